This is an optimization exercise on Yosys and OpenROAD, whose aim is small area, not a production implementation.
RTL that was checked went through simulation tests only; none was proved equivalent to the original.
The runs stand in the order in which they began. Some may have run side by side, so a run need not build on the results above it, and the first need not be the original design.
The series may have gaps, and a smaller design here may also do less where the tests do not look.
Only the layout flow was run in runs 3 to 5; the RTL was not checked for function there.
The clock cells of runs 9 to 14 come from the design's own scripts or RTL, not from TritonCTS.
The clock port is modelled as an ideal driver, which makes a skipped or thinned clock tree look cheaper than it is; a real chip needs a root buffer or a tree.

<file path="flow/run.sh">
#!/bin/bash
# synth_recipe.tcl (not shown) runs the flow's synth.tcl, then flattens the netlist and writes it again
# the make line also repeats each setting of config.mk as NAME=value (left out here)
make -C /OpenROAD-flow-scripts/flow DESIGN_CONFIG=/design/flow/config.mk WORK_HOME=/design/flow/orfs CLKGATE_MAP_FILE= SYNTH_SCRIPT=/design/flow/synth_recipe.tcl finish
</file>
<file path="flow/config.mk">
export PLATFORM = sky130hd
export DESIGN_NAME = uart
export DESIGN_NICKNAME = uart
export VERILOG_FILES = /design/flow/design.v
export SDC_FILE = /design/flow/constraint.sdc
export NUM_CORES = 4
export LEC_CHECK = 0
export CAP_MARGIN = 20
export CORE_MARGIN = 2
export CORE_UTILIZATION = 40
export SLEW_MARGIN = 20
</file>
<file path="flow/constraint.sdc">
create_clock -name core_clock -period 5.0 [get_ports {clk}]
set_input_delay 1.0000 -clock core_clock [delete_from_list [all_inputs] [get_ports {clk}]]
set_output_delay 1.0000 -clock core_clock [all_outputs]
set_load 0.01 [all_outputs]
</file>
<file path="flow/design.v">
module baud_counter(
    input                   rst_n,
    input                   clk,
    input                   rd_n,
    input                   wr_n,                   
    input                   TEN,
    input                   REN,
    input       [1:0]       SM, 
    input       [7:0]       din,
    input       [7:0]       AB, 
    output      [7:0]       dout,               
    output                  TC                     
    );
    reg [7:0]               th, thB;
    reg [7:0]               tl, tlB;
    wire                    thselect, tlselect;     
    wire                    ENtimec;
    always @(posedge clk or negedge rst_n)
        if(!rst_n) begin
            thB <= 8'b0;
            tlB <= 8'b0;
        end else begin
            if(!wr_n && thselect) thB <= din;        
            if(!wr_n && tlselect) tlB <= din;
        end
    always @(posedge clk)                            
        if(!ENtimec || TC)                           
            if(SM == 2'b00) begin
                th <= 8'b1111_1111;
                tl <= 8'b1111_1010;                  
            end else begin
                th <= thB;
                tl <= tlB;
            end
        else
            {th, tl} <= {th, tl} + 1'b1;            
    assign  thselect = (AB == 8'h97);
    assign  tlselect = (AB == 8'h96);
    assign  dout = (!rd_n && thselect) ? thB : 
                   (!rd_n && tlselect) ? tlB : 8'b0;
    assign  ENtimec = TEN || REN;                    
    assign  TC = &{th, tl};                          
endmodule
module control(
    input wire              rst_n,
    input wire              clk,
    input wire  [7:0]       din,
    input wire  [7:0]       AB,
    input wire              set_rb8,
    input wire              rb8,
    input wire              rd_n,
    input wire              wr_n,
    input wire              TI,
    input wire              RI,
    output wire             tb8,
    output wire             REN,
    output wire [7:0]       dout,
    output wire [1:0]       SM,
    output wire             SM2,                   
    output wire             SCON_RI,
    output wire             Intuart
    );
    reg [7:0]               SCON;
    wire                    SCON_select;
    always @(posedge clk or negedge rst_n)
        if(!rst_n)
            SCON <= 8'b0;
        else if(!wr_n && SCON_select)
            SCON <= din;
        else begin
            if(TI) SCON[1] <= 1'b1;       
            if(RI) SCON[0] <= 1'b1;
            if(set_rb8) SCON[2] <= rb8;
        end
    assign  SCON_select = (AB == 8'h99);
    assign  dout = (!rd_n && SCON_select) ? SCON : 8'b0;
    assign  SM = SCON[7:6];
    assign  SM2 = SCON[5];
    assign  REN = SCON[4];
    assign  tb8 = SCON[3];
    assign  Intuart = SCON[1] || SCON[0];
    assign  SCON_RI = SCON[0];
endmodule
module fsm(
    input wire          rst_n,
    input wire          clk,
    input wire  [7:0]   din,
    input wire  [7:0]   AB,
    input wire          wr_n,
    input wire  [1:0]   SM,
    input wire          tb8,
    input wire          TC,
    output reg          TI,
    output reg          TxD,
    output reg          TEN,
    input               REN,
    input               SCON_RI,
    output wire         RxDo,
    output wire         ENRxD,
    output              T7
    );
    reg [3:0]           Tbaud_counter;
    wire                Tbaud;
    wire                T0;
    wire                T8;
    reg                 TxDclk;
    reg [2:0]           Tstate,
                        Next_Tstate;
    reg [2:0]           data_counter;
    wire                data_counter_end;
    reg [7:0]           TBUF;
    wire                TBUF_select;
    assign  ENRxD = !REN && TEN && (SM==2'b00);          
    assign  RxDo = TBUF[0];                              
    assign  TBUF_select = (AB == 8'h98);
    always @(posedge clk or negedge rst_n)
        if(!rst_n)
            TBUF <= 8'b0;
        else if((Tstate==3'b010)) begin
            if(((SM!=2'b00) && Tbaud) || ((SM==2'b00) && T8))
                TBUF <= TBUF >> 1;
        end
        else if(!wr_n && TBUF_select)
            TBUF <= din;
    always @(posedge clk or negedge rst_n)
        if(!rst_n)
            TEN <= 1'b0;
        else if((!wr_n && TBUF_select)|| (SM==2'b0 && REN))    
            TEN <= 1'b1;
        else if((Next_Tstate==3'b000) && Tbaud)
            TEN <= 1'b0;
    always @(posedge clk or negedge rst_n)
        if(!rst_n)
            Tstate <= 3'b000;
        else if(Tbaud)
            Tstate <= Next_Tstate;
    always @(*)
        case(Tstate)
            3'b000,
            3'b100:      TxD = 1'b1;
            3'b001:     TxD = 1'b0;
            3'b010:    
                begin
                    if(SM == 2'b00)
                        TxD = TxDclk;                            
                    else                        
                        TxD = TBUF[0];                           
                end
            3'b011:       TxD = tb8;
            default:    TxD = 1'bx;
        endcase      
    always @(*) begin
        Next_Tstate = 3'b000;
        case(Tstate)
            3'b000:begin
                if(!TEN)
                    Next_Tstate = 3'b000;
                else if(SM == 2'b00)             
                    case (REN)
                        1'b1:   if(!SCON_RI)    Next_Tstate = 3'b010;
                                else            Next_Tstate = 3'b000;   
                        1'b0:                   Next_Tstate = 3'b010;
                        default :  ;
                    endcase
                else
                    Next_Tstate = 3'b001;       
            end
            3'b001:                      
                Next_Tstate = 3'b010;
            3'b010:begin
                if(data_counter_end)
                    case(SM)
                        2'b00:Next_Tstate = 3'b000;           
                        2'b01:Next_Tstate = 3'b100;           
                        2'b10,
                        2'b11:Next_Tstate = 3'b011;            
                        default:;
                    endcase
                else
                    Next_Tstate = 3'b010;
            end
            3'b011:
                Next_Tstate = 3'b100;
            3'b100:
                Next_Tstate = 3'b000;
            default:
                Next_Tstate = 3'bx;
        endcase
    end
    always @(posedge clk)
        if(!TEN)
            Tbaud_counter <= 4'b0000;
        else if(TC)
            Tbaud_counter <= Tbaud_counter+1'b1;
    assign  Tbaud = (Tbaud_counter == 4'b1111) && TC;
    assign  T7 = (Tbaud_counter == 4'b0111) && TC;         
    assign  T8 = (Tbaud_counter == 4'b1000) && TC;
    assign  data_counter_end = (data_counter==3'b111);
    always @(posedge clk)
        if(Tstate!=3'b010)
            data_counter <= 0;
        else if(Tbaud)
            data_counter <= data_counter+1'b1;
    always @(posedge clk)
        if(SM==2'b10)
            TI <= (Tstate==3'b011) && Tbaud;
        else if((SM==2'b00) && REN)                          
            TI <= 1'b0;
        else
            TI <= data_counter_end && Tbaud;                  
    always @(posedge clk)
        if(Tstate!=3'b010)
            TxDclk <= 1'b0;
        else if(T7 || Tbaud)
            TxDclk <= !TxDclk;
endmodule
module receive(
    input wire           rst_n,
    input wire           clk,
    input wire  [7: 0]   AB,
    output wire [7: 0]   dout,
    input wire           rd_n,
    input wire  [1: 0]   SM,
    input wire           SM2,
    output reg           set_rb8,
                         rb8,
    input wire           TC,
    output reg           RI,
    input wire           SCON_RI,
    input wire           RxD,
    input wire           REN,
    input wire           T7
    );
    reg         [3: 0]   Rbaud_counter;
    wire                 Rbaud;
    wire                 R7,R8,R9;
    reg         [2: 0]   Rstate,
                         Next_Rstate;
    reg                 Rxdin;                  
    reg         [2: 0]  data_capture;
    reg                 Rvalid;  
    reg         [2: 0]  data_counter;
    wire                data_counter_end;
    reg         [7: 0]  Rshift,
                        RBUF;
    wire                RBUF_select;
    wire                recvJudge;    
    always @(posedge clk or negedge rst_n)
        if(!rst_n)
            Rvalid <= 1'b0;
        else if(SM == 2'b00)
            Rvalid <= REN;
        else case (Rstate)
            3'b000:  if(REN)
                        Rvalid <= !RxD;
            3'b001: if(Rbaud)
                        Rvalid <= !Rxdin;
            3'b011:   if(Rbaud)
                        Rvalid <= recvJudge;
            3'b100:  if((SM == 2'b01) && Rbaud)
                        Rvalid <= recvJudge;
            default :;
        endcase
    always @(posedge clk)
        if(!REN)
            data_capture <= 3'b111;
        else if(R7 || R8 || R9) begin                 
            data_capture[0] <= RxD;
            data_capture[2:1] <= data_capture[1:0];
        end
    always @(data_capture)
        case(data_capture)
            3'b111, 3'b011, 3'b110, 3'b101 : Rxdin = 1'b1;
            default:Rxdin = 1'b0;
        endcase
    always @(posedge clk or negedge rst_n)
        if(!rst_n)
            Rstate <= 3'b000;
        else if(Rbaud)
            Rstate <= Next_Rstate;
    always @(*) begin
        Next_Rstate = 3'b000;
        case(Rstate)
            3'b000:begin
                if(!REN)
                    Next_Rstate = 3'b000;
                else if(SM == 2'b00)
                    if(!SCON_RI)
                        Next_Rstate = 3'b010;
                    else
                        Next_Rstate = 3'b000;
                else if(Rvalid)
                    Next_Rstate = 3'b001;
                else
                    Next_Rstate = 3'b000;
            end
            3'b001:begin
                if(!Rxdin)
                    Next_Rstate = 3'b010;
                else
                    Next_Rstate = 3'b000;
            end
            3'b010:begin
                if(data_counter_end)
                    case(SM)
                        2'b00,
                        2'b01 : Next_Rstate = 3'b100;
                        2'b10,
                        2'b11 : Next_Rstate = 3'b011;
                        default: ;
                    endcase
                else
                    Next_Rstate = Rstate;
            end
            3'b011:   if(recvJudge)
                        Next_Rstate = 3'b100;
                    else
                        Next_Rstate = 3'b000;
            3'b100:  Next_Rstate = 3'b000;
            default: ;
        endcase
    end
    always @(posedge clk)
        if(Rstate != 3'b010)
            data_counter <= 3'b000;
        else if((Rstate == 3'b010) && Rbaud)
            data_counter <= data_counter + 1'b1;
    always @(posedge clk) begin
        if((Rstate == 3'b010) && Rbaud)
            Rshift <= {Rxdin, Rshift[7: 1]};
    end
    always @(posedge clk or negedge rst_n)
        if(!rst_n)
            RBUF <= 8'b0;
        else if((Rstate == 3'b100) && Rbaud)
            case (SM)
                2'b01:  if(recvJudge)
                            RBUF <= Rshift;
                default:    RBUF <= Rshift;
            endcase
    always @(*)
        if(Rstate == 3'b011 && recvJudge) begin
            set_rb8 = Rbaud;
            rb8     = Rxdin;
        end else begin
            set_rb8 = 0;
            rb8     = 0;
        end
    always @(posedge clk)
        if(!REN)                               
            Rbaud_counter <= 4'b1111;
        else if(Rvalid && TC)
            Rbaud_counter <= Rbaud_counter + 1'b1;
        else if(!Rvalid)
            Rbaud_counter <= 4'b1111;
    assign  Rbaud = (SM == 2'b00)? (T7) : ((Rbaud_counter == 4'b1111) && TC);
    assign  R7 = (Rbaud_counter == 4'b0111) && TC;
    assign  R8 = (Rbaud_counter == 4'b1000) && TC;
    assign  R9 = (Rbaud_counter == 4'b1001) && TC;
    always @(posedge clk)
        RI <= (Rstate == 3'b100) && Rbaud;
    assign  data_counter_end = (data_counter == 3'b111);
    assign  RBUF_select = (AB == 8'h98);
    assign  dout = (!rd_n && RBUF_select) ? RBUF : 8'b0;
    assign recvJudge    = (Rxdin || !SM2) && !SCON_RI; 
endmodule
module uart(
    input           rst_n,
    input           clk,
    input   [7:0]   AB,
    input   [7:0]   DB_i,
    output  [7:0]   DB_o,
    output          DB_oe,
    input           RxD_i,
    output          RxD_o,
    output          RxD_oe,
    input           rd,
    input           wr,
    output  wire    TxD,
    output  wire    Intuart     
    );
    wire            RxD;
    wire    [7:0]   din;
    wire    [7:0]   douttimer;
    wire    [7:0]   doutbuf;
    wire    [7:0]   doutcon;
    wire    [7:0]   dout;
    wire            TC;         
    wire            rb8;        
    wire    [1:0]   SM;        
    wire            SM2;
    wire            uart_select;
    wire            REN;
    wire            TEN;
    wire            tb8;
    wire            TI;
    wire            RxDo;       
    wire            set_rb8;
    wire            RI;
    wire            T7;
    wire            SCON_RI;
    wire            ENRxD;      
    assign  RxD_o = RxDo;
    assign  RxD_oe = ENRxD;
    assign  RxD = ENRxD ? RxDo : RxD_i;
    assign  din = DB_i;
    assign  dout = douttimer | doutbuf | doutcon;
    assign  DB_o = dout;
    assign  DB_oe = !rd && uart_select;
    assign  uart_select = (AB[7:4] == 4'b1001) & (   
                          (AB[3:0] == 4'b0110) |     
                          (AB[3:0] == 4'b0111) |              
                          (AB[3:0] == 4'b1000) |     
                          (AB[3:0] == 4'b1001)        
                        );
    baud_counter counter(
        .rst_n      (rst_n       ),
        .clk        (clk        ),
        .din        (din        ),
        .dout       (douttimer  ),
        .AB         (AB         ),
        .rd_n       (rd         ),
        .wr_n       (wr         ),
        .TEN        (TEN        ),
        .REN        (REN        ),
        .SM         (SM         ),
        .TC         (TC         )
    );
    fsm fsm1(
        .rst_n      (rst_n       ),
        .clk        (clk        ),
        .AB         (AB         ),
        .din        (din        ),
        .wr_n       (wr         ),
        .SM         (SM         ),
        .tb8        (tb8        ),
        .TC         (TC         ),
        .TI         (TI         ),
        .TxD        (TxD        ),
        .TEN        (TEN        ),
        .REN        (REN        ),
        .RxDo       (RxDo       ),
        .ENRxD      (ENRxD      ),
        .SCON_RI    (SCON_RI    ),
        .T7         (T7         )
    );
    receive receive1(
        .rst_n      (rst_n       ),
        .clk        (clk        ),
        .AB         (AB         ),
        .dout       (doutbuf    ),
        .rd_n       (rd         ),
        .SM         (SM         ),
        .SM2        (SM2        ),
        .set_rb8    (set_rb8    ),
        .rb8        (rb8        ),
        .TC         (TC         ),
        .RI         (RI         ),
        .RxD        (RxD        ),
        .REN        (REN        ),
        .SCON_RI    (SCON_RI    ),
        .T7         (T7         )
    );
    control control1(
        .rst_n      (rst_n       ),
        .clk        (clk        ),
        .din        (din        ),
        .dout       (doutcon    ),
        .AB         (AB         ),
        .rd_n       (rd         ),
        .wr_n       (wr         ),
        .SM         (SM         ),
        .SM2        (SM2        ),
        .REN        (REN        ),
        .tb8        (tb8        ),
        .set_rb8    (set_rb8    ),
        .rb8        (rb8        ),
        .TI         (TI         ),
        .RI         (RI         ),
        .SCON_RI    (SCON_RI    ),
        .Intuart    (Intuart    )
    );
endmodule
</file>
==> results of run 1 <==
[worst paths after layout]
check                                   startpoint  depth (start not counted)  slack (ns)                  to
worst max register to register    control1.SCON[7]                          4        2.17  receive1.Rshift[0]
worst max-delay path                         AB[6]                          7        0.63             DB_o[1]
worst min register to register  receive1.Rshift[4]                          0        0.46  receive1.Rshift[3]
worst min-delay path            receive1.Rshift[4]                          0        0.46  receive1.Rshift[3]
max in group asynchronous                    rst_n                          2        3.87      counter.tlB[6]
min in group asynchronous                    rst_n                          2        0.71    receive1.RBUF[4]
[cells in the final DEF (no fill, tap or decap), types with 8 or more instances in the layout]
cell	count
a21oi_1	25
clkbuf_8	9
clkdlybuf4s50_1	32
dfrtp_1	48
dfxtp_1	36
edfxtp_1	8
ha_1	10
inv_1	13
mux2_1	9
mux2_2	24
mux2i_1	17
nand2_1	27
nand3_1	12
nand4_1	8
nor2_1	28
nor3_1	14
o21ai_0	17
xnor2_1	8
xor2_1	13
[metrics by stage]
stage | cell area (um^2) | std cells | hold slack [ns] | util [%]
after floorplan | 4500 | 431 | 0.419 | -
after global placement | 4960 | 592 | 0.441 | 45.6
after detailed placement | 4960 | 592 | 0.439 | 45.6
after CTS | 5150 | 608 | 0.468 | 47.3
after global routing | 5160 | 608 | 0.479 | 47.4
final | 5160 | 608 | 0.462 | 47.4
[registers in the layout (all words and copies together) (netlist names), 4 cells and up]
register                cells
fsm1.TBUF                   8
counter.tl                  8
fsm1.Tbaud_counter          4
counter.thB                 8
control1.SCON               8
counter.th                  8
receive1.Rbaud_counter      4
counter.tlB                 8
receive1.RBUF               8
receive1.Rshift             8
[layer usage]
metal | routed length (um) | share of wire (%) | GRT usage, % | vias to the layer above
li1 | - | - | - | 1646
met1 | 5170 | 50 | 26.1 | 1645
met2 | 4540 | 44 | 28.0 | 58
met3 | 411 | 4.0 | 2.35 | 10
met4 | 149 | 1.5 | 6.78 | 0
met5 | 0 | 0 | 0 | -
[critical path: stages]
cell	delay, ns
clkdlybuf4s50_1	0.39
nand4bb_1	0.34
or2_2	0.39
nor2_1	0.41
a22oi_1	0.15
o21ai_0	0.12
clkdlybuf4s50_1	0.57
[cell families (layout without fill, tap and decap cells)]
family / Yosys count / count (layout) / share of synthesized area [%]
compound gates: 91 / 91 / 13.2
xor+xnor: 21 / 21 / 4.09
fa+ha+maj: 11 / 11 / 3.01
buf+inv: 30 / 67 / 2.73
flops: 92 / 92 / 48.1
mux: 50 / 50 / 12.0
simple gates: 136 / 136 / 16.8
[area by class of cell]
class	count	area [um^2]	area share (%)
Multi-Input combinational cell	309	2220	43.0
Sequential cell	92	2160	41.9
Timing Repair Buffer	38	363	7.04
Tap cell	140	175	3.40
Clock buffer	9	124	2.40
Clock inverter	7	65.1	1.26
Inverter	13	48.8	0.946
==> reports/results.ini, run 1 <==
[status]
outcome=finished clean

[die]
initial_core_util_pct=41.3
die_x_um=110
num_rows=38
die_h_um=110
io_pins=34
coreArea_um2=10900
die-area_um2=12100

[timing]
fin_ws_ns=0.628
fmax_mhz=229
setup_tns_ns=0
hold_viol_final=0
tightest_slew_ns=0.987
grt_setup_unrepaired=false
finalCritPeriodShare_pct=87.4
clock_skew_ns=0.0137
period_minus_slack_ns=4.37
drv_slew=0
setup_viol=0
relSlewSlack_pct=33.6

[drt]
drt-total-wl_um=10300
firstDrtPassIters=5
drtIter0Drc=143
drc=0
vias_per_cell=5.52
wl_per_cell_um=16.9
via_count=3359
postRouteAntennaNets=0

[placed_design]
gp_congestion=0.837
dpl.hpwl_um=7520
post-place-ws_ns=0.650
port_buffers=33

[logic_synthesis]
synthesis.nets=462
synthesis.instances=431
synthArstFlopShare_pct=52.2
yosysTopAreaCellShare_pct=26.7
yosys-top-cells-area=dfrtp_1, dfxtp_1, mux2_2
synth_area_per_cell_um2=10.4
synth_area_um2=4500
ys_dominant_reg_cell=dfrtp_1
synth_common_cells=dfrtp_1, dfxtp_1, nor2_1
seq_area_frac_synth_pct=48.1
yosysMostFrequentCell=dfrtp_1
synth_top_cell_by_area=dfrtp_1
ys_types=68
ys_warn_count=4
synth_edf_count=8
ys_ff_latch=92

[layout]
diodes=0
nets=494
fill_cells=1037
drive_gt1_share_pct=14.1
syn2layout_area_growth_pct=14.7

[critical_path]
arrival_ns=3.37
crit_fanout=8
startpoint_type=input port
cp-end-kind=output pin
critPathKind=input port to output pin
cp.required_ns=4.00

[clock_network]
clock_path_buffers=2
cts_sinks=92
htree_levels=3
post_cts_resized=0
cts_buffers=9
cts_hold_buffers=0
cts_tree=built
clkSlewWorstSetupHoldPaths_ns=0.10
post-cts-setup-buffers=0
insertion_delay_ns=0.38
clockRootBuffer=clkbuf_8

[global_routing]
overflow=0
grt_usage_pct=18.2
antenna_found_initial=0
grt_max_degree=49
grt_pass1_wl_um=16700
grt_pass1_vias=3294

[min_path]
hp-class=flop to flop

[run]
cap_violations=0

Power of run 1 is not shown: the default activity estimate is doubtful for this run.
==> run 2, diff against run 1 <==
--- a/flow/config.mk
+++ b/flow/config.mk
@@ -7,5 +7,6 @@
 export LEC_CHECK = 0
+export ABC_AREA = 1
 export CAP_MARGIN = 20
 export CORE_MARGIN = 2
-export CORE_UTILIZATION = 40
+export CORE_UTILIZATION = 70
 export SLEW_MARGIN = 20
==> reports/results.ini, run 2 <==
[timing]
setup_tns_ns=0  ; unchanged
tightest_slew_ns=0.844  ; was 0.987 ns
clock_skew_ns=0.0108  ; was 0.0137 ns
setup_viol=0  ; unchanged
drv_slew=0  ; unchanged
period_minus_slack_ns=4.30  ; was 4.37 ns
grt_setup_unrepaired=false  ; unchanged
hold_viol_final=0  ; unchanged
finalCritPeriodShare_pct=86.0  ; was 87.4%
fmax_mhz=233  ; was 229 MHz
relSlewSlack_pct=43.5  ; was 33.6%

[logic_synthesis]
synth_mux_area_share_pct=0  ; was 12.0%
synthArstFlopShare_pct=52.2  ; unchanged
synth_xor_area_share_pct=2.47  ; was 4.09%
synth-simple-area-share_pct=28.8  ; was 16.8%
yosysTopAreaCellShare_pct=26.1  ; was 26.7%
ys_types=40  ; was 68
yosys-top-cells-area=dfrtp_1, dfxtp_1, nand2_1  ; was dfrtp_1, dfxtp_1, mux2_2
ys_warn_count=4  ; unchanged
synth_area_um2=4610  ; was 4500 um^2
synth_edf_count=8  ; unchanged
synth_top_family_by_area=simple AND/OR/NAND/NOR gates  ; unchanged
synthesis.nets=622  ; was 462
synthAdderAreaFrac_pct=2.72  ; was 3.01%
synth_area_per_cell_um2=7.80  ; was 10.4 um^2
synth_top_cell_by_area=dfrtp_1  ; unchanged
synth_common_cells=nand2_1, o21ai_0, inv_1  ; was dfrtp_1, dfxtp_1, nor2_1
synth_compound_area_share_pct=13.2  ; about the same
seq_area_frac_synth_pct=46.9  ; was 48.1%
ys_ff_latch=92  ; unchanged
yosysMostFrequentCell=nand2_1  ; was dfrtp_1
synthesis.instances=591  ; was 431
ys_dominant_reg_cell=dfrtp_1  ; unchanged

[die]
coreArea_um2=6350  ; was 10,900 um^2
die_x_um=85.1  ; was 110 um
die-area_um2=7250  ; was 12,100 um^2
io_pins=34  ; unchanged
num_rows=29  ; was 38
die_h_um=85.1  ; was 110 um
initial_core_util_pct=72.6  ; was 41.3%

[global_routing]
overflow=0  ; unchanged
grt_pass1_vias=3894  ; was 3,294
grt_usage_pct=32.6  ; was 18.2%
antenna_found_initial=0  ; unchanged
grt_max_degree=49  ; unchanged
grt_pass1_wl_um=18400  ; was 16,700 um

[critical_path]
r2r_start=control1.SCON[7]  ; unchanged
startpoint_type=input port  ; unchanged
worstSetupStartpoint=AB[5]  ; was AB[6]
ff2ff_path_depth=5  ; was 4
r2r_slack_ns=2.69  ; was 2.17 ns
rr_endpoint=receive1.Rshift[4]  ; was receive1.Rshift[0]
critPathCapture=DB_o[3]  ; was DB_o[1]
cp.required_ns=4.00  ; about the same
crit_fanout=8  ; unchanged
critPathKind=input port to output pin  ; unchanged
cp-end-kind=output pin  ; unchanged
arrival_ns=3.30  ; was 3.37 ns

[layout]
syn2layout_area_growth_pct=12.8  ; was 14.7%
layout_common_cells=nand2_1, o21ai_0, inv_1  ; was dfrtp_1, dfxtp_1, clkdlybuf4s50_1
final_common_cell=nand2_1  ; was dfrtp_1
nets=657  ; was 494
drive_gt1_share_pct=6.81  ; was 14.1%
diodes=0  ; unchanged
fill_cells=443  ; was 1,037

[clock_network]
post_cts_resized=0  ; unchanged
cts_buffers=9  ; unchanged
post-cts-setup-buffers=0  ; unchanged
clockRootBuffer=clkbuf_8  ; unchanged
clkSlewWorstSetupHoldPaths_ns=0.09  ; was 0.10 ns
clock_path_buffers=2  ; unchanged
cts_tree=built  ; unchanged
cts_hold_buffers=0  ; unchanged
cts_sinks=92  ; unchanged
htree_levels=3  ; unchanged
insertion_delay_ns=0.37  ; was 0.38 ns

[drt]
vias_per_cell=5.85  ; was 5.52
postRouteAntennaNets=0  ; unchanged
drc=0  ; unchanged
firstDrtPassIters=5  ; unchanged
via_count=4140  ; was 3,359
drtIter0Drc=368  ; was 143
wl_per_cell_um=15.6  ; was 16.9 um
drt-total-wl_um=11000  ; was 10,300 um

[min_path]
hp-class=flop to flop  ; unchanged

[placed_design]
gp_congestion=0.927  ; was 0.837
port_buffers=33  ; unchanged
dpl.hpwl_um=8100  ; was 7520 um

[status]
outcome=finished clean  ; unchanged

[run]
cap_violations=0  ; unchanged

==> run 2: cell families after synthesis <==
group	count (synthesis)
compound gates	108
fa+ha+maj	10
flops	92
simple gates	300
xor+xnor	13
buf+inv	68
==> run 2: final cells by class <==
class	instances	area (um^2)	area share (%)
sequential	92	2160	41.6
inverter	59	221	4.26
clock buffer	10	128	2.46
tap	77	96.3	1.85
timing repair buffer	33	328	6.31
multi-input combinational	431	2170	41.8
clock inverter	6	87.6	1.69
==> run 2: routing by layer <==
| metal | vias to the layer above | share of wire, % | GRT usage (%) |
|---|---|---|---|
| met1 | 1920 | 41 | 41.7 |
| met4 | 0 | 4.1 | 16.0 |
| li1 | 2004 | - | - |
| met3 | 43 | 6.2 | 5.06 |
| met5 | - | 0 | 0 |
| met2 | 173 | 48 | 54.1 |
==> run 2: worst max-delay path: stages <==
cell and delay (ns):
clkdlybuf4s50_1 0.41, nor2_1 0.10, nand3_1 0.17, or2_2 0.37
nor2_1 0.40, nand2_1 0.12, nand4_1 0.16, clkdlybuf4s50_1 0.56
==> run 2: through the flow <==
| step | area (um^2) | cells | hold WS, ns | util (%) | worst slack (ns) |
|---|---|---|---|---|---|
| 2_1_floorplan | 4610 | 591 | 0.427 | - | 1.92 |
| 3_3_place_gp | 4980 | 692 | 0.436 | 78.4 | 0.819 |
| 3_5_place_dp | 4980 | 692 | 0.437 | 78.4 | 0.753 |
| 5_1_grt | 5190 | 708 | 0.471 | 81.8 | 0.527 |
| 4_1_cts | 5190 | 708 | 0.462 | 81.8 | 0.730 |
| 6_report | 5190 | 708 | 0.462 | 81.8 | 0.701 |
==> run 2: worst min path at each step <==
stage / startpoint / slack [ns] / endpoint / depth (start not counted)
finish: receive1.Rshift[5] / 0.46 / receive1.Rshift[4] / 0
global route: receive1.Rshift[5] / 0.47 / receive1.Rshift[4] / 0
CTS: receive1.Rshift[5] / 0.46 / receive1.Rshift[4] / 0
detailed placement: receive1.Rshift[2] / 0.44 / receive1.Rshift[1] / 0
global placement: receive1.Rshift[5] / 0.44 / receive1.Rshift[4] / 0
floorplan: fsm1.TxDclk / 0.43 / fsm1.TxDclk / 1
Power of run 2 is not shown: the default activity estimate is doubtful for this run.
==> run 3, diff against run 2 <==
==> flow/design.v (replaced) <==
module uart(
    input           rst_n,
    input           clk,
    input   [7:0]   AB,
    input   [7:0]   DB_i,
    output  [7:0]   DB_o,
    output          DB_oe,
    input           RxD_i,
    output          RxD_o,
    output          RxD_oe,
    input           rd,
    input           wr,
    output          TxD,
    output          Intuart
    );
    localparam [3:0] S_IDLE  = 4'b0000,
                     S_START = 4'b0001,
                     S_CRC   = 4'b0011,
                     S_STOP  = 4'b0100,
                     S_D0    = 4'b1000;
    reg  [7:0]  thB, tlB;        
    reg  [15:0] cnt;             
    reg  [7:0]  SCON;
    reg  [7:0]  TBUF;
    reg  [7:0]  RBUF;
    reg  [7:0]  Rshift;
    reg         TEN;
    reg  [3:0]  ts;              
    reg  [3:0]  tb;              
    reg         TI;
    reg         Rvalid;
    reg  [3:0]  rs;              
    reg  [3:0]  rb;              
    reg  [2:0]  dc;              
    reg         RI;
    wire        sel   = AB[7:4] == 4'b1001;
    wire        we    = !wr && sel;
    wire        we_tl = we && AB[3:0] == 4'b0110;
    wire        we_th = we && AB[3:0] == 4'b0111;
    wire        we_sb = we && AB[3:0] == 4'b1000;
    wire        we_sc = we && AB[3:0] == 4'b1001;
    wire [1:0]  SM   = SCON[7:6];
    wire        SM0  = SM == 2'b00;
    wire        SM2  = SCON[5];
    wire        REN  = SCON[4];
    wire        TB8  = SCON[3];
    wire        SRI  = SCON[0];
    wire        TC     = &cnt;
    wire        EN     = TEN || REN;
    wire [15:0] reload = SM0 ? 16'hFFFA : {thB, tlB};
    always @(posedge clk)
        if (!rst_n) begin
            thB <= 8'b0;
            tlB <= 8'b0;
        end else begin
            if (we_th) thB <= DB_i;
            if (we_tl) tlB <= DB_i;
        end
    always @(posedge clk)
        if (!EN || TC) cnt <= reload;
        else           cnt <= cnt + 1'b1;
    wire        t_idle  = ts == S_IDLE;
    wire        t_data  = ts[3];
    wire        t_crc   = ts == S_CRC;
    wire        t_stop  = ts == S_STOP;
    wire        t_dend  = ts == 4'b1111;
    wire        Tbaud   = tb == 4'd15 && TC;
    wire        T7      = tb == 4'd7  && TC;
    wire        T8      = tb == 4'd8  && TC;
    reg  [3:0]  ts_next;
    always @(*) begin
        ts_next = S_IDLE;
        if (t_data) begin
            if (!t_dend)       ts_next = ts + 1'b1;
            else if (SM0)      ts_next = S_IDLE;
            else if (!SM[1])   ts_next = S_STOP;
            else               ts_next = S_CRC;
        end else if (t_idle) begin
            if (!TEN)          ts_next = S_IDLE;
            else if (!SM0)     ts_next = S_START;
            else if (REN && SRI) ts_next = S_IDLE;
            else               ts_next = S_D0;
        end else if (ts == S_START)
            ts_next = S_D0;
        else if (t_crc)
            ts_next = S_STOP;
    end
    always @(posedge clk)
        if (!rst_n)
            ts <= S_IDLE;
        else if (Tbaud)
            ts <= ts_next;
    always @(posedge clk)
        if (!rst_n)
            TEN <= 1'b0;
        else if (we_sb || (SM0 && REN))
            TEN <= 1'b1;
        else if (ts_next == S_IDLE && Tbaud)
            TEN <= 1'b0;
    always @(posedge clk)
        if (!rst_n)
            TBUF <= 8'b0;
        else if (t_data) begin
            if (SM0 ? T8 : Tbaud)
                TBUF <= TBUF >> 1;
        end else if (we_sb)
            TBUF <= DB_i;
    always @(posedge clk)
        if (!TEN)    tb <= 4'd0;
        else if (TC) tb <= tb + 1'b1;
    always @(posedge clk)
        if (SM == 2'b10)      TI <= t_crc && Tbaud;
        else if (SM0 && REN)  TI <= 1'b0;
        else                  TI <= t_dend && Tbaud;
    assign TxD = t_data ? (SM0 ? tb[3] : TBUF[0]) :
                 t_crc  ? TB8 :
                 (ts != S_START);
    wire        r_idle  = rs == S_IDLE;
    wire        r_data  = rs[3];
    wire        r_start = rs == S_START;
    wire        r_crc   = rs == S_CRC;
    wire        r_stop  = rs == S_STOP;
    wire        r_dend  = rs == 4'b1111;
    wire        Rbaud   = SM0 ? T7 : (rb == 4'd15 && TC);
    wire        R789    = (rb == 4'd7 || rb == 4'd8 || rb == 4'd9) && TC;
    wire        Rxdin   = (dc[0] & dc[1]) | (dc[0] & dc[2]) | (dc[1] & dc[2]);
    wire        judge   = (Rxdin || !SM2) && !SRI;
    reg  [3:0]  rs_next;
    always @(*) begin
        rs_next = S_IDLE;
        if (r_data) begin
            if (!r_dend)       rs_next = rs + 1'b1;
            else if (!SM[1])   rs_next = S_STOP;
            else               rs_next = S_CRC;
        end else if (r_idle) begin
            if (!REN)          rs_next = S_IDLE;
            else if (SM0)      rs_next = SRI ? S_IDLE : S_D0;
            else               rs_next = Rvalid ? S_START : S_IDLE;
        end else if (r_start)
            rs_next = Rxdin ? S_IDLE : S_D0;
        else if (r_crc)
            rs_next = judge ? S_STOP : S_IDLE;
    end
    always @(posedge clk)
        if (!rst_n)
            rs <= S_IDLE;
        else if (Rbaud)
            rs <= rs_next;
    always @(posedge clk)
        if (!rst_n)
            Rvalid <= 1'b0;
        else if (SM0)
            Rvalid <= REN;
        else if (r_idle) begin
            if (REN) Rvalid <= !RxD_i;
        end else if (r_start) begin
            if (Rbaud) Rvalid <= !Rxdin;
        end else if (r_crc || (r_stop && SM == 2'b01)) begin
            if (Rbaud) Rvalid <= judge;
        end
    always @(posedge clk)
        if (!REN || !Rvalid) rb <= 4'b1111;
        else if (TC)         rb <= rb + 1'b1;
    always @(posedge clk)
        if (!REN)      dc <= 3'b111;
        else if (R789) dc <= {dc[1:0], RxD_i};
    always @(posedge clk)
        if (r_data && Rbaud)
            Rshift <= {Rxdin, Rshift[7:1]};
    always @(posedge clk)
        if (!rst_n)
            RBUF <= 8'b0;
        else if (r_stop && Rbaud && (SM != 2'b01 || judge))
            RBUF <= Rshift;
    always @(posedge clk)
        RI <= r_stop && Rbaud;
    always @(posedge clk)
        if (!rst_n)
            SCON <= 8'b0;
        else if (we_sc)
            SCON <= DB_i;
        else begin
            if (TI) SCON[1] <= 1'b1;
            if (RI) SCON[0] <= 1'b1;
            if (r_crc && judge && Rbaud) SCON[2] <= Rxdin;
        end
    assign DB_oe   = !rd && sel && (AB[3:1] == 3'b011 || AB[3:1] == 3'b100);
    assign DB_o    = AB[3] ? (AB[0] ? SCON : RBUF) : (AB[0] ? thB : tlB);
    assign Intuart = SCON[1] || SCON[0];
    assign RxD_oe  = !REN && TEN && SM0;
    assign RxD_o   = TBUF[0];
endmodule
--- a/flow/config.mk
+++ b/flow/config.mk
@@ -7,6 +7,5 @@
 export LEC_CHECK = 0
-export ABC_AREA = 1
 export CAP_MARGIN = 20
 export CORE_MARGIN = 2
-export CORE_UTILIZATION = 70
+export CORE_UTILIZATION = 40
 export SLEW_MARGIN = 20
==> reports/results.ini, run 3 <==
[clock_network]
post_cts_resized=0  ; unchanged
cts_buffers=9  ; unchanged
clkSlewWorstSetupHoldPaths_ns=0.09  ; about the same
post-cts-setup-buffers=0  ; unchanged
clockRootBuffer=clkbuf_8  ; unchanged
insertion_delay_ns=0.38  ; was 0.37 ns
cts_tree=built  ; unchanged
cts_hold_buffers=0  ; unchanged
clock_path_buffers=2  ; unchanged
cts_sinks=87  ; was 92
htree_levels=3  ; unchanged

[timing]
hold_viol_final=0  ; unchanged
setup_tns_ns=0  ; unchanged
clock_skew_ns=0.0106  ; was 0.0108 ns
drv_slew=0  ; unchanged
grt_setup_unrepaired=false  ; unchanged
tightest_slew_ns=0.838  ; was 0.844 ns
period_minus_slack_ns=3.96  ; was 4.30 ns
fmax_mhz=253  ; was 233 MHz
setup_viol=0  ; unchanged
finalCritPeriodShare_pct=79.2  ; was 86.0%
relSlewSlack_pct=44.0  ; was 43.5%

[global_routing]
antenna_found_initial=0  ; unchanged
grt_max_degree=47  ; was 49
grt_usage_pct=19.5  ; was 32.6%
grt_pass1_wl_um=17500  ; was 18,400 um
grt_pass1_vias=3398  ; was 3,894
overflow=0  ; unchanged

[layout]
diodes=0  ; unchanged
largest_reg_flops=16
drive_gt1_share_pct=8.10  ; was 6.81%
syn2layout_area_growth_pct=14.3  ; was 12.8%
nets=534  ; was 657
layout_common_cells=dfxtp_1, nor2_1, nand2_1, mux2i_1, clkdlybuf4s50_1  ; was nand2_1, o21ai_0, inv_1
regMostFlops=cnt
final_common_cell=dfxtp_1  ; was nand2_1
final_util_pct=46.3  ; was 81.8%

[drt]
vias_per_cell=5.46  ; was 5.85
via_count=3527  ; was 4,140
drt-total-wl_um=10800  ; was 11,000 um
drtIter0Drc=201  ; was 368
drc=0  ; unchanged
firstDrtPassIters=4  ; was 5
postRouteAntennaNets=0  ; unchanged
wl_per_cell_um=16.7  ; was 15.6 um

[die]
io_pins=34  ; unchanged
die-area_um2=11700  ; was 7250 um^2
initial_core_util_pct=40.5  ; was 72.6%
die_h_um=108  ; was 85.1 um
die_x_um=108  ; was 85.1 um
coreArea_um2=10700  ; was 6350 um^2
num_rows=38  ; was 29

[status]
outcome=finished clean  ; unchanged

[logic_synthesis]
synth_area_um2=4350  ; was 4610 um^2
synth_edf_count=8  ; unchanged
seq_area_frac_synth_pct=41.9  ; was 46.9%
yosys-top-cells-area=dfxtp_1, mux2i_1, nor2_1  ; was dfrtp_1, dfxtp_1, nand2_1
synthesis.nets=509  ; was 622
ys_warn_count=1  ; was 4
synth_common_cells=dfxtp_1, nor2_1, mux2i_1, nand2_1  ; was nand2_1, o21ai_0, inv_1
ys_types=61  ; was 40
yosysMostFrequentCell=dfxtp_1  ; was nand2_1
ys_ff_latch=87  ; was 92
synthArstFlopShare_pct=0  ; was 52.2%
yosysTopAreaCellShare_pct=36.4  ; was 26.1%
ys_dominant_reg_cell=dfxtp_1  ; was dfrtp_1
synth_top_cell_by_area=dfxtp_1  ; was dfrtp_1
synthesis.instances=476  ; was 591
synth_area_per_cell_um2=9.14  ; was 7.80 um^2

[critical_path]
crit_fanout=5  ; was 8
cp.required_ns=4.00  ; about the same
path_depth=5  ; was 8
crit_slowest_cell=clkdlybuf4s50_1  ; unchanged
critPathKind=input port to output pin  ; unchanged
cp_cell_sequence=clkdlybuf4s50_1 > nor3b_1 > nor2_1 > nor3_1 > clkdlybuf4s50_1  ; was clkdlybuf4s50_1 > nor2_1 > nand3_1 > or2_2 > nor2_1 > nand2_1 > nand4_1 > clkdlybuf4s50_1
cp-end-kind=output pin  ; unchanged
ff2ff_path_depth=4  ; was 5
cp_num_buf_inv=2  ; unchanged
cpLargestDelayFamily=buffers and inverters  ; was simple AND/OR/NAND/NOR gates
startpoint_type=input port  ; unchanged
arrival_ns=2.96  ; was 3.30 ns
cpPeakStageDelay_ns=0.67  ; was 0.56 ns
critical_path.most_common_cell=clkdlybuf4s50_1

[placed_design]
port_buffers=33  ; unchanged
gp_congestion=0.872  ; was 0.927
dpl.hpwl_um=7880  ; was 8100 um

[min_path]
hp-class=flop to flop  ; unchanged
hold_depth=0  ; unchanged

[run]
cap_violations=0  ; unchanged

## run 3: cell type report
type	instances	area, um^2
clock buffer	9	124
clock inverter	7	76.3
sequential	87	1820
multi-input combinational	347	2340
tap	140	175
fill	1087	5780
timing repair buffer	38	368
inverter	18	67.6
## run 3: kinds of logic after synthesis
| family | Yosys count | share of synthesized area, % |
|---|---|---|
| AOI/OAI and AO/OA | 84 | 12.7 |
| xor gates and xnor gates | 19 | 3.83 |
| adders and majority gates | 13 | 3.68 |
| buffers and inverters | 42 | 4.37 |
| DFF | 87 | 41.9 |
| muxes | 47 | 13.1 |
| and+or+nand+nor | 184 | 20.4 |
## run 3: metrics by stage
step / worst slack, ns / std cells / hold slack, ns / area, um^2
finish: 1.04 / 646 / 0.461 / 4970
global route: 0.991 / 646 / 0.470 / 4970
CTS: 1.04 / 646 / 0.465 / 4970
detailed placement: 1.04 / 630 / 0.442 / 4770
global placement: 1.08 / 629 / 0.430 / 4760
floorplan: 2.04 / 476 / 0.406 / 4350
## run 3: worst register-to-register path: cells and delay by family (launching register included)
kind / cells / cell delay, ns
AND/OR/NAND/NOR: 4 / 1.79
flip-flops: 1 / 0.42
## run 3: final timing paths
path	from	to	slack (ns)
setup / recovery	AB[3]	DB_oe	1.04
hold / removal	Rshift[2]	Rshift[1]	0.46
setup reg to reg	cnt[10]	Rshift[7]	2.42
hold reg to reg	Rshift[2]	Rshift[1]	0.46
## run 3: metal layers
layer | GRT usage [%] | vias to the layer above | share of wire (%) | routed length, um
met5 | 0 | - | 0 | 0
met4 | 9.89 | 0 | 3.1 | 332
met3 | 3.13 | 25 | 4.1 | 439
met2 | 30.0 | 82 | 46 | 4930
met1 | 26.6 | 1663 | 47 | 5060
li1 | - | 1757 | - | -
Power of run 3 is not shown: the default activity estimate is doubtful for this run.
==> run 4, diff against run 3 <==
==> flow/flow/run.sh (new file) <==
#!/bin/bash
# Layout flow: the standard flow, with an area-oriented abc mapping in synthesis
# and minimum-size port buffers. Each tool's output is logged under orfs/logs; make's
# own output goes to flow_make.log.
set -euo pipefail
W=$(pwd)
export MY_ABC_SCRIPT=$W/flow/area.abc
bash standard.sh SYNTH_SCRIPT=$W/flow/synth.tcl \
  "BUFFER_PORTS_ARGS=-buffer_cell sky130_fd_sc_hd__buf_1" finish > $W/flow_make.log 2>&1
==> flow/flow/area.abc (new file) <==
strash
dch
amap
topo
==> flow/flow/synth.tcl (new file) <==
# The standard synthesis script, with abc given the area-oriented script in MY_ABC_SCRIPT
proc synth {args} { yosys synth -nofsm -noshare {*}$args }
proc abc {args} {
  set i [lsearch -exact $args -script]
  if { $i >= 0 && [info exists ::env(MY_ABC_SCRIPT)] } {
    lset args [expr { $i + 1 }] $::env(MY_ABC_SCRIPT)
  }
  yosys abc {*}$args
}
source $::env(SCRIPTS_DIR)/synth.tcl
# left out here: clear keep_hierarchy, flatten, clean up, hide names made inside functions, write 1_2_yosys.v
==> flow/standard.sh (new file) <==
#!/bin/bash
# synth_recipe.tcl (not shown) runs the flow's synth.tcl, then flattens the netlist and writes it again
# the make line also repeats each setting of config.mk as NAME=value (left out here)
make -C /OpenROAD-flow-scripts/flow DESIGN_CONFIG=/design/flow/config.mk WORK_HOME=/design/flow/orfs CLKGATE_MAP_FILE= SYNTH_SCRIPT=/design/flow/synth_recipe.tcl "${@:-finish}"
removed: flow/run.sh
==> reports/results.ini, run 4 <==
[placed_design]
dpl.hpwl_um=7610  ; was 7880 um
place_area_um2=4280  ; was 4770 um^2
gp_congestion=0.927  ; was 0.872
port_buffers=33  ; unchanged

[critical_path]
r2r_slack_ns=1.00  ; was 2.42 ns
crit_fanout=11  ; was 5
critPathKind=flop to flop  ; was input port to output pin
startpoint_type=flop  ; was input port
arrival_ns=4.29  ; was 2.96 ns
cp.required_ns=5.29  ; was 4.00 ns
cp-end-kind=flop  ; was output pin

[drt]
vias_per_cell=5.65  ; was 5.46
via_count=3602  ; was 3,527
drtIter0Drc=289  ; was 201
postRouteAntennaNets=0  ; unchanged
wl_per_cell_um=16.2  ; was 16.7 um
drc=0  ; unchanged
firstDrtPassIters=5  ; was 4
drt-total-wl_um=10400  ; was 10,800 um

[clock_network]
clock_path_buffers=2  ; unchanged
clockRootBuffer=clkbuf_8  ; unchanged
insertion_delay_ns=0.37  ; was 0.38 ns
htree_levels=3  ; unchanged
post_cts_resized=0  ; unchanged
cts_tree=built  ; unchanged
clkSlewWorstSetupHoldPaths_ns=0.08  ; was 0.09 ns
cts_hold_buffers=0  ; unchanged
cts_buffers=9  ; unchanged
post-cts-setup-buffers=0  ; unchanged
cts_sinks=87  ; unchanged

[layout]
largest_reg_flops=16  ; unchanged
final_area_um2=4490  ; was 4970 um^2
fill_cells=973  ; was 1,087
nets=533  ; was 534
drive_gt1_share_pct=4.75  ; was 8.10%
final_util_pct=46.6  ; was 46.3%
final_common_cell=dfxtp_1  ; unchanged
syn2layout_area_growth_pct=14.4  ; was 14.3%
regMostFlops=cnt  ; unchanged
layout_common_cells=dfxtp_1, clkinv_1, nor2_1  ; was dfxtp_1, nor2_1, nand2_1, mux2i_1, clkdlybuf4s50_1
diodes=0  ; unchanged

[global_routing]
antenna_found_initial=0  ; unchanged
grt_pass1_vias=3300  ; was 3,398
overflow=0  ; unchanged
grt_max_degree=35  ; was 47
grt_pass1_wl_um=16800  ; was 17,500 um
grt_usage_pct=20.7  ; was 19.5%

[die]
coreArea_um2=9640  ; was 10,700 um^2
die-area_um2=10600  ; was 11,700 um^2
num_rows=36  ; was 38
die_h_um=103  ; was 108 um
die_x_um=103  ; was 108 um
io_pins=34  ; unchanged
initial_core_util_pct=40.8  ; was 40.5%

[timing]
setup_tns_ns=0  ; unchanged
period_minus_slack_ns=4.00  ; was 3.96 ns
relSlewSlack_pct=33.2  ; was 44.0%
finalCritPeriodShare_pct=80.0  ; was 79.2%
setup_viol=0  ; unchanged
grt_setup_unrepaired=false  ; unchanged
hold_viol_final=0  ; unchanged
tightest_slew_ns=0.995  ; was 0.838 ns
drv_slew=0  ; unchanged
clock_skew_ns=0.0109  ; was 0.0106 ns
fmax_mhz=250  ; was 253 MHz

[run]
cap_violations=0  ; unchanged

[logic_synthesis]
synth_edf_count=8  ; unchanged
ys_types=33  ; was 61
synthArstFlopShare_pct=0  ; unchanged
ys_warn_count=1  ; unchanged
yosysTopAreaCellShare_pct=40.3  ; was 36.4%
yosysMostFrequentCell=dfxtp_1  ; unchanged
synthesis.instances=448  ; was 476
ys_ff_latch=87  ; unchanged
synthesis.nets=481  ; was 509
synth_common_cells=dfxtp_1, clkinv_1, nor2_1  ; was dfxtp_1, nor2_1, mux2i_1, nand2_1
yosys-top-cells-area=dfxtp_1, clkinv_1, edfxtp_1  ; was dfxtp_1, mux2i_1, nor2_1
synth_top_cell_by_area=dfxtp_1  ; unchanged
seq_area_frac_synth_pct=46.4  ; was 41.9%
synth_area_um2=3930  ; was 4350 um^2
ys_dominant_reg_cell=dfxtp_1  ; unchanged
synth_area_per_cell_um2=8.77  ; was 9.14 um^2

[status]
outcome=finished clean  ; unchanged

[min_path]
hp-class=flop to flop  ; unchanged

run 4: worst max-delay path: stages (launching register included):
cell      delay, ns
dfxtp_1        0.37
ha_1           0.19
nand3_1        0.13
nor2_1         0.16
clkinv_1       0.12
nor3_1         0.36
and3_1         0.25
nand3_1        0.08
buf_4          0.19
a221oi_1       0.54
clkinv_1       0.41
nor2_1         0.70
o221ai_1       0.26
a21oi_1        0.16
run 4: area by class of cell:
type | count | area (um^2) | share of cell area, %
repair buffers | 41 | 184 | 4.09
flip-flops and latches | 87 | 1820 | 40.5
multi-input cells | 293 | 1860 | 41.4
clock buffers | 11 | 153 | 3.40
inverters | 68 | 255 | 5.68
clock inverters | 5 | 55.1 | 1.23
well taps | 133 | 166 | 3.70
run 4: metrics by stage:
| step | worst slack [ns] | std cells | hold slack, ns |
|---|---|---|---|
| 2_1_floorplan | 1.75 | 448 | 0.428 |
| 3_3_place_gp | 1.14 | 622 | 0.440 |
| 3_5_place_dp | 1.05 | 622 | 0.441 |
| 6_report | 1.00 | 638 | 0.454 |
| 5_1_grt | 0.705 | 638 | 0.475 |
| 4_1_cts | 1.01 | 638 | 0.457 |
run 4: cell families after synthesis:
family                   after synthesis  synth area share (%)
AO/OA/AOI/OAI                        163                  30.3
XOR/XNOR                               1                 0.223
adder cells (fa/ha/maj)               12                  3.82
buffers and inverters                 68                  6.50
flip-flops                            87                  46.4
AND/OR/NAND/NOR                      117                  12.8
run 4: worst paths after layout:
check	depth (start not counted)	start	endpoint
setup reg to reg	13	cnt[0]	rs[2]
hold reg to reg	2	TBUF[6]	TBUF[6]
setup / recovery	13	cnt[0]	rs[2]
hold / removal	2	TBUF[6]	TBUF[6]
run 4: routing by layer:
layer / vias to the layer above / wire, um / part of all wire (%) / track usage (%)
met4: 0 / 205 / 2.0 / 7.19
met1: 1719 / 4960 / 48 / 27.5
met3: 17 / 391 / 3.8 / 4.88
met2: 72 / 4810 / 46 / 33.2
li1: 1794 / - / - / -
met5: - / 0 / 0 / 0
Power of run 4 is not shown: the default activity estimate is doubtful for this run.
==> run 5, diff against run 4 <==
==> flow/flow/run.sh (replaced) <==
#!/bin/bash
# Layout flow: the standard flow (standard.sh) with
#  - synthesis: adders left to abc, and abc given an area-oriented script (flow/area.abc);
#    registers are mapped exactly as in the standard synthesis
#  - minimum-size buffers on the ports
#  - clock tree without dummy loads, larger sink clusters
# make's output goes to flow_make.log; each tool's log is under orfs/logs.
set -euo pipefail
W=$(pwd)
export MY_ABC_SCRIPT=$W/flow/area.abc
bash standard.sh SYNTH_SCRIPT=$W/flow/synth.tcl ADDER_MAP_FILE= \
  "BUFFER_PORTS_ARGS=-buffer_cell sky130_fd_sc_hd__buf_1" \
  "CTS_ARGS=-sink_clustering_enable -repair_clock_nets -dont_use_dummy_load -sink_clustering_size 30 -buf_list sky130_fd_sc_hd__clkbuf_8" \
  finish > $W/flow_make.log 2>&1
==> flow/flow/area.abc (replaced) <==
strash
dc2
dch
amap
topo
--- a/flow/config.mk
+++ b/flow/config.mk
@@ -9,3 +9,4 @@
 export CORE_MARGIN = 2
-export CORE_UTILIZATION = 40
+export CORE_UTILIZATION = 65
+export GPL_TIMING_DRIVEN = 0
 export SLEW_MARGIN = 20
==> reports/results.ini, run 5 <==
[die]
die-area_um2=6300  ; was 10,600 um^2
die_x_um=79.4  ; was 103 um
initial_core_util_pct=67.0  ; was 40.8%
die_h_um=79.4  ; was 103 um
coreArea_um2=5510  ; was 9640 um^2
io_pins=34  ; unchanged
num_rows=27  ; was 36

[drt]
drt-total-wl_um=8910  ; was 10,400 um
via_count=3391  ; was 3,602
drc=0  ; unchanged
vias_per_cell=6.34  ; was 5.65
firstDrtPassIters=5  ; unchanged
wl_met3_um=522  ; was 391 um
postRouteAntennaNets=0  ; unchanged
drtIter0Drc=298  ; was 289
top_layer_used=met4  ; unchanged
drt-met1-wl_um=4170  ; was 4960 um
wl_per_cell_um=16.6  ; was 16.2 um
wl_met2_um=4130  ; was 4810 um

[timing]
finalCritPeriodShare_pct=86.3  ; was 80.0%
setup_tns_ns=0  ; unchanged
grt_setup_unrepaired=false  ; unchanged
period_minus_slack_ns=4.32  ; was 4.00 ns
relSlewSlack_pct=32.9  ; was 33.2%
setup_viol=0  ; unchanged
tightest_slew_ns=1.01  ; was 0.995 ns
clock_skew_ns=0.0243  ; was 0.0109 ns
hold_viol_final=0  ; unchanged
fmax_mhz=232  ; was 250 MHz
drv_slew=0  ; unchanged
fin_ws_ns=0.683  ; was 1.00 ns

[global_routing]
grt_pass1_vias=3046  ; was 3,300
grt_usage_pct=29.8  ; was 20.7%
grt_pass1_wl_um=14600  ; was 16,800 um
grt_max_degree=29  ; was 35
antenna_found_initial=0  ; unchanged
overflow=0  ; unchanged

[placed_design]
gp_congestion=0.891  ; was 0.927
dpl.hpwl_um=6360  ; was 7610 um
post-place-ws_ns=0.597  ; was 1.05 ns
port_buffers=33  ; unchanged

[logic_synthesis]
synth_top_cell_by_area=dfxtp_1  ; unchanged
seq_area_frac_synth_pct=49.4  ; was 46.4%
synth_edf_count=8  ; unchanged
synthArstFlopShare_pct=0  ; unchanged
ys_warn_count=1  ; unchanged
ys_ff_latch=87  ; unchanged
synth_common_cells=dfxtp_1, nor2_1, clkinv_1  ; was dfxtp_1, clkinv_1, nor2_1
synthesis.nets=441  ; was 481
yosysMostFrequentCell=dfxtp_1  ; unchanged
ys_types=35  ; was 33
yosys-top-cells-area=dfxtp_1, nor2_1, edfxtp_1  ; was dfxtp_1, clkinv_1, edfxtp_1
synth_area_um2=3690  ; was 3930 um^2
yosysTopAreaCellShare_pct=42.8  ; was 40.3%
ys_dominant_reg_cell=dfxtp_1  ; unchanged
synth_area_per_cell_um2=8.79  ; was 8.77 um^2
synthesis.instances=420  ; was 448

[critical_path]
ff2ff_path_depth=17  ; was 13
startpoint_type=flop  ; unchanged
critPathCapture=TBUF[0]  ; was rs[2]
cp.required_ns=5.23  ; was 5.29 ns
r2r_start=cnt[0]  ; unchanged
crit_fanout=14  ; was 11
arrival_ns=4.55  ; was 4.29 ns
critPathKind=flop to flop  ; unchanged
cp-end-kind=flop  ; unchanged
r2r_slack_ns=0.68  ; was 1.00 ns
rr_endpoint=TBUF[0]  ; was rs[2]
worstSetupStartpoint=cnt[0]  ; unchanged

[layout]
drive_gt1_share_pct=2.81  ; was 4.75%
regMostFlops=cnt  ; unchanged
final_util_pct=73.5  ; was 46.6%
fill_cells=451  ; was 973
largest_reg_flops=16  ; unchanged
diodes=0  ; unchanged
final_common_cell=dfxtp_1  ; unchanged
layout_common_cells=dfxtp_1, nor2_1, clkinv_1  ; was dfxtp_1, clkinv_1, nor2_1
syn2layout_area_growth_pct=9.63  ; was 14.4%
nets=486  ; was 533

[clock_network]
cts_sinks=87  ; unchanged
clockRootBuffer=clkbuf_8  ; unchanged
insertion_delay_ns=0.35  ; was 0.37 ns
clkSlewWorstSetupHoldPaths_ns=0.08  ; about the same
htree_levels=3  ; unchanged
clock_path_buffers=2  ; unchanged
cts_buffers=9  ; unchanged
cts_tree=built  ; unchanged
post-cts-setup-buffers=0  ; unchanged

[run]
cap_violations=0  ; unchanged

[min_path]
hp-class=flop to flop  ; unchanged

[status]
outcome=finished clean  ; unchanged

[run 5: changes by cell type after synthesis, sizes merged, moves of 7 or more]
| cell | change |
|---|---|
| clkinv | -24 |
| a22oi | -15 |
| nor2 | +15 |
| ha | -12 |
| and3 | +11 |
| o32ai | +9 |
| a211oi | +8 |
| a221oi | -7 |
[run 5: layout make-up]
cell class              count  area, um^2  area share (%)
inverters                  44         165            4.08
clock buffers               9         124            3.06
flip-flops and latches     87        1820            45.0
well taps                  72        90.1            2.23
repair buffers             34         131            3.25
multi-input cells         289        1710            42.4
[run 5: how the worst min path moves through the flow]
stage / start / to / slack [ns] / depth (start not counted)
floorplan: TBUF[1] / TBUF[1] / 0.42 / 2
global placement: TBUF[6] / TBUF[6] / 0.43 / 2
detailed placement: TBUF[2] / TBUF[2] / 0.44 / 2
CTS: Rshift[7] / Rshift[6] / 0.45 / 0
global route: TBUF[2] / TBUF[2] / 0.46 / 2
finish: TBUF[2] / TBUF[2] / 0.44 / 2
[run 5: per-stage QoR]
step                area (um^2)  instances  hold slack, ns
floorplan                  3690        420           0.418
detailed placement         3920        526           0.439
global route               4050        535           0.457
finish                     4050        535           0.443
CTS                        4040        535           0.446
global placement           3910        525           0.430
[run 5: logic make-up (layout without fill, tap and decap cells)]
group           Yosys count  after routing  synth area share [%]
compound gates          146            146                  28.8
buf+inv                  44             87                  4.47
flops                    87             87                  49.4
simple gates            143            143                  17.4
[run 5: critical path, stage by stage, from the launching register on]
cell	delay (ns)
dfxtp_1	0.39
and3_1	0.23
and2_0	0.20
and3_1	0.21
and3_1	0.20
and3_1	0.20
and3_1	0.24
and3_1	0.22
nand2_1	0.10
nor2_2	0.31
clkinv_1	0.24
nor2_1	0.24
nand2_1	0.19
clkinv_1	0.16
a32oi_1	0.08
o21ai_0	0.29
clkinv_1	0.34
o221a_1	0.36
[run 5: timing repair]
action,in CTS,in global routing
hold buffers,0,0
setup endpoints to repair,0,6
gates resized for setup,0,1
[run 5: per-layer routing]
layer | track usage, % | vias up
li1 | - | 1673
met1 | 41.2 | 1586
met2 | 49.2 | 121
met3 | 3.98 | 11
met4 | 8.45 | 0
met5 | 0 | -
Power of run 5 is not shown: the default activity estimate is doubtful for this run.
==> run 6, diff against run 5 <==
--- a/flow/design.v
+++ b/flow/design.v
@@ -17,3 +17,3 @@
                      S_START = 4'b0001,
-                     S_CRC   = 4'b0011,
+                     S_CRC   = 4'b0010,
                      S_STOP  = 4'b0100,
@@ -63,4 +63,5 @@
     wire        t_data  = ts[3];
-    wire        t_crc   = ts == S_CRC;
-    wire        t_stop  = ts == S_STOP;
+    wire        t_start = !ts[3] && ts[0];
+    wire        t_crc   = !ts[3] && ts[1];
+    wire        t_stop  = !ts[3] && ts[2];
     wire        t_dend  = ts == 4'b1111;
@@ -82,3 +83,3 @@
             else               ts_next = S_D0;
-        end else if (ts == S_START)
+        end else if (t_start)
             ts_next = S_D0;
@@ -97,3 +98,3 @@
             TEN <= 1'b1;
-        else if (ts_next == S_IDLE && Tbaud)
+        else if (Tbaud && (t_stop || (t_dend && SM0)))
             TEN <= 1'b0;
@@ -116,8 +117,8 @@
                  t_crc  ? TB8 :
-                 (ts != S_START);
+                 !t_start;
     wire        r_idle  = rs == S_IDLE;
     wire        r_data  = rs[3];
-    wire        r_start = rs == S_START;
-    wire        r_crc   = rs == S_CRC;
-    wire        r_stop  = rs == S_STOP;
+    wire        r_start = !rs[3] && rs[0];
+    wire        r_crc   = !rs[3] && rs[1];
+    wire        r_stop  = !rs[3] && rs[2];
     wire        r_dend  = rs == 4'b1111;
==> reports/results.ini, run 6 <==
[clock_network]
clock_path_buffers=2  ; unchanged
clockRootBuffer=clkbuf_8  ; unchanged
post_cts_resized=0  ; unchanged
cts_sinks=87  ; unchanged
post-cts-setup-buffers=0  ; unchanged
htree_levels=3  ; unchanged
cts_hold_buffers=0  ; unchanged
cts_buffers=9  ; unchanged
insertion_delay_ns=0.35  ; about the same
cts_tree=built  ; unchanged
clkSlewWorstSetupHoldPaths_ns=0.08  ; about the same

[drt]
drtIter0Drc=256  ; was 298
firstDrtPassIters=6  ; was 5
wl_per_cell_um=16.4  ; was 16.6 um
postRouteAntennaNets=0  ; unchanged
drt-total-wl_um=8810  ; was 8910 um
drc=0  ; unchanged
vias_per_cell=6.24  ; was 6.34
via_count=3342  ; was 3,391

[layout]
layout_common_cells=dfxtp_1, nor2_1, clkinv_1  ; unchanged
drive_gt1_share_pct=2.59  ; was 2.81%
regMostFlops=cnt  ; unchanged
largest_reg_flops=16  ; unchanged
multiInputGateArea_um2=1680  ; was 1710 um^2
fill_cells=444  ; was 451
final_common_cell=dfxtp_1  ; unchanged
syn2layout_area_growth_pct=9.55  ; was 9.63%
diodes=0  ; unchanged
final_util_pct=73.4  ; was 73.5%
regArea_um2=1820  ; unchanged
nets=487  ; was 486

[die]
die-area_um2=6260  ; was 6300 um^2
io_pins=34  ; unchanged
num_rows=27  ; unchanged
coreArea_um2=5470  ; was 5510 um^2
die_h_um=79.1  ; was 79.4 um
initial_core_util_pct=67.0  ; about the same
die_x_um=79.1  ; was 79.4 um

[logic_synthesis]
synth-simple-area-share_pct=17.6  ; was 17.4%
synth_top_family_by_area=compound AO/OA/AOI/OAI gates  ; unchanged
ys_types=32  ; was 35
synthArstFlopShare_pct=0  ; unchanged
synthesis.nets=442  ; was 441
ys_ff_latch=87  ; unchanged
synthesis.instances=421  ; was 420
synth_compound_area_share_pct=28.0  ; was 28.8%
synth_area_per_cell_um2=8.71  ; was 8.79 um^2
synth_edf_count=8  ; unchanged
ys_warn_count=1  ; unchanged
yosysTopAreaCellShare_pct=43.1  ; was 42.8%
yosysMostFrequentCell=dfxtp_1  ; unchanged
synth_area_um2=3670  ; was 3690 um^2
yosys-top-cells-area=dfxtp_1, nor2_1, edfxtp_1  ; unchanged
synth_mux_area_share_pct=0  ; unchanged
synthAdderAreaFrac_pct=0  ; unchanged
synth_top_cell_by_area=dfxtp_1  ; unchanged
ys_dominant_reg_cell=dfxtp_1  ; unchanged
seq_area_frac_synth_pct=49.7  ; was 49.4%
synth_xor_area_share_pct=0  ; unchanged
synth_common_cells=dfxtp_1, nor2_1, clkinv_1  ; unchanged

[timing]
clock_skew_ns=0.0162  ; was 0.0243 ns
grt_setup_unrepaired=false  ; unchanged
fmax_mhz=233  ; was 232 MHz
setup_tns_ns=0  ; unchanged
period_minus_slack_ns=4.30  ; was 4.32 ns
finalCritPeriodShare_pct=86.0  ; was 86.3%
drv_slew=0  ; unchanged
hold_viol_final=0  ; unchanged
tightest_slew_ns=1.01  ; about the same
setup_viol=0  ; unchanged
relSlewSlack_pct=32.6  ; was 32.9%

[global_routing]
grt_usage_pct=29.3  ; was 29.8%
overflow=0  ; unchanged
grt_max_degree=31  ; was 29
grt_pass1_wl_um=14300  ; was 14,600 um
antenna_found_initial=0  ; unchanged
grt_pass1_vias=3035  ; was 3,046

[placed_design]
dpl.hpwl_um=6340  ; was 6360 um
port_buffers=33  ; unchanged
gp_congestion=0.858  ; was 0.891

[critical_path]
critPathKind=flop to flop  ; unchanged
crit_fanout=14  ; unchanged
worstSetupStartpoint=cnt[0]  ; unchanged
cp_cell_sequence=and3_1 > and2_0 > and3_1 > and3_1 > and3_1 > and3_1 > and3_1 > nand2_1 > nor2_2 > clkinv_1 > nor2_1 > nand2_1 > nor2_1 > a31oi_1 > o21ai_0 > clkinv_1 > o221a_1  ; was and3_1 > and2_0 > and3_1 > and3_1 > and3_1 > and3_1 > and3_1 > nand2_1 > nor2_2 > clkinv_1 > nor2_1 > nand2_1 > clkinv_1 > a32oi_1 > o21ai_0 > clkinv_1 > o221a_1
cp-end-kind=flop  ; unchanged
r2r_start=cnt[0]  ; unchanged
startpoint_type=flop  ; unchanged
critical_path.most_common_cell=and3_1  ; unchanged
arrival_ns=4.55  ; about the same
cp.required_ns=5.25  ; was 5.23 ns
crit_slowest_cell=dfxtp_1  ; unchanged
rr_endpoint=TBUF[0]  ; unchanged
r2r_slack_ns=0.70  ; was 0.68 ns
cpPeakStageDelay_ns=0.38  ; was 0.39 ns
ff2ff_path_depth=17  ; unchanged

[min_path]
hold_depth=2  ; unchanged
hp-class=flop to flop  ; unchanged
min_from=TBUF[5]  ; was TBUF[2]
whs_endpoint=TBUF[5]  ; was TBUF[2]

[run]
cap_violations=0  ; unchanged

[status]
outcome=finished clean  ; unchanged

## run 6: cell count changes after synthesis, moves of 3 or more
cell      before  now
a211oi_1      23   20
a21oi_1       22   27
nand3_1       12    9
nor3_1        12   18
o221a_1       13   10
## run 6: cell families (layout without fill, tap and decap cells)
| group | after synthesis | count (layout) |
|---|---|---|
| compound gates | 144 | 144 |
| buf+inv | 46 | 89 |
| flops | 87 | 87 |
| simple gates | 144 | 144 |
## run 6: routing by layer
layer	share of wire, %	up-vias	track usage [%]
met5	0	-	0
met4	1.7	0	8.79
met3	6.5	16	7.05
met2	49	110	49.7
met1	43	1538	37.0
li1	-	1678	-
## run 6: worst max-delay path by stage
stage | slack (ns) | endpoint
floorplan | 1.24 | cnt[10]
global placement | 0.07 | cnt[12]
detailed placement | 0.58 | TBUF[0]
CTS | 0.50 | TBUF[0]
global route | 0.13 | TBUF[3]
finish | 0.70 | TBUF[0]
## run 6: final cells by class
class / instances / area share [%]
sequential: 87 / 45.3
inverter: 46 / 4.30
timing repair buffer: 34 / 3.27
clock buffer: 9 / 3.08
tap: 72 / 2.24
multi-input combinational: 288 / 41.8
## run 6: per-stage QoR
step | hold WS (ns) | instance area [um^2] | setup slack, ns | std cells
floorplan | 0.418 | 3670 | 1.24 | 421
global placement | 0.430 | 3880 | 0.0665 | 526
detailed placement | 0.437 | 3890 | 0.582 | 527
CTS | 0.447 | 4020 | 0.501 | 536
global route | 0.473 | 4020 | 0.130 | 536
finish | 0.448 | 4020 | 0.700 | 536
## run 6: worst max-delay path: cells and delay by family, from the launching register on
family	cells	cell delay [ns]
buf+inv	2	0.59
compound gates	3	0.73
simple gates	12	2.51
flops	1	0.38
Power of run 6 is not shown: the default activity estimate is doubtful for this run.
==> run 7, diff against run 6 <==
--- a/flow/config.mk
+++ b/flow/config.mk
@@ -9,4 +9,5 @@
 export CORE_MARGIN = 2
-export CORE_UTILIZATION = 65
+export CORE_UTILIZATION = 80
 export GPL_TIMING_DRIVEN = 0
+export PLACE_DENSITY = 0.9
 export SLEW_MARGIN = 20
==> reports/results.ini, run 7 <==
[status]
outcome=finished clean  ; unchanged

[die]
initial_core_util_pct=83.7  ; was 67.0%
io_pins=34  ; unchanged
die-area_um2=5140  ; was 6260 um^2
coreArea_um2=4380  ; was 5470 um^2
die_x_um=71.7  ; was 79.1 um
num_rows=24  ; was 27
die_h_um=71.7  ; was 79.1 um

[timing]
grt_setup_unrepaired=false  ; unchanged
tightest_slew_ns=1.04  ; was 1.01 ns
drv_slew=0  ; unchanged
setup_tns_ns=0  ; unchanged
fmax_mhz=219  ; was 233 MHz
period_minus_slack_ns=4.57  ; was 4.30 ns
relSlewSlack_pct=30.4  ; was 32.6%
clock_skew_ns=0.0159  ; was 0.0162 ns
setup_viol=0  ; unchanged
finalCritPeriodShare_pct=91.4  ; was 86.0%
hold_viol_final=0  ; unchanged

[logic_synthesis]
seq_area_frac_synth_pct=49.7  ; unchanged
yosys-top-cells-area=dfxtp_1, nor2_1, edfxtp_1  ; unchanged
ys_types=32  ; unchanged
ys_warn_count=1  ; unchanged
yosysMostFrequentCell=dfxtp_1  ; unchanged
synth_top_cell_by_area=dfxtp_1  ; unchanged
synth_common_cells=dfxtp_1, nor2_1, clkinv_1  ; unchanged
synthesis.instances=421  ; unchanged
synthArstFlopShare_pct=0  ; unchanged
yosysTopAreaCellShare_pct=43.1  ; unchanged
synth_area_per_cell_um2=8.71  ; unchanged
synth_edf_count=8  ; unchanged
synth_area_um2=3670  ; unchanged
ys_dominant_reg_cell=dfxtp_1  ; unchanged
ys_ff_latch=87  ; unchanged
synthesis.nets=442  ; unchanged

[min_path]
hp-class=flop to flop  ; unchanged

[global_routing]
grt_pass1_vias=3312  ; was 3,035
grt_usage_pct=38.9  ; was 29.3%
grt_pass1_wl_um=15300  ; was 14,300 um
overflow=0  ; unchanged
antenna_found_initial=0  ; unchanged
grt_max_degree=31  ; unchanged

[clock_network]
clock_path_buffers=2  ; unchanged
cts_buffers=9  ; unchanged
clkSlewWorstSetupHoldPaths_ns=0.08  ; about the same
cts_hold_buffers=0  ; unchanged
htree_levels=3  ; unchanged
post-cts-setup-buffers=0  ; unchanged
cts_sinks=87  ; unchanged
insertion_delay_ns=0.36  ; was 0.35 ns
clockRootBuffer=clkbuf_8  ; unchanged
cts_tree=built  ; unchanged

[critical_path]
r2r_slack_ns=0.43  ; was 0.70 ns
worstSetupStartpoint=cnt[0]  ; unchanged
critPathCapture=TBUF[3]  ; was TBUF[0]
cp.required_ns=5.24  ; was 5.25 ns
ff2ff_path_depth=18  ; was 17
startpoint_type=flop  ; unchanged
r2r_start=cnt[0]  ; unchanged
arrival_ns=4.81  ; was 4.55 ns
critPathKind=flop to flop  ; unchanged
rr_endpoint=TBUF[3]  ; was TBUF[0]
cp-end-kind=flop  ; unchanged
crit_fanout=14  ; unchanged

[drt]
drc=0  ; unchanged
firstDrtPassIters=6  ; unchanged
drtIter0Drc=584  ; was 256
vias_per_cell=7.15  ; was 6.24
drt-total-wl_um=9810  ; was 8810 um
postRouteAntennaNets=0  ; unchanged
via_count=3690  ; was 3,342
wl_per_cell_um=19.0  ; was 16.4 um

[layout]
syn2layout_area_growth_pct=8.87  ; was 9.55%
final_common_cell=dfxtp_1  ; unchanged
drive_gt1_share_pct=2.59  ; unchanged
nets=487  ; unchanged
regMostFlops=cnt  ; unchanged
final_cells=516  ; was 536
largest_reg_flops=16  ; unchanged
final_area_um2=3990  ; was 4020 um^2
diodes=0  ; unchanged
layout_common_cells=dfxtp_1, nor2_1, clkinv_1  ; unchanged
fill_cells=197  ; was 444

[placed_design]
place_area_um2=3870  ; was 3890 um^2
gp_congestion=0.914  ; was 0.858
port_buffers=33  ; unchanged
dpl.hpwl_um=6540  ; was 6340 um
placed_cells_incl_taps=507  ; was 527

[run]
cap_violations=0  ; unchanged

[run 7: cell counts after synthesis]
No cell type changed its count.
[run 7: worst min path at each step]
stage / cells after the start / startpoint / slack [ns] / endpoint
after CTS: 2 / TBUF[2] / 0.45 / TBUF[2]
after global placement: 2 / TBUF[6] / 0.43 / TBUF[6]
final: 2 / TBUF[4] / 0.44 / TBUF[4]
after floorplan: 2 / TBUF[1] / 0.42 / TBUF[1]
after global routing: 2 / TBUF[4] / 0.46 / TBUF[4]
after detailed placement: 2 / TBUF[2] / 0.43 / TBUF[2]
[run 7: cells by family (layout without fill, tap and decap cells)]
family | after synthesis | in the layout | share of synthesized area (%)
compound gates | 144 | 144 | 28.0
buf+inv | 46 | 89 | 4.71
flops | 87 | 87 | 49.7
simple gates | 144 | 144 | 17.6
[run 7: final cells by class]
class	instances	area, um^2	share of cell area (%)
well taps	52	65.1	1.63
multi-input cells	288	1680	42.0
clock buffers	9	124	3.10
flip-flops and latches	87	1820	45.6
repair buffers	34	131	3.29
inverters	46	173	4.32
[run 7: per-layer routing]
metal | global-route usage, % | vias to the layer above | wire (um)
met5 | 0 | - | 0
met4 | 20.1 | 0 | 441
met3 | 8.30 | 62 | 1030
met2 | 66.3 | 278 | 4700
met1 | 46.1 | 1677 | 3650
li1 | - | 1673 | -
[run 7: repair_timing]
action                                 4_1_cts  5_1_grt
setup endpoints to repair                    0        8
resized for setup                            0        1
endpoints found under the hold margin        0        0
[run 7: worst max-delay path, cell delays in order, from the launching register on]
cell and delay (ns):
dfxtp_1 0.40, and3_1 0.26, and2_0 0.22, and3_1 0.22, and3_1 0.20, and3_1 0.20
and3_1 0.23, and3_1 0.22, nand2_1 0.11, nor2_2 0.33, clkinv_1 0.28, nor2_1 0.26
nand2_1 0.20, nor2_1 0.21, a31oi_1 0.07, o21ai_0 0.29, clkinv_1 0.36, o21ai_0 0.32
a21oi_1 0.06
[run 7: per-stage QoR]
step	worst slack, ns	hold WS (ns)	utilization (%)
after global routing	0.113	0.462	91.1
after CTS	0.364	0.447	91.0
after global placement	0.221	0.430	88.0
after floorplan	1.24	0.418	-
final	0.431	0.445	91.1
after detailed placement	0.447	0.433	88.2
Power of run 7 is not shown: the default activity estimate is doubtful for this run.
==> run 8, diff against run 7 <==
--- a/flow/design.v
+++ b/flow/design.v
@@ -15,7 +15,7 @@
     );
-    localparam [3:0] S_IDLE  = 4'b0000,
-                     S_START = 4'b0001,
-                     S_CRC   = 4'b0010,
-                     S_STOP  = 4'b0100,
-                     S_D0    = 4'b1000;
+    localparam [1:0] S_IDLE  = 2'b00,
+                     S_START = 2'b01,
+                     S_CRC   = 2'b10,
+                     S_STOP  = 2'b11;
+    localparam [3:0] S_D0    = 4'b1000;
     reg  [7:0]  thB, tlB;        
@@ -29,3 +29,2 @@
     reg  [3:0]  tb;              
-    reg         TI;
     reg         Rvalid;
@@ -34,3 +33,2 @@
     reg  [2:0]  dc;              
-    reg         RI;
     wire        sel   = AB[7:4] == 4'b1001;
@@ -61,7 +59,8 @@
         else           cnt <= cnt + 1'b1;
-    wire        t_idle  = ts == S_IDLE;
     wire        t_data  = ts[3];
-    wire        t_start = !ts[3] && ts[0];
-    wire        t_crc   = !ts[3] && ts[1];
-    wire        t_stop  = !ts[3] && ts[2];
+    wire        t_idle  = !t_data && ts[1:0] == S_IDLE;
+    wire        t_start = !t_data && ts[1:0] == S_START;
+    wire        t_crc   = !t_data && ts[1:0] == S_CRC;
+    wire        t_stop  = !t_data && ts[1:0] == S_STOP;
+    wire        TI      = !t_data && ts[2];
     wire        t_dend  = ts == 4'b1111;
@@ -72,12 +71,12 @@
     always @(*) begin
-        ts_next = S_IDLE;
+        ts_next = {2'b00, S_IDLE};
         if (t_data) begin
             if (!t_dend)       ts_next = ts + 1'b1;
-            else if (SM0)      ts_next = S_IDLE;
-            else if (!SM[1])   ts_next = S_STOP;
-            else               ts_next = S_CRC;
+            else if (SM0)      ts_next = {1'b0, !REN, S_IDLE};
+            else if (!SM[1])   ts_next = {2'b01, S_STOP};
+            else               ts_next = {1'b0, SM[0], S_CRC};
         end else if (t_idle) begin
-            if (!TEN)          ts_next = S_IDLE;
-            else if (!SM0)     ts_next = S_START;
-            else if (REN && SRI) ts_next = S_IDLE;
+            if (!TEN)          ts_next = {2'b00, S_IDLE};
+            else if (!SM0)     ts_next = {2'b00, S_START};
+            else if (REN && SRI) ts_next = {2'b00, S_IDLE};
             else               ts_next = S_D0;
@@ -86,3 +85,3 @@
         else if (t_crc)
-            ts_next = S_STOP;
+            ts_next = {1'b0, SM == 2'b10, S_STOP};
     end
@@ -90,5 +89,7 @@
         if (!rst_n)
-            ts <= S_IDLE;
+            ts <= {2'b00, S_IDLE};
         else if (Tbaud)
             ts <= ts_next;
+        else
+            ts[2] <= ts[2] & ts[3];
     always @(posedge clk)
@@ -111,6 +112,2 @@
         else if (TC) tb <= tb + 1'b1;
-    always @(posedge clk)
-        if (SM == 2'b10)      TI <= t_crc && Tbaud;
-        else if (SM0 && REN)  TI <= 1'b0;
-        else                  TI <= t_dend && Tbaud;
     assign TxD = t_data ? (SM0 ? tb[3] : TBUF[0]) :
@@ -118,7 +115,8 @@
                  !t_start;
-    wire        r_idle  = rs == S_IDLE;
     wire        r_data  = rs[3];
-    wire        r_start = !rs[3] && rs[0];
-    wire        r_crc   = !rs[3] && rs[1];
-    wire        r_stop  = !rs[3] && rs[2];
+    wire        r_idle  = !r_data && rs[1:0] == S_IDLE;
+    wire        r_start = !r_data && rs[1:0] == S_START;
+    wire        r_crc   = !r_data && rs[1:0] == S_CRC;
+    wire        r_stop  = !r_data && rs[1:0] == S_STOP;
+    wire        RI      = !r_data && rs[2];
     wire        r_dend  = rs == 4'b1111;
@@ -130,15 +128,17 @@
     always @(*) begin
-        rs_next = S_IDLE;
+        rs_next = {2'b00, S_IDLE};
         if (r_data) begin
             if (!r_dend)       rs_next = rs + 1'b1;
-            else if (!SM[1])   rs_next = S_STOP;
-            else               rs_next = S_CRC;
+            else if (!SM[1])   rs_next = {2'b00, S_STOP};
+            else               rs_next = {2'b00, S_CRC};
         end else if (r_idle) begin
-            if (!REN)          rs_next = S_IDLE;
-            else if (SM0)      rs_next = SRI ? S_IDLE : S_D0;
-            else               rs_next = Rvalid ? S_START : S_IDLE;
+            if (!REN)          rs_next = {2'b00, S_IDLE};
+            else if (SM0)      rs_next = SRI ? {2'b00, S_IDLE} : S_D0;
+            else               rs_next = Rvalid ? {2'b00, S_START} : {2'b00, S_IDLE};
         end else if (r_start)
-            rs_next = Rxdin ? S_IDLE : S_D0;
+            rs_next = Rxdin ? {2'b00, S_IDLE} : S_D0;
         else if (r_crc)
-            rs_next = judge ? S_STOP : S_IDLE;
+            rs_next = judge ? {2'b00, S_STOP} : {2'b00, S_IDLE};
+        else if (r_stop)
+            rs_next = {2'b01, S_IDLE};
     end
@@ -146,5 +146,7 @@
         if (!rst_n)
-            rs <= S_IDLE;
+            rs <= {2'b00, S_IDLE};
         else if (Rbaud)
             rs <= rs_next;
+        else
+            rs[2] <= rs[2] & rs[3];
     always @(posedge clk)
@@ -176,4 +178,2 @@
     always @(posedge clk)
-        RI <= r_stop && Rbaud;
-    always @(posedge clk)
         if (!rst_n)
--- a/flow/config.mk
+++ b/flow/config.mk
@@ -9,5 +9,4 @@
 export CORE_MARGIN = 2
-export CORE_UTILIZATION = 80
+export CORE_UTILIZATION = 65
 export GPL_TIMING_DRIVEN = 0
-export PLACE_DENSITY = 0.9
 export SLEW_MARGIN = 20
==> reports/results.ini, run 8 <==
[min_path]
min_from=Rshift[7]  ; was TBUF[4]
whs_endpoint=Rshift[6]  ; was TBUF[4]
hold_depth=0  ; was 2
hp-class=flop to flop  ; unchanged

[layout]
fill_cells=438  ; was 197
largest_reg_flops=16  ; unchanged
final_area_um2=3990  ; unchanged
nets=479  ; was 487
final_cells=528  ; was 516
layout_common_cells=dfxtp_1, nor2_1, clkinv_1  ; unchanged
diodes=0  ; unchanged
final_common_cell=dfxtp_1  ; unchanged
regMostFlops=cnt  ; unchanged
drive_gt1_share_pct=3.29  ; was 2.59%
syn2layout_area_growth_pct=10.6  ; was 8.87%

[timing]
drv_slew=0  ; unchanged
setup_tns_ns=0  ; unchanged
tightest_slew_ns=1.01  ; was 1.04 ns
finalCritPeriodShare_pct=90.5  ; was 91.4%
grt_setup_unrepaired=false  ; unchanged
fmax_mhz=221  ; was 219 MHz
period_minus_slack_ns=4.52  ; was 4.57 ns
relSlewSlack_pct=32.5  ; was 30.4%
setup_viol=0  ; unchanged
worst_hold_slack_ns=0.457  ; was 0.445 ns
clock_skew_ns=0.0228  ; was 0.0159 ns
hold_viol_final=0  ; unchanged

[drt]
via_count=3374  ; was 3,690
wl_per_cell_um=16.8  ; was 19.0 um
drtIter0Drc=262  ; was 584
vias_per_cell=6.39  ; was 7.15
drt-total-wl_um=8890  ; was 9810 um
drc=0  ; unchanged
postRouteAntennaNets=0  ; unchanged
firstDrtPassIters=5  ; was 6

[critical_path]
cpPeakStageDelay_ns=0.46  ; was 0.40 ns
critPathKind=flop to flop  ; unchanged
cp_cell_sequence=and3_1 > and2_0 > and3_1 > and3_1 > and3_1 > and3_1 > and3_1 > nand2_1 > nor2_2 > clkinv_1 > a221oi_1 > clkinv_1 > nor2_1 > clkinv_1 > or3_1 > o221a_1  ; was and3_1 > and2_0 > and3_1 > and3_1 > and3_1 > and3_1 > and3_1 > nand2_1 > nor2_2 > clkinv_1 > nor2_1 > nand2_1 > nor2_1 > a31oi_1 > o21ai_0 > clkinv_1 > o21ai_0 > a21oi_1
r2r_slack_ns=0.48  ; was 0.43 ns
rr_endpoint=RBUF[1]  ; was TBUF[3]
worstSetupStartpoint=cnt[0]  ; unchanged
critical_path.most_common_cell=and3_1  ; unchanged
crit_fanout=8  ; was 14
cp.required_ns=5.22  ; was 5.24 ns
ff2ff_path_depth=16  ; was 18
cp-end-kind=flop  ; unchanged
crit_slowest_cell=or3_1  ; was dfxtp_1
arrival_ns=4.74  ; was 4.81 ns
startpoint_type=flop  ; unchanged
r2r_start=cnt[0]  ; unchanged

[placed_design]
placed_cells_incl_taps=519  ; was 507
gp_congestion=0.868  ; was 0.914
port_buffers=33  ; unchanged
dpl.hpwl_um=6310  ; was 6540 um
place_area_um2=3850  ; was 3870 um^2

[logic_synthesis]
yosysTopAreaCellShare_pct=42.7  ; was 43.1%
synth_area_um2=3610  ; was 3670 um^2
ys_warn_count=1  ; unchanged
synthesis.instances=412  ; was 421
synth_edf_count=8  ; unchanged
yosys-top-cells-area=dfxtp_1, nor2_1, edfxtp_1  ; unchanged
seq_area_frac_synth_pct=49.4  ; was 49.7%
synth_common_cells=dfxtp_1, nor2_1, clkinv_1  ; unchanged
synth_area_per_cell_um2=8.76  ; was 8.71 um^2
synthesis.nets=433  ; was 442
ys_dominant_reg_cell=dfxtp_1  ; unchanged
synthArstFlopShare_pct=0  ; unchanged
ys_types=34  ; was 32
synth_top_cell_by_area=dfxtp_1  ; unchanged
ys_ff_latch=85  ; was 87
yosysMostFrequentCell=dfxtp_1  ; unchanged

[die]
io_pins=34  ; unchanged
die_h_um=78.5  ; was 71.7 um
die_x_um=78.5  ; was 71.7 um
initial_core_util_pct=66.4  ; was 83.7%
num_rows=27  ; was 24
die-area_um2=6170  ; was 5140 um^2
coreArea_um2=5440  ; was 4380 um^2

[clock_network]
clkSlewWorstSetupHoldPaths_ns=0.08  ; about the same
clock_path_buffers=2  ; unchanged
htree_levels=3  ; unchanged
clockRootBuffer=clkbuf_8  ; unchanged
cts_tree=built  ; unchanged
insertion_delay_ns=0.35  ; was 0.36 ns
cts_sinks=85  ; was 87
post-cts-setup-buffers=0  ; unchanged
cts_hold_buffers=0  ; unchanged
cts_buffers=9  ; unchanged

[run]
cap_violations=0  ; unchanged

[global_routing]
antenna_found_initial=0  ; unchanged
grt_pass1_wl_um=14200  ; was 15,300 um
grt_max_degree=32  ; was 31
overflow=0  ; unchanged
grt_pass1_vias=3031  ; was 3,312
grt_usage_pct=29.6  ; was 38.9%

[status]
outcome=finished clean  ; unchanged

-- run 8: cell types whose count changed in the layout (fill, tap and decap cells not counted), moves of 2 or more --
cell,before,now
nor2b_1,5,2
dfxtp_1,79,77
nand3_1,9,5
clkinv_1,46,42
a211oi_1,20,17
a221oi_1,12,17
o211ai_1,2,0
o21ai_0,21,23
a41oi_1,0,2
nor3_1,18,16
-- run 8: kinds of logic (layout without fill, tap and decap cells) --
group	Yosys count	count (layout)	share of synthesized area [%]
AOI/OAI and AO/OA	146	146	29.0
buffers and inverters	42	86	4.37
DFF	85	85	49.4
and+or+nand+nor	139	139	17.3
-- run 8: stage by stage --
stage | util [%] | worst slack (ns)
CTS | 73.0 | 0.0794
finish | 73.4 | 0.476
global placement | 70.3 | 0.0315
floorplan | - | 1.05
global route | 73.4 | 0.0109
detailed placement | 70.8 | 0.118
-- run 8: how the worst max path moves through the flow --
stage | endpoint | cells past startpoint | slack (ns)
after detailed placement | TBUF[0] | 19 | 0.12
final | RBUF[1] | 16 | 0.48
after floorplan | TBUF[0] | 19 | 1.05
after CTS | TBUF[0] | 19 | 0.08
after global placement | cnt[10] | 13 | 0.03
after global routing | rs[1] | 15 | 0.01
-- run 8: what timing repair did --
item / 4_1_cts / 5_1_grt
endpoints found under the setup margin: 0 / 18
endpoints found under the hold margin: 0 / 0
resized for setup: 0 / 4
-- run 8: worst max-delay path: cells and delay by family (launching register included) --
| kind | cells | cell delay, ns |
|---|---|---|
| DFF | 1 | 0.40 |
| and+or+nand+nor | 11 | 2.71 |
| AOI/OAI and AO/OA | 2 | 0.70 |
| buffers and inverters | 3 | 0.60 |
-- run 8: layout make-up --
| cell class | instances | area (um^2) | area share, % |
|---|---|---|---|
| well taps | 72 | 90.1 | 2.26 |
| clock buffers | 9 | 124 | 3.10 |
| inverters | 42 | 158 | 3.95 |
| flip-flops and latches | 85 | 1780 | 44.6 |
| repair buffers | 35 | 146 | 3.67 |
| multi-input cells | 285 | 1690 | 42.4 |
-- run 8: metal layers --
| metal | routed length, um | vias up | global-route usage [%] |
|---|---|---|---|
| met3 | 523 | 25 | 6.44 |
| met1 | 3880 | 1580 | 38.2 |
| li1 | - | 1656 | - |
| met5 | 0 | - | 0 |
| met2 | 4250 | 113 | 47.6 |
| met4 | 245 | 0 | 13.3 |
Power of run 8 is not shown: the default activity estimate is doubtful for this run.
==> run 9, diff against run 8 <==
==> flow/flow/run.sh (replaced) <==
#!/bin/bash
# Layout flow: the standard flow (standard.sh) with
#  - synthesis: adders left to abc, and abc given an area-oriented script (flow/area.abc);
#    registers are mapped exactly as in the standard synthesis
#  - minimum-size buffers on the ports
#  - a one-level clock tree (flow/cts_manual.tcl) in place of the H-tree
# make's output goes to flow_make.log; each tool's log is under orfs/logs.
set -euo pipefail
W=$(pwd)
export MY_ABC_SCRIPT=$W/flow/area.abc
export CTS_MANUAL_N=4
export CTS_MANUAL_BUF=sky130_fd_sc_hd__clkbuf_16
bash standard.sh SYNTH_SCRIPT=$W/flow/synth.tcl ADDER_MAP_FILE= \
  "BUFFER_PORTS_ARGS=-buffer_cell sky130_fd_sc_hd__buf_1" \
  PRE_CTS_TCL=$W/flow/cts_manual.tcl \
  finish > $W/flow_make.log 2>&1
==> flow/flow/cts_manual.tcl (new file) <==
# Sourced before CTS (PRE_CTS_TCL): replaces clock_tree_synthesis with a one-level tree.
# The flip-flops are split by position into CTS_MANUAL_N groups (recursive halving along
# the longer side); each group gets one clock buffer at its centroid, driven by the clock
# port. Every flip-flop is thus one buffer away from the port.
proc clock_tree_synthesis { args } {
  set nclusters $::env(CTS_MANUAL_N)
  set bufmaster $::env(CTS_MANUAL_BUF)
  set block [ord::get_db_block]
  set clknet [[$block findBTerm clk] getNet]
  set sinks {}
  foreach it [$clknet getITerms] {
    set inst [$it getInst]
    lassign [$inst getLocation] x y
    lappend sinks [list $it $x $y]
  }
  set groups [list $sinks]
  while { [llength $groups] < $nclusters } {
    set gi 0
    set best -1
    for { set i 0 } { $i < [llength $groups] } { incr i } {
      if { [llength [lindex $groups $i]] > $best } {
        set best [llength [lindex $groups $i]]
        set gi $i
      }
    }
    set g [lindex $groups $gi]
    set xs [lmap s $g { lindex $s 1 }]
    set ys [lmap s $g { lindex $s 2 }]
    set dx [expr { [tcl::mathfunc::max {*}$xs] - [tcl::mathfunc::min {*}$xs] }]
    set dy [expr { [tcl::mathfunc::max {*}$ys] - [tcl::mathfunc::min {*}$ys] }]
    set k [expr { $dx > $dy ? 1 : 2 }]
    set g [lsort -integer -index $k $g]
    set h [expr { [llength $g] / 2 }]
    set groups [lreplace $groups $gi $gi [lrange $g 0 [expr { $h - 1 }]] [lrange $g $h end]]
  }
  set master [[ord::get_db] findMaster $bufmaster]
  set n 0
  foreach g $groups {
    set sx 0
    set sy 0
    foreach s $g {
      set sx [expr { $sx + [lindex $s 1] }]
      set sy [expr { $sy + [lindex $s 2] }]
    }
    set cx [expr { $sx / [llength $g] }]
    set cy [expr { $sy / [llength $g] }]
    set inst [odb::dbInst_create $block $master "clkbuf_leaf_$n"]
    set net [odb::dbNet_create $block "clknet_leaf_$n"]
    $net setSigType CLOCK
    foreach s $g {
      set it [lindex $s 0]
      $it disconnect
      $it connect $net
    }
    [$inst findITerm A] connect $clknet
    [$inst findITerm X] connect $net
    $inst setLocation $cx $cy
    $inst setPlacementStatus PLACED
    incr n
  }
  $clknet setSigType CLOCK
  puts "clock_tree_synthesis (manual): $n buffers of $bufmaster for [llength $sinks] sinks"
}
==> reports/results.ini, run 9 <==
[drt]
vias_per_cell=6.42  ; was 6.39
firstDrtPassIters=5  ; unchanged
drc=0  ; unchanged
via_count=3359  ; was 3,374
wl_per_cell_um=16.8  ; about the same
drt-total-wl_um=8810  ; was 8890 um
drtIter0Drc=241  ; was 262
postRouteAntennaNets=0  ; unchanged

[min_path]
hp-class=flop to flop  ; unchanged
min_from=Rshift[7]  ; unchanged

[timing]
fmax_mhz=220  ; was 221 MHz
hold_viol_final=0  ; unchanged
setup_viol=0  ; unchanged
period_minus_slack_ns=4.55  ; was 4.52 ns
setup_tns_ns=0  ; unchanged
grt_setup_unrepaired=false  ; unchanged
clock_skew_ns=0.00747  ; was 0.0228 ns
tightest_slew_ns=1.01  ; about the same
drv_slew=0  ; unchanged
finalCritPeriodShare_pct=90.9  ; was 90.5%
relSlewSlack_pct=33.0  ; was 32.5%

[critical_path]
worstSetupStartpoint=cnt[0]  ; unchanged
cp.required_ns=5.04  ; was 5.22 ns
arrival_ns=4.59  ; was 4.74 ns
cpPeakStageDelay_ns=0.46  ; about the same
cp_cell_sequence=and3_1 > and2_0 > and3_1 > and3_1 > and3_1 > and3_1 > and3_1 > nand2_1 > nor2_2 > clkinv_1 > a221oi_1 > clkinv_1 > nor2_1 > clkinv_1 > or3_1 > o221a_1  ; unchanged
critical_path.most_common_cell=and3_1  ; unchanged
cp-end-kind=flop  ; unchanged
critPathKind=flop to flop  ; unchanged
crit_slowest_cell=or3_1  ; unchanged
startpoint_type=flop  ; unchanged
r2r_start=cnt[0]  ; unchanged
crit_fanout=8  ; unchanged

[clock_network]
clkSlewWorstSetupHoldPaths_ns=0.09  ; was 0.08 ns
post-cts-setup-buffers=0  ; unchanged
insertion_delay_ns=0.15  ; was 0.35 ns

[logic_synthesis]
yosys-top-cells-area=dfxtp_1, nor2_1, edfxtp_1  ; unchanged
yosysTopAreaCellShare_pct=42.7  ; unchanged
synthArstFlopShare_pct=0  ; unchanged
synth_common_cells=dfxtp_1, nor2_1, clkinv_1  ; unchanged
synth_top_cell_by_area=dfxtp_1  ; unchanged
synthesis.instances=412  ; unchanged
ys_dominant_reg_cell=dfxtp_1  ; unchanged
ys_types=34  ; unchanged
synth_area_per_cell_um2=8.76  ; unchanged
yosysMostFrequentCell=dfxtp_1  ; unchanged
seq_area_frac_synth_pct=49.4  ; unchanged
synth_area_um2=3610  ; unchanged
synthesis.nets=433  ; unchanged
ys_warn_count=1  ; unchanged
synth_edf_count=8  ; unchanged
ys_ff_latch=85  ; unchanged

[global_routing]
grt_max_degree=32  ; unchanged
met1_usage_pct=38.9  ; was 38.2%
overflow=0  ; unchanged
use_met2_pct=48.2  ; was 47.6%
grt-busiest-layer=met2  ; unchanged
use_met3_pct=1.72  ; was 6.44%
antenna_found_initial=0  ; unchanged
grt_pass1_wl_um=14100  ; was 14,200 um
grt_pass1_vias=2958  ; was 3,031
grt_usage_pct=27.9  ; was 29.6%

[die]
die_x_um=78.5  ; unchanged
die_h_um=78.5  ; unchanged
die-area_um2=6170  ; unchanged
io_pins=34  ; unchanged
initial_core_util_pct=66.4  ; unchanged
num_rows=27  ; unchanged
coreArea_um2=5440  ; unchanged

[placed_design]
gp_congestion=0.868  ; unchanged
dpl.hpwl_um=6310  ; unchanged
port_buffers=33  ; unchanged

[run]
cap_violations=0  ; unchanged

[layout]
diodes=0  ; unchanged
largest_reg_flops=16  ; unchanged
final_common_cell=dfxtp_1  ; unchanged
regMostFlops=cnt  ; unchanged
syn2layout_area_growth_pct=9.84  ; was 10.6%
layout_common_cells=dfxtp_1, nor2_1, clkinv_1  ; unchanged
nets=474  ; was 479
drive_gt1_share_pct=2.44  ; was 3.29%

[status]
outcome=finished clean  ; unchanged

run 9: cell counts after synthesis:
Identical to the previous run, type by type.
run 9: worst paths after layout:
path | end | slack [ns] | cells after the start
worst max-delay path | RBUF[1] | 0.45 | 16
worst min-delay path | Rshift[6] | 0.45 | 0
worst max register to register | RBUF[1] | 0.45 | 16
worst min register to register | Rshift[6] | 0.45 | 0
run 9: layer usage:
layer  routed length (um)  up-vias  share of wire (%)
met5                    0        -                  0
met4                  220        0                2.5
met3                  412       21                4.7
met2                 4240      113                 48
met1                 3930     1578                 45
li1                     -     1647                  -
run 9: metrics by stage:
| stage | cell area (um^2) | hold slack [ns] | util [%] | setup WS (ns) | cells |
|---|---|---|---|---|---|
| after floorplan | 3610 | 0.426 | - | 1.05 | 412 |
| after global placement | 3820 | 0.437 | 70.3 | 0.0315 | 517 |
| after detailed placement | 3850 | 0.441 | 70.8 | 0.118 | 519 |
| after CTS | 3950 | 0.438 | 72.6 | 0.109 | 523 |
| after global routing | 3970 | 0.469 | 72.9 | 0.0211 | 523 |
| final | 3970 | 0.453 | 72.9 | 0.454 | 523 |
run 9: final cells by class:
| class | instances | area (um^2) |
|---|---|---|
| flip-flops and latches | 85 | 1780 |
| inverters | 42 | 158 |
| repair buffers | 35 | 146 |
| multi-input cells | 285 | 1690 |
| fillers | 440 | 1470 |
| well taps | 72 | 90.1 |
| plain buffers | 4 | 100 |
run 9: timing repair:
action	CTS	global route
setup endpoints to repair	0	18
hold buffers	0	0
endpoints found under the hold margin	0	0
gates resized for setup	0	4
run 9: logic make-up (layout without fill, tap and decap cells):
kind of cell	after synthesis	after routing	synth area share (%)
buffers and inverters	42	81	4.37
AOI/OAI and AO/OA	146	146	29.0
and+or+nand+nor	139	139	17.3
DFF	85	85	49.4
run 9: worst max-delay path: cells and delay by family (launching register included):
kind | cells | cell delay [ns]
compound gates | 2 | 0.71
buf+inv | 3 | 0.63
flops | 1 | 0.40
simple gates | 11 | 2.70
Power of run 9 is not shown: the default activity estimate is doubtful for this run.
==> run 10, diff against run 9 <==
--- a/flow/config.mk
+++ b/flow/config.mk
@@ -7,3 +7,3 @@
 export LEC_CHECK = 0
-export CAP_MARGIN = 20
+export CAP_MARGIN = 0
 export CORE_MARGIN = 2
@@ -11,2 +11,2 @@
 export GPL_TIMING_DRIVEN = 0
-export SLEW_MARGIN = 20
+export SLEW_MARGIN = 0
==> reports/results.ini, run 10 <==
[drt]
vias_per_cell=6.44  ; was 6.42
via_count=3366  ; was 3,359
drt-total-wl_um=8860  ; was 8810 um
firstDrtPassIters=5  ; unchanged
postRouteAntennaNets=0  ; unchanged
wl_per_cell_um=16.9  ; was 16.8 um
drtIter0Drc=272  ; was 241
drc=0  ; unchanged

[timing]
relSlewSlack_pct=29.4  ; was 33.0%
finalCritPeriodShare_pct=90.5  ; was 90.9%
setup_viol=0  ; unchanged
tightest_slew_ns=1.06  ; was 1.01 ns
drv_slew=0  ; unchanged
clock_skew_ns=0.00682  ; was 0.00747 ns
period_minus_slack_ns=4.52  ; was 4.55 ns
setup_tns_ns=0  ; unchanged
fmax_mhz=221  ; was 220 MHz
hold_viol_final=0  ; unchanged
grt_setup_unrepaired=false  ; unchanged
fin_ws_ns=0.476  ; was 0.454 ns

[layout]
final_common_cell=dfxtp_1  ; unchanged
nets=474  ; unchanged
regMostFlops=cnt  ; unchanged
largest_reg_flops=16  ; unchanged
diodes=0  ; unchanged
syn2layout_area_growth_pct=9.88  ; was 9.84%
layout_common_cells=dfxtp_1, nor2_1, clkinv_1  ; unchanged
fill_cells=417  ; was 440
drive_gt1_share_pct=2.22  ; was 2.44%

[die]
num_rows=27  ; unchanged
initial_core_util_pct=66.4  ; unchanged
die-area_um2=6170  ; unchanged
die_x_um=78.5  ; unchanged
io_pins=34  ; unchanged
coreArea_um2=5440  ; unchanged
die_h_um=78.5  ; unchanged

[global_routing]
grt_max_degree=32  ; unchanged
grt_usage_pct=28.1  ; was 27.9%
overflow=0  ; unchanged
grt_pass1_vias=3013  ; was 2,958
grt_pass1_wl_um=14100  ; about the same
antenna_found_initial=0  ; unchanged

[status]
outcome=finished clean  ; unchanged

[logic_synthesis]
synth_top_cell_by_area=dfxtp_1  ; unchanged
synth_area_um2=3610  ; unchanged
yosysMostFrequentCell=dfxtp_1  ; unchanged
synth_common_cells=dfxtp_1, nor2_1, clkinv_1  ; unchanged
synthesis.instances=412  ; unchanged
yosysTopAreaCellShare_pct=42.7  ; unchanged
synthArstFlopShare_pct=0  ; unchanged
seq_area_frac_synth_pct=49.4  ; unchanged
synth_area_per_cell_um2=8.76  ; unchanged
yosys-top-cells-area=dfxtp_1, nor2_1, edfxtp_1  ; unchanged
synthesis.nets=433  ; unchanged
ys_dominant_reg_cell=dfxtp_1  ; unchanged
ys_ff_latch=85  ; unchanged
synth_edf_count=8  ; unchanged
ys_warn_count=1  ; unchanged
ys_types=34  ; unchanged

[critical_path]
cp-end-kind=flop  ; unchanged
cpPeakStageDelay_ns=0.47  ; was 0.46 ns
cp_cell_sequence=and3_1 > and2_0 > and3_1 > and3_1 > and3_1 > and3_1 > and3_1 > nand2_1 > nor2_2 > clkinv_1 > a221oi_1 > clkinv_1 > nor2_1 > clkinv_1 > or3_1 > o221a_1  ; unchanged
critPathKind=flop to flop  ; unchanged
arrival_ns=4.56  ; was 4.59 ns
startpoint_type=flop  ; unchanged
crit_slowest_cell=or3_1  ; unchanged
crit_fanout=8  ; unchanged
cp.required_ns=5.04  ; about the same
critical_path.most_common_cell=and3_1  ; unchanged

[clock_network]
insertion_delay_ns=0.15  ; about the same
clkSlewWorstSetupHoldPaths_ns=0.09  ; about the same
post-cts-setup-buffers=0  ; unchanged

[placed_design]
gp_congestion=0.868  ; unchanged
port_buffers=33  ; unchanged
post-place-ws_ns=0.102  ; was 0.118 ns
dpl.hpwl_um=6340  ; was 6310 um

[min_path]
hp-class=flop to flop  ; unchanged

[run]
cap_violations=0  ; unchanged

## run 10: area by class of cell
| type | count | area [um^2] | area share, % |
|---|---|---|---|
| tap | 72 | 90.1 | 2.27 |
| inverter | 42 | 158 | 3.97 |
| multi-input combinational | 285 | 1690 | 42.5 |
| buffer | 4 | 100 | 2.52 |
| timing repair buffer | 35 | 150 | 3.79 |
| sequential | 85 | 1780 | 44.9 |
## run 10: worst paths after layout
path,startpoint,endpoint,slack (ns),depth (start not counted)
hold reg to reg,Rshift[7],Rshift[6],0.45,0
hold / removal,Rshift[7],Rshift[6],0.45,0
setup / recovery,cnt[0],RBUF[1],0.48,16
setup reg to reg,cnt[0],RBUF[1],0.48,16
## run 10: timing repair
item | in CTS | in global routing
endpoints found under the setup margin | 0 | 18
hold buffers | 0 | 0
gates resized for setup | 0 | 3
## run 10: cells by family (layout without fill, tap and decap cells)
family / after synthesis / after routing / synth area share, %
DFF: 85 / 85 / 49.4
and+or+nand+nor: 139 / 139 / 17.3
AOI/OAI and AO/OA: 146 / 146 / 29.0
buffers and inverters: 42 / 81 / 4.37
## run 10: worst max-delay path: cells and delay by family (launching register included)
family	cells	cell delay, ns
simple gates	11	2.66
buf+inv	3	0.61
flops	1	0.40
compound gates	2	0.72
## run 10: metrics by stage
stage	std cells	hold WS, ns	utilization [%]	instance area [um^2]
floorplan	412	0.426	-	3610
global route	523	0.469	72.9	3970
finish	523	0.454	72.9	3970
CTS	523	0.438	72.7	3950
global placement	517	0.437	70.3	3820
detailed placement	519	0.441	70.8	3850
## run 10: layer usage
| layer | up-vias | routed length, um | track usage [%] | part of all wire (%) |
|---|---|---|---|---|
| met4 | 0 | 197 | 7.19 | 2.2 |
| met3 | 17 | 408 | 1.61 | 4.6 |
| met1 | 1592 | 3960 | 38.8 | 45 |
| met2 | 113 | 4290 | 48.1 | 48 |
| met5 | - | 0 | 0 | 0 |
| li1 | 1644 | - | - | - |
Power of run 10 is not shown: the default activity estimate is doubtful for this run.
==> run 11, diff against run 10 <==
--- a/flow/flow/run.sh
+++ b/flow/flow/run.sh
@@ -2,3 +2,3 @@
 # Layout flow: the standard flow (standard.sh) with
-#  - synthesis: adders left to abc, and abc given an area-oriented script (flow/area.abc);
+#  - synthesis: adders left to abc, and abc given an area-oriented script (flow/area.abc: deepsyn, then area mapping);
 #    registers are mapped exactly as in the standard synthesis
==> flow/flow/area.abc (replaced) <==
strash
&get -n
&deepsyn -I 20 -J 5 -S 1
&put
dch
amap
topo
--- a/flow/config.mk
+++ b/flow/config.mk
@@ -7,3 +7,3 @@
 export LEC_CHECK = 0
-export CAP_MARGIN = 0
+export CAP_MARGIN = 20
 export CORE_MARGIN = 2
@@ -11,2 +11,2 @@
 export GPL_TIMING_DRIVEN = 0
-export SLEW_MARGIN = 0
+export SLEW_MARGIN = 20
==> reports/results.ini, run 11 <==
[placed_design]
place_area_um2=3730  ; was 3850 um^2
dpl.hpwl_um=6220  ; was 6340 um
gp_congestion=0.962  ; was 0.868
port_buffers=33  ; unchanged

[timing]
setup_viol=0  ; unchanged
clock_skew_ns=0.0105  ; was 0.00682 ns
period_minus_slack_ns=4.34  ; was 4.52 ns
drv_slew=0  ; unchanged
hold_viol_final=0  ; unchanged
grt_setup_unrepaired=false  ; unchanged
tightest_slew_ns=0.976  ; was 1.06 ns
finalCritPeriodShare_pct=86.8  ; was 90.5%
fmax_mhz=230  ; was 221 MHz
setup_tns_ns=0  ; unchanged
worst_hold_slack_ns=0.467  ; was 0.454 ns
relSlewSlack_pct=34.9  ; was 29.4%

[critical_path]
critical_path.most_common_cell=and3_1  ; unchanged
cpLargestDelayFamily=simple AND/OR/NAND/NOR gates  ; unchanged
crit_fanout=8  ; unchanged
arrival_ns=4.42  ; was 4.56 ns
cp.required_ns=5.08  ; was 5.04 ns
crit_slowest_cell=nor3_1  ; was or3_1
cp_num_buf_inv=3  ; unchanged
cp-end-kind=flop  ; unchanged
critPathKind=flop to flop  ; unchanged
startpoint_type=flop  ; unchanged
cp_cell_sequence=and3_1 > and3_1 > and3_1 > and3_1 > and3_1 > and3_1 > and3_1 > nand2_1 > clkinv_1 > and3_1 > nand2_1 > clkinv_1 > nand2_1 > clkinv_1 > a21oi_1 > nor2_1 > nor3_1 > a22oi_1 > o21ai_0  ; was and3_1 > and2_0 > and3_1 > and3_1 > and3_1 > and3_1 > and3_1 > nand2_1 > nor2_2 > clkinv_1 > a221oi_1 > clkinv_1 > nor2_1 > clkinv_1 > or3_1 > o221a_1
cpPeakStageDelay_ns=0.80  ; was 0.47 ns

[logic_synthesis]
synthesis.instances=426  ; was 412
synth_common_cells=nor2_1, dfxtp_1, clkinv_1  ; was dfxtp_1, nor2_1, clkinv_1
ys_dominant_reg_cell=dfxtp_1  ; unchanged
synth_top_cell_by_area=dfxtp_1  ; unchanged
ys_ff_latch=85  ; unchanged
synthesis.nets=447  ; was 433
seq_area_frac_synth_pct=50.7  ; was 49.4%
synth_edf_count=8  ; unchanged
yosysTopAreaCellShare_pct=43.9  ; was 42.7%
yosysMostFrequentCell=nor2_1  ; was dfxtp_1
synthArstFlopShare_pct=0  ; unchanged
ys_warn_count=1  ; unchanged
synth_area_per_cell_um2=8.25  ; was 8.76 um^2
ys_types=31  ; was 34
synth_area_um2=3510  ; was 3610 um^2
yosys-top-cells-area=dfxtp_1, nor2_1, edfxtp_1  ; unchanged

[die]
num_rows=26  ; was 27
io_pins=34  ; unchanged
die_h_um=77.5  ; was 78.5 um
initial_core_util_pct=67.9  ; was 66.4%
die_x_um=77.5  ; was 78.5 um
coreArea_um2=5170  ; was 5440 um^2
die-area_um2=6010  ; was 6170 um^2

[drt]
drtIter0Drc=282  ; was 272
drt-total-wl_um=8240  ; was 8860 um
via_count=3204  ; was 3,366
drc=0  ; unchanged
wl_per_cell_um=15.4  ; was 16.9 um
vias_per_cell=6.00  ; was 6.44
postRouteAntennaNets=0  ; unchanged
firstDrtPassIters=5  ; unchanged

[run]
cap_violations=0  ; unchanged

[layout]
syn2layout_area_growth_pct=9.08  ; was 9.88%
regMostFlops=cnt  ; unchanged
layout_common_cells=nor2_1, dfxtp_1, clkinv_1  ; was dfxtp_1, nor2_1, clkinv_1
final_area_um2=3830  ; was 3970 um^2
final_common_cell=nor2_1  ; was dfxtp_1
diodes=0  ; unchanged
drive_gt1_share_pct=1.08  ; was 2.22%
largest_reg_flops=16  ; unchanged
nets=487  ; was 474

[clock_network]
post-cts-setup-buffers=0  ; unchanged
clkSlewWorstSetupHoldPaths_ns=0.09  ; about the same
post_cts_resized=0  ; unchanged
cts_hold_buffers=0  ; unchanged
insertion_delay_ns=0.15  ; about the same

[global_routing]
grt_usage_pct=28.0  ; was 28.1%
overflow=0  ; unchanged
grt_pass1_wl_um=13900  ; was 14,100 um
grt_max_degree=23  ; was 32
grt_pass1_vias=2992  ; was 3,013
antenna_found_initial=0  ; unchanged

[status]
outcome=finished clean  ; unchanged

[min_path]
hp-class=flop to flop  ; unchanged

## run 11: changes by cell type after synthesis, sizes merged, moves of 9 or more
cell,change
o32ai,-9
a21oi,-20
o21ai,+15
clkinv,+11
o22ai,+22
o221a,-10
o22a,+15
a221oi,-17
nand3,+13
a211oi,-13
nand2,+11
## run 11: metal layers
layer	up-vias	share of wire (%)	track usage (%)
met1	1498	45	38.3
met2	88	48	48.7
met3	21	4.1	1.40
met5	-	0	0
li1	1597	-	-
met4	0	2.9	7.14
## run 11: kinds of logic (layout without fill, tap and decap cells)
logic type	count (synthesis)	after routing	share of synthesized area [%]
buffers and inverters	53	91	5.66
and+or+nand+nor	169	169	21.7
DFF	85	85	50.7
AOI/OAI and AO/OA	119	119	21.9
## run 11: through the flow
| stage | worst slack (ns) | cells | utilization [%] |
|---|---|---|---|
| global route | 0.189 | 534 | 74.1 |
| finish | 0.658 | 534 | 74.1 |
| global placement | 0.905 | 529 | 72.0 |
| floorplan | 1.53 | 426 | - |
| detailed placement | 0.830 | 530 | 72.2 |
| CTS | 0.735 | 534 | 74.1 |
## run 11: final cells by class
class | instances | area, um^2
fillers | 429 | 1340
repair buffers | 34 | 131
inverters | 53 | 199
plain buffers | 4 | 100
flip-flops and latches | 85 | 1780
well taps | 70 | 87.6
multi-input cells | 288 | 1530
## run 11: final timing paths
path,end,startpoint,cells after the start,slack (ns)
setup / recovery,TBUF[1],cnt[2],19,0.66
hold / removal,Rshift[6],Rshift[7],0,0.47
setup reg to reg,TBUF[1],cnt[2],19,0.66
hold reg to reg,Rshift[6],Rshift[7],0,0.47
## run 11: worst register-to-register path, cell delays in order (launching register included)
cell and delay [ns]:
dfxtp_1 0.32, and3_1 0.20, and3_1 0.20, and3_1 0.19
and3_1 0.20, and3_1 0.19, and3_1 0.21, and3_1 0.22
nand2_1 0.22, clkinv_1 0.16, and3_1 0.21, nand2_1 0.09
clkinv_1 0.09, nand2_1 0.12, clkinv_1 0.15, a21oi_1 0.18
nor2_1 0.15, nor3_1 0.81, a22oi_1 0.23, o21ai_0 0.12
Power of run 11 is not shown: the default activity estimate is doubtful for this run.
==> run 12, diff against run 11 <==
--- a/flow/design.v
+++ b/flow/design.v
@@ -21,3 +21,3 @@
     reg  [7:0]  thB, tlB;        
-    reg  [15:0] cnt;             
+    reg  [15:0] cnt_n;           
     reg  [7:0]  SCON;
@@ -45,3 +45,3 @@
     wire        SRI  = SCON[0];
-    wire        TC     = &cnt;
+    wire        TC     = cnt_n == 16'd0;
     wire        EN     = TEN || REN;
@@ -57,4 +57,4 @@
     always @(posedge clk)
-        if (!EN || TC) cnt <= reload;
-        else           cnt <= cnt + 1'b1;
+        if (!EN || TC) cnt_n <= ~reload;
+        else           cnt_n <= cnt_n - 1'b1;
     wire        t_data  = ts[3];
==> reports/results.ini, run 12 <==
[logic_synthesis]
synth_area_um2=3520  ; was 3510 um^2
synth_mux_area_share_pct=0  ; unchanged
synthAdderAreaFrac_pct=0  ; unchanged
ys_types=27  ; was 31
yosys-top-cells-area=dfxtp_1, clkinv_1, o22ai_1  ; was dfxtp_1, nor2_1, edfxtp_1
synth_compound_area_share_pct=25.8  ; was 21.9%
seq_area_frac_synth_pct=50.6  ; was 50.7%
synth_top_cell_by_area=dfxtp_1  ; unchanged
synth_top_family_by_area=compound AO/OA/AOI/OAI gates  ; unchanged
synthesis.nets=454  ; was 447
ys_warn_count=1  ; unchanged
synth-simple-area-share_pct=14.0  ; was 21.7%
yosysMostFrequentCell=clkinv_1  ; was nor2_1
ys_ff_latch=85  ; unchanged
synthArstFlopShare_pct=0  ; unchanged
synth_common_cells=clkinv_1, dfxtp_1, nor2_1, o22ai_1, o21ai_0  ; was nor2_1, dfxtp_1, clkinv_1
ys_dominant_reg_cell=dfxtp_1  ; unchanged
synth_area_per_cell_um2=8.14  ; was 8.25 um^2
synth_edf_count=8  ; unchanged
yosysTopAreaCellShare_pct=43.8  ; was 43.9%
synthesis.instances=433  ; was 426
synth_xor_area_share_pct=0  ; unchanged

[die]
coreArea_um2=5170  ; unchanged
num_rows=26  ; unchanged
die_x_um=77.6  ; was 77.5 um
io_pins=34  ; unchanged
initial_core_util_pct=68.1  ; was 67.9%
die-area_um2=6030  ; was 6010 um^2
die_h_um=77.6  ; was 77.5 um

[timing]
setup_viol=0  ; unchanged
tightest_slew_ns=0.815  ; was 0.976 ns
drv_slew=0  ; unchanged
relSlewSlack_pct=45.5  ; was 34.9%
finalCritPeriodShare_pct=89.9  ; was 86.8%
period_minus_slack_ns=4.50  ; was 4.34 ns
hold_viol_final=0  ; unchanged
fmax_mhz=222  ; was 230 MHz
setup_tns_ns=0  ; unchanged
fin_ws_ns=0.503  ; was 0.658 ns
worst_hold_slack_ns=0.454  ; was 0.467 ns
clock_skew_ns=0.0116  ; was 0.0105 ns

[layout]
drive_gt1_share_pct=7.56  ; was 1.08%
nets=499  ; was 487
final_common_cell=clkinv_1  ; was nor2_1
layout_common_cells=clkinv_1, dfxtp_1, o22ai_1  ; was nor2_1, dfxtp_1, clkinv_1
syn2layout_area_growth_pct=13.7  ; was 9.08%
largest_reg_flops=16  ; unchanged
fill_cells=385  ; was 429
final_area_um2=4010  ; was 3830 um^2
diodes=0  ; unchanged
regMostFlops=cnt_n  ; was cnt

[critical_path]
cpPeakStageDelay_ns=0.41  ; was 0.80 ns
arrival_ns=4.53  ; was 4.42 ns
crit_slowest_cell=or3_4  ; was nor3_1
cp.required_ns=5.03  ; was 5.08 ns
critPathKind=flop to flop  ; unchanged
cp-end-kind=flop  ; unchanged
critical_path.most_common_cell=nor2_2  ; was and3_1
startpoint_type=flop  ; unchanged
crit_fanout=8  ; unchanged

[min_path]
hp-class=flop to flop  ; unchanged

[drt]
vias_per_cell=6.00  ; about the same
postRouteAntennaNets=0  ; unchanged
firstDrtPassIters=5  ; unchanged
drc=0  ; unchanged
via_count=3274  ; was 3,204
wl_per_cell_um=15.9  ; was 15.4 um
drt-total-wl_um=8660  ; was 8240 um
drtIter0Drc=262  ; was 282

[global_routing]
overflow=0  ; unchanged
grt_usage_pct=28.2  ; was 28.0%
grt_max_degree=23  ; unchanged
antenna_found_initial=0  ; unchanged
grt_pass1_wl_um=13900  ; about the same
grt_pass1_vias=2995  ; was 2,992

[placed_design]
dpl.hpwl_um=6240  ; was 6220 um
place_area_um2=3730  ; about the same
gp_congestion=0.877  ; was 0.962
port_buffers=33  ; unchanged
post-place-ws_ns=-1.02  ; was 0.830 ns

[clock_network]
cts_hold_buffers=0  ; unchanged
insertion_delay_ns=0.16  ; was 0.15 ns
clkSlewWorstSetupHoldPaths_ns=0.08  ; was 0.09 ns

[run]
cap_violations=0  ; unchanged

[status]
outcome=finished clean  ; unchanged

run 12: cells by family (layout without fill, tap and decap cells):
logic type / Yosys count / count (layout)
AOI/OAI and AO/OA: 146 / 146
and+or+nand+nor: 111 / 111
buffers and inverters: 91 / 134
DFF: 85 / 85
run 12: area by class of cell:
cell class / count / area [um^2] / area share, %
buffer: 4 / 100 / 2.50
inverter: 91 / 342 / 8.53
tap: 70 / 87.6 / 2.19
multi-input combinational: 257 / 1520 / 38.0
sequential: 85 / 1780 / 44.5
timing repair buffer: 39 / 173 / 4.31
run 12: timing repair:
action / CTS / global route
gates resized for setup: 10 / 26
endpoints found under the setup margin: 27 / 45
buffers inserted: 2 / 4
pin swaps: 2 / 6
run 12: worst max-delay path: cells and delay by family (launching register included):
family	cells	cell delay, ns
and+or+nand+nor	18	2.86
DFF	1	0.37
buffers and inverters	9	0.92
AOI/OAI and AO/OA	2	0.21
run 12: path summary, 6_finish.rpt:
path / endpoint / slack [ns] / cells after the start / from
max: RBUF[5] / 0.50 / 29 / cnt_n[0]
min: cnt_n[10] / 0.45 / 1 / thB[2]
max reg2reg: RBUF[5] / 0.50 / 29 / cnt_n[0]
min reg2reg: cnt_n[10] / 0.45 / 1 / thB[2]
run 12: metal layers:
layer  part of all wire, %  global-route usage, %  vias up
met1                    43                   39.3     1507
met3                   8.8                   3.60       10
met5                     0                      0        -
met2                    47                   48.0      149
met4                  0.92                   4.46        0
li1                      -                      -     1608
run 12: per-stage QoR:
stage               utilization (%)  instances
detailed placement             72.2        536
floorplan                         -        433
finish                         77.4        546
global placement               72.2        536
global route                   77.4        546
CTS                            75.3        542
Power of run 12 is not shown: the default activity estimate is doubtful for this run.
==> run 13, diff against run 12 <==
--- a/flow/design.v
+++ b/flow/design.v
@@ -21,3 +21,3 @@
     reg  [7:0]  thB, tlB;        
-    reg  [15:0] cnt_n;           
+    reg  [15:0] cnt;             
     reg  [7:0]  SCON;
@@ -45,3 +45,3 @@
     wire        SRI  = SCON[0];
-    wire        TC     = cnt_n == 16'd0;
+    wire        TC     = &cnt;
     wire        EN     = TEN || REN;
@@ -57,4 +57,4 @@
     always @(posedge clk)
-        if (!EN || TC) cnt_n <= ~reload;
-        else           cnt_n <= cnt_n - 1'b1;
+        if (!EN || TC) cnt <= reload;
+        else           cnt <= cnt + 1'b1;
     wire        t_data  = ts[3];
==> flow/flow/run.sh (replaced) <==
#!/bin/bash
# Layout flow: the standard flow (standard.sh) with
#  - synthesis: adders left to abc, and abc given an area-oriented script (flow/area.abc:
#    deepsyn, area mapping, then sizing to a delay target); registers are mapped exactly
#    as in the standard synthesis
#  - minimum-size buffers on the ports
#  - a one-level clock tree of four buffers (flow/cts_manual.tcl) in place of the H-tree
# make's output goes to flow_make.log; each tool's log is under orfs/logs.
set -euo pipefail
W=$(pwd)
export MY_ABC_SCRIPT=$W/flow/area.abc
export CTS_MANUAL_SPLIT=0.66
export CTS_MANUAL_BIG=sky130_fd_sc_hd__clkbuf_16
export CTS_MANUAL_SMALL=sky130_fd_sc_hd__clkbuf_8
bash standard.sh SYNTH_SCRIPT=$W/flow/synth.tcl ADDER_MAP_FILE= \
  "BUFFER_PORTS_ARGS=-buffer_cell sky130_fd_sc_hd__buf_1" \
  PRE_CTS_TCL=$W/flow/cts_manual.tcl \
  finish > $W/flow_make.log 2>&1
==> flow/flow/area.abc (replaced) <==
strash
&get -n
&deepsyn -I 20 -J 5 -S 1
&put
dch
amap
topo
upsize -D 3400
dnsize -D 3400
==> flow/flow/cts_manual.tcl (replaced) <==
# Sourced before CTS (PRE_CTS_TCL): replaces clock_tree_synthesis with a one-level tree
# of four clock buffers, each driven by the clock port. The flip-flops are split by
# position (halving along the longer side of each group's bounding box): first into a
# larger part (fraction CTS_MANUAL_SPLIT of them) and a smaller one, then each part in
# two. The two groups of the larger part get CTS_MANUAL_BIG buffers, the other two
# CTS_MANUAL_SMALL ones; each buffer starts at its group's centroid.
proc cts_manual_bisect { g frac } {
  set xs [lmap s $g { lindex $s 1 }]
  set ys [lmap s $g { lindex $s 2 }]
  set dx [expr { [tcl::mathfunc::max {*}$xs] - [tcl::mathfunc::min {*}$xs] }]
  set dy [expr { [tcl::mathfunc::max {*}$ys] - [tcl::mathfunc::min {*}$ys] }]
  set k [expr { $dx > $dy ? 1 : 2 }]
  set g [lsort -integer -index $k $g]
  set h [expr { int(round([llength $g] * $frac)) }]
  return [list [lrange $g 0 [expr { $h - 1 }]] [lrange $g $h end]]
}

proc clock_tree_synthesis { args } {
  set block [ord::get_db_block]
  set clknet [[$block findBTerm clk] getNet]
  set sinks {}
  foreach it [$clknet getITerms] {
    set inst [$it getInst]
    lassign [$inst getLocation] x y
    lappend sinks [list $it $x $y]
  }
  lassign [cts_manual_bisect $sinks $::env(CTS_MANUAL_SPLIT)] big small
  lassign [cts_manual_bisect $big 0.5] g0 g1
  lassign [cts_manual_bisect $small 0.5] g2 g3
  set n 0
  foreach g [list $g0 $g1 $g2 $g3] \
    m [list $::env(CTS_MANUAL_BIG) $::env(CTS_MANUAL_BIG) \
         $::env(CTS_MANUAL_SMALL) $::env(CTS_MANUAL_SMALL)] {
    set master [[ord::get_db] findMaster $m]
    set sx 0
    set sy 0
    foreach s $g {
      set sx [expr { $sx + [lindex $s 1] }]
      set sy [expr { $sy + [lindex $s 2] }]
    }
    set cx [expr { $sx / [llength $g] }]
    set cy [expr { $sy / [llength $g] }]
    set inst [odb::dbInst_create $block $master "clkbuf_leaf_$n"]
    set net [odb::dbNet_create $block "clknet_leaf_$n"]
    $net setSigType CLOCK
    foreach s $g {
      set it [lindex $s 0]
      $it disconnect
      $it connect $net
    }
    [$inst findITerm A] connect $clknet
    [$inst findITerm X] connect $net
    $inst setLocation $cx $cy
    $inst setPlacementStatus PLACED
    puts "clock_tree_synthesis (manual): buffer $n, $m, [llength $g] sinks"
    incr n
  }
  $clknet setSigType CLOCK
}
==> reports/results.ini, run 13 <==
[drt]
vias_per_cell=5.96  ; was 6.00
drtIter0Drc=300  ; was 262
drt-total-wl_um=8160  ; was 8660 um
wl_per_cell_um=15.3  ; was 15.9 um
drc=0  ; unchanged
postRouteAntennaNets=0  ; unchanged
firstDrtPassIters=5  ; unchanged
via_count=3180  ; was 3,274

[timing]
setup_viol=0  ; unchanged
tightest_slew_ns=0.989  ; was 0.815 ns
fmax_mhz=233  ; was 222 MHz
finalCritPeriodShare_pct=85.7  ; was 89.9%
relSlewSlack_pct=34.1  ; was 45.5%
hold_viol_final=0  ; unchanged
setup_tns_ns=0  ; unchanged
drv_slew=0  ; unchanged
grt_setup_unrepaired=false
period_minus_slack_ns=4.29  ; was 4.50 ns
clock_skew_ns=0.0150  ; was 0.0116 ns

[global_routing]
antenna_found_initial=0  ; unchanged
grt_pass1_vias=2930  ; was 2,995
grt_max_degree=29  ; was 23
overflow=0  ; unchanged
grt_usage_pct=27.6  ; was 28.2%
grt_pass1_wl_um=13800  ; was 13,900 um

[critical_path]
startpoint_type=flop  ; unchanged
critPathKind=flop to flop  ; unchanged
cpPeakStageDelay_ns=0.75  ; was 0.41 ns
cp.required_ns=5.07  ; was 5.03 ns
worstSetupStartpoint=cnt[2]  ; was cnt_n[0]
arrival_ns=4.36  ; was 4.53 ns
cp-end-kind=flop  ; unchanged
cp_cell_sequence=and3_1 > and3_1 > and3_1 > and3_1 > and3_1 > and3_1 > and3_1 > nand2_1 > clkinv_1 > and3_1 > nand2_1 > clkinv_1 > nand2_1 > clkinv_1 > a21oi_1 > nor2_1 > nor3_1 > a22oi_1 > o21ai_0
crit_slowest_cell=nor3_1  ; was or3_4
critical_path.most_common_cell=and3_1  ; was nor2_2
crit_fanout=8  ; unchanged
r2r_start=cnt[2]  ; was cnt_n[0]

[run]
cap_violations=0  ; unchanged

[die]
initial_core_util_pct=67.9  ; was 68.1%
die_h_um=77.5  ; was 77.6 um
num_rows=26  ; unchanged
coreArea_um2=5170  ; unchanged
die-area_um2=6010  ; was 6030 um^2
io_pins=34  ; unchanged
die_x_um=77.5  ; was 77.6 um

[logic_synthesis]
synthesis.nets=447  ; was 454
yosysTopAreaCellShare_pct=43.9  ; was 43.8%
yosysMostFrequentCell=nor2_1  ; was clkinv_1
synthesis.instances=426  ; was 433
ys_types=31  ; was 27
synth_top_cell_by_area=dfxtp_1  ; unchanged
synth_common_cells=nor2_1, dfxtp_1, clkinv_1  ; was clkinv_1, dfxtp_1, nor2_1, o22ai_1, o21ai_0
ys_ff_latch=85  ; unchanged
synth_area_um2=3510  ; was 3520 um^2
synth_edf_count=8  ; unchanged
yosys-top-cells-area=dfxtp_1, nor2_1, edfxtp_1  ; was dfxtp_1, clkinv_1, o22ai_1
ys_warn_count=1  ; unchanged
synthArstFlopShare_pct=0  ; unchanged
synth_area_per_cell_um2=8.25  ; was 8.14 um^2
seq_area_frac_synth_pct=50.7  ; was 50.6%
ys_dominant_reg_cell=dfxtp_1  ; unchanged

[placed_design]
gp_congestion=0.962  ; was 0.877
dpl.hpwl_um=6220  ; was 6240 um
port_buffers=33  ; unchanged

[min_path]
hp-class=flop to flop  ; unchanged
min_from=Rshift[3]  ; was thB[2]

[layout]
regArea_um2=1780  ; unchanged
layout_common_cells=nor2_1, dfxtp_1, clkinv_1  ; was clkinv_1, dfxtp_1, o22ai_1
fill_cells=439  ; was 385
syn2layout_area_growth_pct=8.44  ; was 13.7%
final_common_cell=nor2_1  ; was clkinv_1
nets=487  ; was 499
diodes=0  ; unchanged
largest_reg_flops=16  ; unchanged
multiInputGateArea_um2=1530  ; was 1520 um^2
regMostFlops=cnt  ; was cnt_n
drive_gt1_share_pct=1.08  ; was 7.56%

[clock_network]
post_cts_resized=0  ; was 10
insertion_delay_ns=0.16  ; about the same
post-cts-setup-buffers=0  ; was 2
clkSlewWorstSetupHoldPaths_ns=0.10  ; was 0.08 ns
cts_hold_buffers=0  ; unchanged

[status]
outcome=finished clean  ; unchanged

-- run 13: kinds of logic (layout without fill, tap and decap cells) --
family                 count (synthesis)  count (layout)  share of synthesized area [%]
and+or+nand+nor                      169             169                           21.7
AOI/OAI and AO/OA                    119             119                           21.9
DFF                                   85              85                           50.7
buffers and inverters                 53              91                           5.66
-- run 13: final timing paths --
path                                   to  slack [ns]  cells past startpoint
worst max register to register    TBUF[2]        0.71                     19
worst min register to register  Rshift[2]        0.47                      0
worst min-delay path            Rshift[2]        0.47                      0
worst max-delay path              TBUF[2]        0.71                     19
-- run 13: per-layer routing --
| layer | share of wire, % | track usage, % |
|---|---|---|
| met5 | 0 | 0 |
| met4 | 2.0 | 4.46 |
| met3 | 5.1 | 1.40 |
| met2 | 48 | 48.5 |
| met1 | 45 | 38.5 |
-- run 13: worst max-delay path, delay by kind of cell, from the launching register on --
kind | cells | cell delay [ns]
AOI/OAI and AO/OA | 3 | 0.50
buffers and inverters | 3 | 0.41
DFF | 1 | 0.33
and+or+nand+nor | 13 | 2.94
-- run 13: layout make-up --
class                   count  share of cell area [%]
plain buffers               4                    2.04
inverters                  53                    5.22
multi-input cells         288                    40.2
flip-flops and latches     85                    46.8
well taps                  70                    2.30
repair buffers             34                    3.45
-- run 13: through the flow --
stage	instance area (um^2)	utilization (%)	setup slack, ns	hold WS (ns)	cells
2_1_floorplan	3510	-	1.53	0.426	426
3_3_place_gp	3720	72.0	0.905	0.440	529
3_5_place_dp	3730	72.2	0.830	0.449	530
4_1_cts	3810	73.7	0.813	0.458	534
5_1_grt	3810	73.7	0.210	0.496	534
6_report	3810	73.7	0.714	0.473	534
Power of run 13 is not shown: the default activity estimate is doubtful for this run.
==> run 14, diff against run 13 <==
--- a/flow/flow/run.sh
+++ b/flow/flow/run.sh
@@ -11,5 +11,5 @@
 export MY_ABC_SCRIPT=$W/flow/area.abc
-export CTS_MANUAL_SPLIT=0.66
+export CTS_MANUAL_SPLIT=0.76
 export CTS_MANUAL_BIG=sky130_fd_sc_hd__clkbuf_16
-export CTS_MANUAL_SMALL=sky130_fd_sc_hd__clkbuf_8
+export CTS_MANUAL_SMALL=sky130_fd_sc_hd__clkbuf_4
 bash standard.sh SYNTH_SCRIPT=$W/flow/synth.tcl ADDER_MAP_FILE= \
==> reports/results.ini, run 14 <==
[global_routing]
grt_pass1_vias=2937  ; was 2,930
antenna_found_initial=0  ; unchanged
grt_max_degree=34  ; was 29
grt_usage_pct=28.0  ; was 27.6%
overflow=0  ; unchanged
grt_pass1_wl_um=13900  ; was 13,800 um

[die]
coreArea_um2=5170  ; unchanged
io_pins=34  ; unchanged
initial_core_util_pct=67.9  ; unchanged
die-area_um2=6010  ; unchanged
die_x_um=77.5  ; unchanged
num_rows=26  ; unchanged
die_h_um=77.5  ; unchanged

[logic_synthesis]
ys_warn_count=1  ; unchanged
synthArstFlopShare_pct=0  ; unchanged
synth_top_cell_by_area=dfxtp_1  ; unchanged
synth_area_per_cell_um2=8.25  ; unchanged
synth_area_um2=3510  ; unchanged
yosysMostFrequentCell=nor2_1  ; unchanged
synth_edf_count=8  ; unchanged
synthesis.instances=426  ; unchanged
ys_types=31  ; unchanged
synthesis.nets=447  ; unchanged
yosys-top-cells-area=dfxtp_1, nor2_1, edfxtp_1  ; unchanged
seq_area_frac_synth_pct=50.7  ; unchanged
synth_common_cells=nor2_1, dfxtp_1, clkinv_1  ; unchanged
ys_ff_latch=85  ; unchanged
ys_dominant_reg_cell=dfxtp_1  ; unchanged
yosysTopAreaCellShare_pct=43.9  ; unchanged

[critical_path]
cp_num_buf_inv=3  ; unchanged
critical_path.most_common_cell=and3_1  ; unchanged
cp-end-kind=flop  ; unchanged
r2r_slack_ns=0.72  ; was 0.71 ns
crit_fanout=8  ; unchanged
startpoint_type=flop  ; unchanged
arrival_ns=4.37  ; was 4.36 ns
rr_endpoint=TBUF[2]  ; unchanged
critPathCapture=TBUF[2]  ; unchanged
cpLargestDelayFamily=simple AND/OR/NAND/NOR gates  ; unchanged
r2r_start=cnt[2]  ; unchanged
cp_cell_sequence=and3_1 > and3_1 > and3_1 > and3_1 > and3_1 > and3_1 > and3_1 > nand2_1 > clkinv_1 > and3_1 > nand2_1 > clkinv_1 > nand2_1 > clkinv_1 > a21oi_1 > nor2_1 > nor3_1 > a22oi_1 > o21ai_0  ; unchanged
path_depth=19  ; unchanged
worstSetupStartpoint=cnt[2]  ; unchanged
critPathKind=flop to flop  ; unchanged
cpPeakStageDelay_ns=0.76  ; was 0.75 ns
ff2ff_path_depth=19  ; unchanged
cp.required_ns=5.10  ; was 5.07 ns
crit_slowest_cell=nor3_1  ; unchanged

[min_path]
hp-class=flop to flop  ; unchanged

[layout]
diodes=0  ; unchanged
nets=487  ; unchanged
syn2layout_area_growth_pct=8.08  ; was 8.44%
final_area_um2=3800  ; was 3810 um^2
final_cells=534  ; unchanged
regMostFlops=cnt  ; unchanged
drive_gt1_share_pct=1.08  ; unchanged
layout_common_cells=nor2_1, dfxtp_1, clkinv_1  ; unchanged
largest_reg_flops=16  ; unchanged
final_common_cell=nor2_1  ; unchanged

[placed_design]
port_buffers=33  ; unchanged
placed_cells_incl_taps=530  ; unchanged
dpl.hpwl_um=6220  ; unchanged
place_area_um2=3730  ; unchanged
gp_congestion=0.962  ; unchanged

[status]
outcome=finished clean  ; unchanged

[timing]
hold_viol_final=0  ; unchanged
tightest_slew_ns=0.997  ; was 0.989 ns
setup_tns_ns=0  ; unchanged
setup_viol=0  ; unchanged
relSlewSlack_pct=33.5  ; was 34.1%
grt_setup_unrepaired=false  ; unchanged
fmax_mhz=234  ; was 233 MHz
drv_slew=0  ; unchanged
finalCritPeriodShare_pct=85.5  ; was 85.7%
period_minus_slack_ns=4.28  ; was 4.29 ns
clock_skew_ns=0.00790  ; was 0.0150 ns

[run]
cap_violations=0  ; unchanged

[clock_network]
insertion_delay_ns=0.17  ; was 0.16 ns
post-cts-setup-buffers=0  ; unchanged
cts_hold_buffers=0  ; unchanged
post_cts_resized=0  ; unchanged
clkSlewWorstSetupHoldPaths_ns=0.11  ; was 0.10 ns

[drt]
drt-total-wl_um=8230  ; was 8160 um
postRouteAntennaNets=0  ; unchanged
firstDrtPassIters=7  ; was 5
wl_per_cell_um=15.4  ; was 15.3 um
drc=0  ; unchanged
vias_per_cell=5.99  ; was 5.96
drtIter0Drc=222  ; was 300
via_count=3201  ; was 3,180

## run 14: area by class of cell
type,count,area (um^2)
Sequential cell,85,1780
Multi-Input combinational cell,288,1530
Fill cell,441,1380
Inverter,53,199
Timing Repair Buffer,34,131
Tap cell,70,87.6
Buffer,4,65.1
## run 14: logic make-up (layout without fill, tap and decap cells)
group / count (synthesis) / count (layout) / synth area share, %
flip-flops: 85 / 85 / 50.7
AND/OR/NAND/NOR: 169 / 169 / 21.7
buffers and inverters: 53 / 91 / 5.66
AO/OA/AOI/OAI: 119 / 119 / 21.9
## run 14: worst min-delay path by stage
stage                         start        end  slack [ns]  cells past startpoint
after floorplan             TBUF[7]    TBUF[7]        0.43                      2
after global placement      TBUF[7]    TBUF[7]        0.44                      2
after detailed placement  Rshift[4]  Rshift[3]        0.45                      0
after CTS                 Rshift[7]  Rshift[6]        0.45                      0
after global routing      Rshift[7]  Rshift[6]        0.49                      0
final                     Rshift[7]  Rshift[6]        0.47                      0
## run 14: routing by layer
layer	part of all wire, %	GRT usage (%)
met1	46	39.0
met5	0	0
met3	4.4	1.51
met2	49	49.6
met4	1.0	3.39
## run 14: metrics by stage
| step | worst slack (ns) | hold slack, ns | utilization [%] |
|---|---|---|---|
| final | 0.723 | 0.475 | 73.4 |
| after global routing | 0.219 | 0.491 | 73.4 |
| after CTS | 0.813 | 0.455 | 73.4 |
| after detailed placement | 0.830 | 0.449 | 72.2 |
| after global placement | 0.905 | 0.440 | 72.0 |
| after floorplan | 1.53 | 0.426 | - |
## run 14: worst register-to-register path: stages, from the launching register on
cell and delay (ns):
dfxtp_1 0.33, and3_1 0.20, and3_1 0.20, and3_1 0.19, and3_1 0.20, and3_1 0.19
and3_1 0.21, and3_1 0.22, nand2_1 0.21, clkinv_1 0.16, and3_1 0.21, nand2_1 0.09
clkinv_1 0.09, nand2_1 0.12, clkinv_1 0.16, a21oi_1 0.18, nor2_1 0.15, nor3_1 0.76
a22oi_1 0.20, o21ai_0 0.11
Power of run 14 is not shown: the default activity estimate is doubtful for this run.

==> re-timing with driven ports <==
How much do the figures lean on ideal ports? The routed layouts below were timed once more, with nothing changed but the port constraints.
Step 1, drivers: a clkbuf_16 drives clk and a buf_2 each remaining input, both assumed.
Step 2 moves the port delays by t, midway between the first and last clock arrival at a register: inputs arrive t later, outputs are due t later. That takes back most of the time a late clock gives input paths.
a / b / c = ideal ports / drivers / drivers and shift; a / b = the first two.
run | t (ns) | slack for setup (ns) | worst setup path after step 2
run 1 | 0.403 | 0.628 / 0.597 / 0.597 | input to output
run 2 | 0.400 | 0.701 / 0.674 / 0.674 | input to output
run 3 | 0.403 | 1.041 / 1.020 / 1.020 | input to output
run 4 | 0.395 | 1.002 / 0.980 / 0.980 | input to output
run 5 | 0.365 | 0.683 / 0.683 / 0.683 | register to register
run 6 | 0.373 | 0.700 / 0.700 / 0.700 | register to register
run 7 | 0.386 | 0.431 / 0.431 / 0.431 | register to register
run 8 | 0.369 | 0.476 / 0.476 / 0.476 | register to register
run 9 | 0.224 | 0.454 / 0.454 / 0.454 | register to register
run 10 | 0.224 | 0.476 / 0.476 / 0.476 | register to register
run 11 | 0.222 | 0.658 / 0.658 / 0.658 | register to register
run 12 | 0.227 | 0.503 / 0.503 / 0.503 | register to register
run 13 | 0.222 | 0.714 / 0.715 / 0.715 | register to register
run 14 | 0.233 | 0.723 / 0.724 / 0.724 | register to register
After both steps setup and hold are still met in every run listed. For run 1, which loses most, drivers alone change the setup slack by -0.031 ns; drivers and shift together by -0.031 ns.
